This is an optimization exercise on Yosys and OpenROAD, whose aim is small area, not a production implementation.
At most, simulation tests tie the RTL to the original design; equivalence was not proved.
Order is by start time. A run may have started before the one above it ended, and the first run may already hold edits.
The series may have gaps, and a smaller design here may also do less where the tests do not look.
The RTL of run 3 was laid out without a check of its function.
The clock cells of runs 8 to 15 come from the design's own scripts or RTL, not from TritonCTS.
The clock port is modelled as an ideal driver, which makes a skipped or thinned clock tree look cheaper than it is; a real chip needs a root buffer or a tree.
No activity file was given, so power comes from the tool's default toggle rates.

`flow/config.mk`:
```
export PLATFORM = sky130hd
export DESIGN_NAME = digitalAssign
export DESIGN_NICKNAME = digitalAssign
export VERILOG_FILES = /design/flow/design.v
export SDC_FILE = /design/flow/constraint.sdc
export NUM_CORES = 4
export LEC_CHECK = 0
export CAP_MARGIN = 20
export CORE_MARGIN = 2
export CORE_UTILIZATION = 40
export SLEW_MARGIN = 20
```
`flow/constraint.sdc`:
```
create_clock -name core_clock -period 10.0 [get_ports {clk}]
set_input_delay 2.0000 -clock core_clock [delete_from_list [all_inputs] [get_ports {clk}]]
set_output_delay 2.0000 -clock core_clock [all_outputs]
set_load 0.01 [all_outputs]
```
`flow/design.v`:
```
module digitalAssign(clk, rst, rst_n, a, b, c, d, e,  indicator, HEX, door, status1, status2, status3, status4, status5, i1, i2, i3, i4, i5, led);
input clk, rst, rst_n, a, b, c, d, e, i1, i2, i3, i4, i5;
output reg[7:0]indicator;
output reg door;
reg[4:0] current_state,next_state;
output [6:0] HEX;
output reg [6:0] status1, status2, status3, status4, status5;
output reg [17:0] led;
parameter IDLE=3'b000, VAL=3'b001, DENIED=3'b010,GRANTED=3'b011,OPEN=3'b100, CLOSE=3'b101;
reg [7:0] result;
wire [11:0] A1; 
wire slow_clk;
wire slow_tick;
wire div_tick;
ClockDivider #(
    .DIV_FACTOR(1500)  
) clock_divider_inst (
    .clk_in(clk),
    .rst(rst),
    .clk_out(slow_clk),
    .tick(div_tick)
);
assign slow_tick = div_tick & ~slow_clk;
wire [17:0] open_led, close_led;   
    open open_inst (
        .clock (clk),
        .rst_n (rst_n),
        .led   (open_led)
		);
	  close close_inst (
        .clock (clk),
        .rst_n (rst_n),
        .led   (close_led)
		);
always@(*) begin
indicator[7:0] = 1'b0;
door = 1'b0;
next_state = current_state;
result = 8'd0;
status1 = 7'b1111111;
status2 = 7'b1111111;
status3 = 7'b1111111;
status4 = 7'b1111111;
status5 = 7'b1111111;
led = 18'b000000000000000000;
case (current_state)
IDLE: begin 
result=3'd0;
indicator[0] = 1'b1;
status1 = 7'b1001111;  
status2 = 7'b1000000;  
status3 = 7'b1000111;  
status4 = 7'b0000110;  
status5 = 7'b1111111;  
led          = 18'b000000000000000000;
	if (a==0)   
		next_state=IDLE;
	else if(a == 1)
		next_state=VAL;
end
VAL: begin 
status1 = 7'b0001100;
status2 = 7'b0001110;
status3 = 7'b1001111;
status4 = 7'b1000000;
status5 = 7'b1111111;
result=3'd1;
led          = 18'b000000000000000000;
indicator[1] = 1'b1;
		if(b==1) begin  
			if((i1==1)&&(i2==1)&&(i3==0)&&(i4==1)&&(i5==0))begin  
				next_state=GRANTED;
			end else begin
				next_state=DENIED;
		end
	end
	else begin
		next_state=VAL;
	end
end
DENIED: begin 
status1 = 7'b1001000;
status2 = 7'b1000000;
status3 = 7'b0001100;
status4 = 7'b0000110;
status5 = 7'b1111111;
indicator[2] = 1'b1;
result=3'd2;
led          = 18'b000000000000000000;
		next_state=DENIED;
end
GRANTED: begin 
status1 = 7'b0001100;
status2 = 7'b0001000;
status3 = 7'b0010010;
status4 = 7'b0010010;
status5 = 7'b1111111;
indicator[0] = 1'b1;
indicator[1] = 1'b1;
indicator[2] = 1'b1;
indicator[3] = 1'b1;
indicator[4] = 1'b1;
indicator[5] = 1'b1;
indicator[6] = 1'b1;
indicator[7] = 1'b1;
led          = 18'b000000000000000000;
result=3'd3;
	if(c == 1) 
		next_state=OPEN;
	else
		next_state=GRANTED;
end
OPEN: begin
    status1       = 7'b1000000;
    status2       = 7'b0001100;
    status3       = 7'b0000110;
    status4       = 7'b1001000; 
    status5       = 7'b1111111;
    indicator[4]  = 1'b1;
    result        = 3'd4;
    door          = 1'b1;
	  led = open_led;
    if (d == 1) 
        next_state = CLOSE;
    else
        next_state = OPEN;
end
CLOSE: begin 
status1 = 7'b1000111;
status2 = 7'b1000000;
status3 = 7'b0010010;
status4 = 7'b0000110;
status5 = 7'b1000110;
indicator[5] = 1'b1;
result=3'd5;
led = close_led;
 if (e == 1) 
        next_state = IDLE;
    else
        next_state = CLOSE;
end
endcase
end 
always@(posedge clk or negedge rst)
begin
	if (!rst) begin
         current_state <= IDLE;
   end else if (slow_tick) begin
			current_state<=next_state;
	end
end
    bin_to_bcd bcd1_converter (
        .binary(result),
        .bcd(A1)
    );
    seven_seg seg2 (
        .bcd(A1[7:0]),
        .hex_out(HEX)
    );
endmodule 
module bin_to_bcd (
    input [7:0] binary,  
    output reg [11:0] bcd  
);
    integer i;
    reg [19:0] shift_reg;  
    always @(*) begin
        shift_reg = {12'd0, binary};
        for (i = 0; i < 8; i = i + 1) begin
            if (shift_reg[19:16] >= 5)
                shift_reg[19:16] = shift_reg[19:16] + 3;
            if (shift_reg[15:12] >= 5)
                shift_reg[15:12] = shift_reg[15:12] + 3;
            if (shift_reg[11:8] >= 5)
                shift_reg[11:8] = shift_reg[11:8] + 3;
            shift_reg = shift_reg << 1;
        end
        bcd = shift_reg[19:8];  
    end
endmodule
module seven_seg (
    input [3:0] bcd,  
    output reg [6:0] hex_out  
);
always @(*)
        case (bcd)
            4'd0: hex_out = 7'b1000000;  
            4'd1: hex_out = 7'b1111001;  
            4'd2: hex_out = 7'b0100100;  
            4'd3: hex_out = 7'b0110000;  
            4'd4: hex_out = 7'b0011001;  
            4'd5: hex_out = 7'b0010010;  
            4'd6: hex_out = 7'b0000010;  
            4'd7: hex_out = 7'b1111000;  
            4'd8: hex_out = 7'b0000000;  
            4'd9: hex_out = 7'b0010000;  
            default: hex_out = 7'b1111111;  
        endcase
endmodule
module close (
    input         clock,        
    input         rst_n,      
    output reg [17:0] led
);
    parameter TICK = 24'h000999;
    reg [23:0] slow_counter;
    always @(posedge clock or negedge rst_n) begin
        if (!rst_n) begin
            slow_counter = 24'd0;
            led          = 18'b000000000000000000;
        end else begin
            if (led == 18'b111111111111111111) begin
                slow_counter = slow_counter;
                led          = led;
            end else begin
                slow_counter = slow_counter + 1'b1;
                if (slow_counter == TICK) begin
                    led[8:0] = {led[7:0], ~led[8]};
						  led[17:9] = {~led[9], led[17:10]};
                    slow_counter = 24'd0;
                end
            end
        end
    end
endmodule
module open (
    input         clock,        
    input         rst_n,      
    output reg [17:0] led
);
    parameter TICK = 24'h000999;
    reg [23:0] slow_counter;
    always @(posedge clock or negedge rst_n) begin
        if (!rst_n) begin
            slow_counter = 24'd0;
            led          = 18'b111111111111111111;
        end else begin
            if (led == 18'b000000000000000000) begin
                slow_counter = slow_counter;
                led          = led;
            end else begin
                slow_counter = slow_counter + 1'b1;
                if (slow_counter == TICK) begin
						  led[8:0] = {~led[0], led[8:1]};
						  led[17:9] = {led[16:9], ~led[17]};
                    slow_counter = 24'd0;
                end
            end
        end
    end
endmodule
module ClockDivider(
    input wire clk_in,        
    input wire rst,         
    output reg clk_out,       
    output wire tick          
);
    parameter DIV_FACTOR = 25_000_000;  
    reg [31:0] counter;  
    assign tick = (counter == (DIV_FACTOR - 1));
    always @(posedge clk_in or negedge rst) begin
        if (!rst) begin
            counter <= 0;
            clk_out <= 0;
        end else begin
            if (tick) begin
                counter <= 0;
                clk_out <= ~clk_out;  
            end else begin
                counter <= counter + 1;
            end
        end
    end
endmodule
```
`flow/run.sh`:
```
#!/bin/bash
# synth_recipe.tcl (not shown) runs the flow's synth.tcl, then flattens the netlist and writes it again
# the make line also repeats each setting of config.mk as NAME=value (left out here)
make -C /OpenROAD-flow-scripts/flow DESIGN_CONFIG=/design/flow/config.mk WORK_HOME=/design/flow/orfs CLKGATE_MAP_FILE= SYNTH_SCRIPT=/design/flow/synth_recipe.tcl finish
```
==> results of run 1 <==
## metal layers
metal,up-vias,wire length [um],GRT usage
met5,-,0,0
met4,0,280,0.0671
met3,22,474,0.0356
met2,93,7620,0.263
met1,2743,7460,0.235
li1,2712,-,-
## layout by cell type, fill, tap and decap left out, types with 4 or more instances in the layout
master / count
dfrtp_1: 102
clkdlybuf4s50_1: 77
nand2_1: 66
xnor2_1: 53
nor2_1: 38
nand3_1: 35
inv_1: 30
nand4_1: 29
nor2b_1: 23
xor2_1: 22
a21oi_1: 21
nor3_1: 21
a22oi_1: 18
dfstp_2: 18
clkbuf_16: 17
and3_1: 16
mux2_2: 15
ha_1: 15
o21ai_0: 13
nor4_1: 11
nand2b_1: 10
and4_1: 10
and2_1: 9
or3_1: 8
mux2_4: 8
mux2_1: 8
mux2i_1: 6
o22ai_1: 5
a211oi_1: 5
a31oi_1: 5
a21o_1: 4
or4_1: 4
nand4b_1: 4
bufinv_16: 4
buf_4: 4
## worst max-delay path, cell delays in order (launching register included)
cell and delay (ns):
dfrtp_1 0.69, inv_1 0.28, ha_1 0.46, a21oi_1 0.05, o21ai_0 0.36, inv_1 0.12, ha_1 0.21, nor2_1 0.14
nor2_1 0.06, clkdlybuf4s50_1 0.48
## Yosys cell counts (all sizes together) (22+ instances only)
cell type  count  area [um^2]
buf           36          258
nor2          39          154
nor2b         23          144
nand4         34          262
nor3          22          115
nand3         37          195
inv           30          113
nand2         66          248
dfrtp        102         2550
xor2          22          193
clkbuf        23         91.3
mux2          31          379
xnor2         53          464
## flip-flops by register name, summed over array words and instances, names as in the netlist
signal / count
close_inst.led: 18
open_inst.led: 18
close_inst.slow_counter: 24
current_state: 3
open_inst.slow_counter: 24
clock_divider_inst.clk_out: 1
clock_divider_inst.counter: 32
## cell families after synthesis
logic type / share of synthesized area
compound gates: 0.0907
xor+xnor: 0.0907
fa+ha+maj: 0.0259
buf+inv: 0.0638
flops: 0.418
mux: 0.0606
other cells: 0.000518
simple gates: 0.250
## final timing paths
kind | to | from | slack [ns] | cells after the start
worst max-delay path | HEX[5] | current_state[1] | 4.73 | 9
worst min-delay path | clock_divider_inst.clk_out | clock_divider_inst.clk_out | 0.47 | 1
worst max register to register | open_inst.led[3] | open_inst.slow_counter[0] | 6.35 | 10
worst min register to register | clock_divider_inst.clk_out | clock_divider_inst.clk_out | 0.47 | 1
max in group asynchronous | current_state[2] | rst | 7.67 | 2
min in group asynchronous | open_inst.slow_counter[23] | rst_n | 1.61 | 1
## through the flow
step	util	area (um^2)
floorplan	-	7250
global placement	0.448	8000
detailed placement	0.448	8000
CTS	0.482	8610
global route	0.483	8610
finish	0.483	8610
## cell type report
class | instances | area, um^2
Clock buffer | 20 | 437
Clock inverter | 12 | 175
Fill cell | 1631 | 9230
Inverter | 30 | 113
Multi-Input combinational cell | 540 | 3760
Sequential cell | 120 | 3030
Tap cell | 229 | 287
Timing Repair Buffer | 82 | 812
==> impl_metrics.ini, run 1 <==
[die]
num_io_pins = 82
die_area_um2 = 19200
die_width_um = 139
num_rows = 49
die_h_um = 139
core_um2 = 17800
start_util = 0.406

[cts]
clock-sinks = 120
clock_path_buffers = 2
worstSkewPairLatency_ns = 0.41
cts_tree = done
numCtsBuffers = 17
cts_resized = 0
cts_setup_buffers = 0
htree_num_levels = 4
clkSlewWorstSetupHoldPaths_ns = 0.05
cts-root-buf = clkbuf_16
cts_hold_buf = 0

[timing]
relSlewSlack = 0.431
holdWs_ns = 0.468
min_period_ns = 5.27
fin_skew_ns = 0.00776
max_freq_mhz = 190
worstMarginPinSlew_ns = 0.854
setup_viol = 0
post-route-period-util = 0.527
setup_tns_ns = 0
slew_viol_final = 0
rsz0062_at_grt = no
setup_slack_ns = 4.73
hold_violations = 0

[critical_path]
cp-start-kind = register
path_max_fanout = 17
critPathKind = reg -> out
cp_data_required_time_ns = 8.00
cp-end-kind = output port
worstPathArrival_ns = 3.27

[global_route]
antenna_found_initial = 0
grt_pass1_wl_um = 27000
grt_pass1_vias = 5348
overflow = 0
grtUsageTotal = 0.170
grt_max_degree = 85

[logic_synthesis]
ys_types = 72
synthCells = 747
synth_seq_cells = 120
syn_area_um2 = 7240
ys.flop_type = dfrtp_1
async_flop_share = 1.00
ys_seq_area_frac = 0.418
yosysWarnings = 7
synth_edf_count = 0
avgSynthCellArea_um2 = 9.69

[placement]
gp_congestion = 0.831
portBuffers = 78
dp.cells = 1001
dpl_worst_slack_ns = 5.22
dp_hpwl_um = 11100

[drt]
drc = 0
drtAntennaViolNets = 0
detailroute.via_count = 5570
wirelength_um = 15800
wl_per_cell_um = 15.3
via_per_inst = 5.39
dr.pass1.iters = 5
drtIter0Drc = 402

[cells_and_area]
nets = 819
diodes = 0
drive_above_1_share = 0.118
syn2layout_area_growth_pct = 18.9
layout.cells.non_filler = 1033

[run_status]
status = complete, no violations

[flow_run]
maxCapViolations = 0

[min_path]
hp-class = reg -> reg
Power of run 1 is not shown: the default activity estimate is doubtful for this run.
==> inputs of run 2 (changes only) <==
==> flow/design.v (replaced) <==
module digitalAssign(clk, rst, rst_n, a, b, c, d, e, indicator, HEX, door,
                     status1, status2, status3, status4, status5,
                     i1, i2, i3, i4, i5, led);
input clk, rst, rst_n, a, b, c, d, e, i1, i2, i3, i4, i5;
output reg [7:0] indicator;
output reg door;
output reg [6:0] HEX;
output reg [6:0] status1, status2, status3, status4, status5;
output reg [17:0] led;
localparam IDLE=3'd0, VAL=3'd1, DENIED=3'd2, GRANTED=3'd3, OPEN=3'd4, CLOSE=3'd5;
reg  [11:0] div;
wire div_fb  = div[11] ^ div[9] ^ div[1] ^ div[0];
wire div_hit = (div[10:9] == 2'b11) & (div[7:4] == 4'b1000) & (div[2:0] == 3'b001);
always @(posedge clk or negedge rst)
    if (!rst) div <= 12'b100001110001;
    else      div <= {div[10:0], div_fb | div_hit};
reg [2:0] state, next_state;
always @(*) begin
    next_state = state;
    case (state)
    IDLE:    if (a) next_state = VAL;
    VAL:     if (b) next_state = ({i1,i2,i3,i4,i5} == 5'b11010) ? GRANTED : DENIED;
    GRANTED: if (c) next_state = OPEN;
    OPEN:    if (d) next_state = CLOSE;
    CLOSE:   if (e) next_state = IDLE;
    default: next_state = state;
    endcase
end
always @(posedge clk or negedge rst)
    if (!rst)         state <= IDLE;
    else if (div_hit) state <= next_state;
reg  [11:0] pre;
wire pre_fb  = pre[11] ^ pre[9] ^ pre[1] ^ pre[0];
wire pre_hit = (pre[11:10] == 2'b01) & (pre[6:0] == 7'b0001000);
reg  [3:0] k;
always @(posedge clk or negedge rst_n)
    if (!rst_n) begin
        pre <= 12'b110000010000;
        k   <= 4'd0;
    end else begin
        pre <= {pre[10:0], pre_fb & ~pre_hit};
        if (pre_hit && k != 4'd9) k <= k + 4'd1;
    end
wire [8:0] t;    
assign t[0] = k != 4'd0;
assign t[1] = k >= 4'd2;
assign t[2] = k >= 4'd3;
assign t[3] = k >= 4'd4;
assign t[4] = k >= 4'd5;
assign t[5] = k >= 4'd6;
assign t[6] = k >= 4'd7;
assign t[7] = k >= 4'd8;
assign t[8] = k >= 4'd9;
wire [8:0] t_rev = {t[0], t[1], t[2], t[3], t[4], t[5], t[6], t[7], t[8]};
wire [17:0] open_led  = {~t, ~t_rev};    
wire [17:0] close_led = {t_rev, t};      
always @(*) begin
    indicator = 8'h00; door = 1'b0; led = 18'd0;
    HEX = 7'b1111111;
    status1 = 7'b1111111; status2 = 7'b1111111; status3 = 7'b1111111;
    status4 = 7'b1111111; status5 = 7'b1111111;
    case (state)
    IDLE: begin
        indicator = 8'h01; HEX = 7'b1000000;
        status1 = 7'b1001111; status2 = 7'b1000000; status3 = 7'b1000111; status4 = 7'b0000110;
    end
    VAL: begin
        indicator = 8'h02; HEX = 7'b1111001;
        status1 = 7'b0001100; status2 = 7'b0001110; status3 = 7'b1001111; status4 = 7'b1000000;
    end
    DENIED: begin
        indicator = 8'h04; HEX = 7'b0100100;
        status1 = 7'b1001000; status2 = 7'b1000000; status3 = 7'b0001100; status4 = 7'b0000110;
    end
    GRANTED: begin
        indicator = 8'hFF; HEX = 7'b0110000;
        status1 = 7'b0001100; status2 = 7'b0001000; status3 = 7'b0010010; status4 = 7'b0010010;
    end
    OPEN: begin
        indicator = 8'h10; HEX = 7'b0011001; door = 1'b1; led = open_led;
        status1 = 7'b1000000; status2 = 7'b0001100; status3 = 7'b0000110; status4 = 7'b1001000;
    end
    CLOSE: begin
        indicator = 8'h20; HEX = 7'b0010010; led = close_led;
        status1 = 7'b1000111; status2 = 7'b1000000; status3 = 7'b0010010; status4 = 7'b0000110;
        status5 = 7'b1000110;
    end
    default: ;
    endcase
end
endmodule
==> impl_metrics.ini, run 2 <==
[logic_synthesis]
ys.flop_type = dfrtp_1
yosysMostFrequentCell = buf_4
avgSynthCellArea_um2 = 9.66
ys_types = 49
yosys-top-cells-count = buf_4, dfrtp_1, nor2_1
syn_area_um2 = 1920
synth_xor_area_frac = 0.0410
synth_seq_cells = 31
synth_top_family_by_area = simple AND/OR/NAND/NOR gates
synth_fa_ha_area_frac = 0.0455
synthCells = 199
yosysTopAreaCell = dfrtp_1
async_flop_share = 1.00
muxShareOfSynthArea = 0.0228
synth_compound_area_frac = 0.131
yosysWarnings = 1
synth_edf_count = 0
ys_seq_area_frac = 0.409
synthTopCellsByArea = dfrtp_1, buf_4, dfstp_2
synth-simple-area-share = 0.187
synth_top_area_frac = 0.299

[cells_and_area]
drive_above_1_share = 0.113
syn2layout_area_growth_pct = 34.4
diodes = 0
layout.cells.non_filler = 302
nets = 267
layout_commonest_cell = clkdlybuf4s50_1
layout_common_cells = clkdlybuf4s50_1, dfrtp_1, nor2_1

[critical_path]
cp-end-kind = output port
cp_data_required_time_ns = 8.00
worstPathArrival_ns = 2.63
critPathTopFamily = buffers and inverters
cp-start-kind = register
worstSetupStartpoint = state[2]
path_max_fanout = 16
path_cells = inv_1 -> nor2_1 -> nand2_1 -> a221oi_1 -> clkdlybuf4s50_1
timing.critical_path.buf_inv = 2
cp_slowest_stage_delay_ns = 0.62
critPathKind = reg -> out
regToRegStartpoint = state[0]
rrSetupSlack_ns = 8.03
slowest_stage = dfrtp_1

[cts]
worstSkewPairLatency_ns = 0.27
cts_tree = done
cts_setup_buffers = 0
htree_num_levels = 2
clock_path_buffers = 2
cts_resized = 0
clkSlewWorstSetupHoldPaths_ns = 0.06
cts-root-buf = clkbuf_8
cts_hold_buf = 0
clock-sinks = 31
numCtsBuffers = 5

[pwr]
p_per_area_nw_per_um2 = 97.8
seqPwrFrac = 0.503
clkPwrFrac = 0.351
power_leakage_nw = 1.14
sw_frac_of_total = 0.227
ir_drop_uv = 115
combPwrFrac = 0.145
switching_power_mw = 0.0573
intPower_mw = 0.195

[placement]
portBuffers = 78
dp_hpwl_um = 3110
dp.cells = 294
gp_congestion = 0.735

[drt]
drtIter0Drc = 82
drc = 0
wirelength_um = 3890
via_per_inst = 4.94
drtAntennaViolNets = 0
dr.pass1.iters = 4
wl_per_cell_um = 12.9
detailroute.via_count = 1491

[timing]
worstMarginPinSlew_ns = 0.782
relSlewSlack = 0.479
setup_viol = 0
min_period_ns = 4.63
max_freq_mhz = 216
post-route-period-util = 0.463
fin_skew_ns = 0.00425
setup_tns_ns = 0
rsz0062_at_grt = no
slew_viol_final = 0
hold_violations = 0

[global_route]
antenna_found_initial = 0
overflow = 0
grt_max_degree = 29
grt_pass1_wl_um = 6110
grt_pass1_vias = 1296
grtUsageTotal = 0.146

[flow_run]
maxCapViolations = 0

[die]
start_util = 0.410
num_rows = 25
die_h_um = 73.3
core_um2 = 4690
die_width_um = 73.3
num_io_pins = 82
die_area_um2 = 5380

[run_status]
status = complete, no violations

[min_path]
hold_start = div[8]
hp-class = reg -> reg
-- run 2: cell types whose count changed after synthesis, moves of 18 or more --
cell,previous run,this run
xor2_1,22,2
nand3_1,35,2
nand2_1,66,17
nor2_1,38,19
xnor2_1,53,7
nor3_1,21,3
inv_1,30,8
nor2b_1,23,2
nand4_1,29,0
dfrtp_1,102,23
-- run 2: path summary, 6_finish.rpt --
kind	end	depth (start not counted)
setup / recovery	led[3]	5
hold / removal	div[9]	0
setup reg to reg	state[0]	4
hold reg to reg	div[9]	0
max in group asynchronous	pre[6]	1
min in group asynchronous	div[9]	1
-- run 2: logic make-up after synthesis --
| logic type | count (synthesis) |
|---|---|
| AO/OA/AOI/OAI | 34 |
| XOR/XNOR | 9 |
| adder cells (fa/ha/maj) | 7 |
| buffers and inverters | 48 |
| flip-flops | 31 |
| multiplexers | 4 |
| other | 1 |
| AND/OR/NAND/NOR | 65 |
-- run 2: layout make-up --
cell class | instances | area [um^2]
clock buffer | 7 | 76.3
inverter | 9 | 33.8
sequential | 31 | 786
clock inverter | 1 | 5.00
multi-input combinational | 122 | 835
tap | 54 | 67.6
fill | 423 | 2110
timing repair buffer | 78 | 781
-- run 2: layer usage --
layer	vias to the layer above	track usage	routed length [um]
met5	-	0	0
met4	0	0.0545	57
met3	5	0.0316	331
met2	64	0.231	1740
met1	695	0.198	1760
li1	727	-	-
-- run 2: stage by stage --
stage / total power, mW / setup slack, ns / cell area [um^2] / utilization / hold WS, ns
2_1_floorplan: 0.148 / 6.24 / 1930 / - / 0.331
3_3_place_gp: 0.167 / 5.73 / 2500 / 0.533 / 0.335
3_5_place_dp: 0.167 / 5.66 / 2500 / 0.533 / 0.337
4_1_cts: 0.258 / 5.34 / 2580 / 0.551 / 0.348
5_1_grt: 0.265 / 5.14 / 2580 / 0.551 / 0.351
6_report: 0.253 / 5.37 / 2580 / 0.551 / 0.344
-- run 2: power groups by stage --
stage	registers [mW]	clock network [mW]	logic (mW)
after detailed placement	0.129	0	0.0373
after global placement	0.129	0	0.0373
after floorplan	0.128	0	0.0195
final	0.127	0.0888	0.0367
after CTS	0.127	0.0935	0.0373
after global routing	0.127	0.0985	0.0397
==> inputs of run 3 (changes only) <==
==> flow/design.v (replaced) <==
module digitalAssign(clk, rst, rst_n, a, b, c, d, e, indicator, HEX, door,
                     status1, status2, status3, status4, status5,
                     i1, i2, i3, i4, i5, led);
input clk, rst, rst_n, a, b, c, d, e, i1, i2, i3, i4, i5;
output reg [7:0] indicator;
output reg door;
output reg [6:0] HEX;
output reg [6:0] status1, status2, status3, status4, status5;
output reg [17:0] led;
localparam [2:0] IDLE = 3'd0;
localparam [2:0] VAL = 3'd1;
localparam [2:0] DENIED = 3'd2;
localparam [2:0] GRANTED = 3'd3;
localparam [2:0] OPEN = 3'd4;
localparam [2:0] CLOSE = 3'd5;
reg  [11:0] div;
wire div_fb  = div[11] ^ div[9] ^ div[1] ^ div[0];
wire div_hit = (div[10:9] == 2'b11) & (div[7:4] == 4'b1000) & (div[2:0] == 3'b001);
always @(posedge clk or negedge rst)
    if (!rst) div <= 12'b100001110001;
    else      div <= {div[10:0], div_fb | div_hit};
reg [2:0] state, next_state;
always @(*) begin
    case (state)
    IDLE:    next_state = a ? VAL : IDLE;
    VAL:     next_state = b ? (({i1,i2,i3,i4,i5} == 5'b11010) ? GRANTED : DENIED) : VAL;
    DENIED:  next_state = DENIED;
    GRANTED: next_state = c ? OPEN : GRANTED;
    OPEN:    next_state = d ? CLOSE : OPEN;
    CLOSE:   next_state = e ? IDLE : CLOSE;
    default: next_state = state;
    endcase
end
always @(posedge clk or negedge rst)
    if (!rst)         state <= IDLE;
    else if (div_hit) state <= next_state;
reg  [11:0] pre;
wire pre_fb  = pre[11] ^ pre[9] ^ pre[1] ^ pre[0];
wire pre_hit = (pre[11:10] == 2'b01) & (pre[6:0] == 7'b0001000);
reg  [3:0] k, k_next;
always @(*) begin
    case (k)
    4'd0: k_next = 4'd1;
    4'd1: k_next = 4'd2;
    4'd2: k_next = 4'd3;
    4'd3: k_next = 4'd4;
    4'd4: k_next = 4'd5;
    4'd5: k_next = 4'd6;
    4'd6: k_next = 4'd7;
    4'd7: k_next = 4'd8;
    4'd8: k_next = 4'd9;
    4'd9: k_next = 4'd9;
    default: k_next = k;
    endcase
end
always @(posedge clk or negedge rst_n)
    if (!rst_n) begin
        pre <= 12'b110000010000;
        k   <= 4'd0;
    end else begin
        pre <= {pre[10:0], pre_fb & ~pre_hit};
        if (pre_hit) k <= k_next;
    end
reg [8:0] lo;
always @(*) begin
    case (k)
    4'd0: lo = 9'b111111111;
    4'd1: lo = 9'b011111111;
    4'd2: lo = 9'b001111111;
    4'd3: lo = 9'b000111111;
    4'd4: lo = 9'b000011111;
    4'd5: lo = 9'b000001111;
    4'd6: lo = 9'b000000111;
    4'd7: lo = 9'b000000011;
    4'd8: lo = 9'b000000001;
    4'd9: lo = 9'b000000000;
    default: lo = 9'b000000000;
    endcase
end
wire [8:0] lc = ~{lo[0], lo[1], lo[2], lo[3], lo[4], lo[5], lo[6], lo[7], lo[8]};
always @(*) begin
    indicator = 8'h00; door = 1'b0; led = 18'd0;
    HEX = 7'b1111111;
    status1 = 7'b1111111; status2 = 7'b1111111; status3 = 7'b1111111;
    status4 = 7'b1111111; status5 = 7'b1111111;
    case (state)
    IDLE: begin
        indicator = 8'b00000001; HEX = 7'b1000000;
        status1 = 7'b1001111; status2 = 7'b1000000; status3 = 7'b1000111;
        status4 = 7'b0000110; status5 = 7'b1111111;
    end
    VAL: begin
        indicator = 8'b00000010; HEX = 7'b1111001;
        status1 = 7'b0001100; status2 = 7'b0001110; status3 = 7'b1001111;
        status4 = 7'b1000000; status5 = 7'b1111111;
    end
    DENIED: begin
        indicator = 8'b00000100; HEX = 7'b0100100;
        status1 = 7'b1001000; status2 = 7'b1000000; status3 = 7'b0001100;
        status4 = 7'b0000110; status5 = 7'b1111111;
    end
    GRANTED: begin
        indicator = 8'b11111111; HEX = 7'b0110000;
        status1 = 7'b0001100; status2 = 7'b0001000; status3 = 7'b0010010;
        status4 = 7'b0010010; status5 = 7'b1111111;
    end
    OPEN: begin
        indicator = 8'b00010000; HEX = 7'b0011001; door = 1'b1; led = {lo[0], lo[1], lo[2], lo[3], lo[4], lo[5], lo[6], lo[7], lo[8], lo};
        status1 = 7'b1000000; status2 = 7'b0001100; status3 = 7'b0000110;
        status4 = 7'b1001000; status5 = 7'b1111111;
    end
    CLOSE: begin
        indicator = 8'b00100000; HEX = 7'b0010010; led = {lc[0], lc[1], lc[2], lc[3], lc[4], lc[5], lc[6], lc[7], lc[8], lc};
        status1 = 7'b1000111; status2 = 7'b1000000; status3 = 7'b0010010;
        status4 = 7'b0000110; status5 = 7'b1000110;
    end
    default: ;
    endcase
end
endmodule
==> flow/flow/run.sh (new file) <==
#!/bin/bash
# Own layout flow: the standard synthesis and ORFS layout, with
#  - combinational cells from synthesis set to their smallest drive strength
#    (the resizer upsizes again wherever timing or slew needs it),
#  - the smallest buffer (buf_1) as the port buffer,
#  - a clock tree of small clock buffers without dummy loads.
set -euo pipefail
export BUFFER_PORTS_ARGS="-buffer_cell sky130_fd_sc_hd__buf_1"
export CTS_ARGS="-sink_clustering_enable -repair_clock_nets -dont_use_dummy_load -buf_list ${CTS_BUFS:-sky130_fd_sc_hd__clkbuf_4}"
export RECOVER_POWER=100

bash standard.sh synth > synth.log 2>&1
NET=orfs/results/$FLOW_PLATFORM/digitalAssign/base/1_2_yosys.v
cp $NET synth_netlist_orig.log
bash flow/downsize.sh $NET "$FLOW_HOME/platforms/$FLOW_PLATFORM/lib/sky130_fd_sc_hd__tt_025C_1v80.lib" > downsize.log 2>&1
touch $NET
bash standard.sh > layout.log 2>&1
==> flow/flow/downsize.sh (new file) <==
#!/bin/bash
# Replace every combinational cell of the netlist $1 by the smallest-area
# member of its family (same function and pins, lower drive strength).
# Flip-flops keep their cell type.
set -euo pipefail
NET=$1; LIB=$2
# cell areas from the liberty file: "name area"
awk '/^[ \t]*cell[ \t]*\(/ { gsub(/.*cell[ \t]*\([ \t]*"?|"?[ \t]*\).*/, ""); c=$0 }
     /^[ \t]*area[ \t]*:/ && c != "" { a=$0; gsub(/.*:[ \t]*|[ \t;]*$/, "", a); print c, a; c="" }' "$LIB" > areas.txt
# smallest member of each family (name without the _N suffix)
awk '{ n=$1; f=n; sub(/_[0-9]+$/, "", f);
       if (!(f in best) || $2+0 < ba[f]) { best[f]=n; ba[f]=$2+0 } }
     END { for (f in best) print f, best[f] }' areas.txt > smallest.txt
cp "$NET" "$NET.in"
awk 'NR==FNR { sm[$1]=$2; next }
     {
       if (match($0, /^[ \t]*sky130_fd_sc_hd__[a-z0-9_]+[ \t]/)) {
         cell=substr($0, RSTART, RLENGTH); gsub(/[ \t]/, "", cell)
         fam=cell; sub(/_[0-9]+$/, "", fam)
         if (fam !~ /__(df|sdf|edf|sedf|dl|sdl|conb|tap|fill|decap)/ && (fam in sm) && sm[fam] != cell) {
           print "resize " cell " -> " sm[fam] > "/dev/stderr"
           sub(cell, sm[fam])
         }
       }
       print
     }' smallest.txt "$NET.in" > "$NET"
rm -f "$NET.in"
==> flow/standard.sh (new file) <==
#!/bin/bash
# synth_recipe.tcl (not shown) runs the flow's synth.tcl, then flattens the netlist and writes it again
# the make line also repeats each setting of config.mk as NAME=value (left out here)
make -C /OpenROAD-flow-scripts/flow DESIGN_CONFIG=/design/flow/config.mk WORK_HOME=/design/flow/orfs CLKGATE_MAP_FILE= SYNTH_SCRIPT=/design/flow/synth_recipe.tcl "${@:-finish}"
removed: flow/run.sh
==> impl_metrics.ini, run 3 <==
[logic_synthesis]
synthCells = 180
syn_area_um2 = 1590
yosysWarnings = 1
avgSynthCellArea_um2 = 8.81

[cts]
numCtsBuffers = 5
htree_num_levels = 2
cts-root-buf = clkbuf_4
cts_resized = 0
clkSlewWorstSetupHoldPaths_ns = 0.09
clock_path_buffers = 2
cts_hold_buf = 0
worstSkewPairLatency_ns = 0.32
cts_tree = done
cts_setup_buffers = 0
clock-sinks = 31

[critical_path]
critPathCapture = led[3]
worstPathArrival_ns = 2.31
r2r_cells = 3
cp-end-kind = output port
r2r-end = state[0]
regToRegStartpoint = state[2]
cp_data_required_time_ns = 8.00
cp-start-kind = register
path_max_fanout = 14
worstSetupStartpoint = state[0]
rrSetupSlack_ns = 8.24
critPathKind = reg -> out

[min_path]
hp-class = reg -> reg
hold_path_depth = 0
hold_start = div[3]

[pwr]
ir_drop_uv = 92.1
power_leakage_nw = 0.836
p_per_area_nw_per_um2 = 103

[timing]
fin_skew_ns = 0.0173
min_period_ns = 4.31
max_freq_mhz = 232
worstMarginPinSlew_ns = 0.805
slew_viol_final = 0
hold_violations = 0
setup_viol = 0
setup_tns_ns = 0
rsz0062_at_grt = no
holdWs_ns = 0.335
post-route-period-util = 0.431
relSlewSlack = 0.464

[die]
die_width_um = 67.0
num_io_pins = 82
die_h_um = 67.0
die_area_um2 = 4490
num_rows = 22
core_um2 = 3740
start_util = 0.424

[drt]
wl_per_cell_um = 11.9
dr.pass1.iters = 4
via_per_inst = 4.72
drc = 0
detailroute.via_count = 1307
drtAntennaViolNets = 0
drtIter0Drc = 52
wirelength_um = 3300

[global_route]
overflow = 0
antenna_found_initial = 0
grtUsageTotal = 0.152
grt_pass1_wl_um = 5060
grt_max_degree = 19
grt_pass1_vias = 1067

[flow_run]
maxCapViolations = 0

[cells_and_area]
drive_above_1_share = 0.0480
diodes = 0
layout_common_cells = buf_1, dfrtp_1, inv_1, nand2_1, nor2_1
layout_commonest_cell = buf_1
fin_util = 0.494
final_area_um2 = 1850
syn2layout_area_growth_pct = 16.6
nets = 244
layout.cells.non_filler = 277

[placement]
dp.cells = 272
dp_hpwl_um = 2510
placed_area_um2 = 1810
gp_congestion = 0.712
portBuffers = 78

[run_status]
status = complete, no violations
-- run 3: worst max-delay path, cell delays in order, from the launching register on --
cell     delay, ns
dfrtp_1       0.58
nor2b_1       0.30
and2_0        0.40
inv_1         0.21
o21ai_0       0.20
o21a_1        0.15
buf_1         0.15
-- run 3: worst min path at each step --
stage / to / slack (ns)
2_1_floorplan: div[9] / 0.33
5_1_grt: div[4] / 0.34
6_report: div[4] / 0.34
4_1_cts: div[4] / 0.33
3_5_place_dp: div[9] / 0.34
3_3_place_gp: div[9] / 0.33
-- run 3: final cells by class --
class | instances | area, um^2
Inverter | 13 | 48.8
Sequential cell | 31 | 786
Tap cell | 48 | 60.1
Fill cell | 373 | 1890
Timing Repair Buffer | 78 | 293
Clock buffer | 5 | 37.5
Multi-Input combinational cell | 102 | 624
-- run 3: metrics by stage --
stage	total power, mW	worst slack [ns]
after global routing	0.200	5.33
final	0.191	5.69
after global placement	0.134	6.12
after CTS	0.193	5.66
after floorplan	0.130	6.27
after detailed placement	0.134	6.02
-- run 3: power breakdown --
group	internal (mW)	switching [mW]	leakage [nW]
Clock	0.0234	0.0361	0.0230
Sequential	0.125	0	0.400
Combinational	0.00181	0.00385	0.414
-- run 3: per-layer routing --
metal / share of wire / up-vias / global-route usage
met5: 0 / - / 0
met1: 0.48 / 600 / 0.224
met3: 0.060 / 5 / 0.0405
li1: - / 658 / -
met2: 0.45 / 44 / 0.214
met4: 0.011 / 0 / 0.0536
==> inputs of run 4 (changes only) <==
--- a/flow/design.v
+++ b/flow/design.v
@@ -13,9 +13,9 @@
 localparam [2:0] GRANTED = 3'd3;
-localparam [2:0] OPEN = 3'd4;
-localparam [2:0] CLOSE = 3'd5;
+localparam [2:0] OPEN = 3'd5;
+localparam [2:0] CLOSE = 3'd4;
 reg  [11:0] div;
-wire div_fb  = div[11] ^ div[9] ^ div[1] ^ div[0];
-wire div_hit = (div[10:9] == 2'b11) & (div[7:4] == 4'b1000) & (div[2:0] == 3'b001);
+wire div_fb  = div[11] ^ (div[0] | div[9]);
+wire div_hit = div[11] & ~div[10] & ~div[9] & div[8] & div[6] & ~div[5] & div[4] & ~div[3] & div[2] & div[1];
 always @(posedge clk or negedge rst)
-    if (!rst) div <= 12'b100001110001;
+    if (!rst) div <= 12'b000001100100;
     else      div <= {div[10:0], div_fb | div_hit};
@@ -37,4 +37,4 @@
 reg  [11:0] pre;
-wire pre_fb  = pre[11] ^ pre[9] ^ pre[1] ^ pre[0];
-wire pre_hit = (pre[11:10] == 2'b01) & (pre[6:0] == 7'b0001000);
+wire pre_fb  = pre[11] ^ (pre[3] | pre[6]);
+wire pre_hit = pre[10] & ~pre[9] & ~pre[8] & ~pre[6] & ~pre[5] & pre[4] & ~pre[2] & pre[1] & ~pre[0];
 reg  [3:0] k, k_next;
@@ -57,3 +57,3 @@
     if (!rst_n) begin
-        pre <= 12'b110000010000;
+        pre <= 12'b100100100100;
         k   <= 4'd0;
@@ -116,3 +116,12 @@
     end
-    default: ;
+    3'd6: begin   
+        indicator = 8'b00100100; HEX = 7'b0010110; door = 1'b0;
+        status1 = 7'b1000000; status2 = 7'b1000000; status3 = 7'b0010000;
+        status4 = 7'b0000110; status5 = 7'b1000110;
+    end
+    3'd7: begin   
+        indicator = 8'b11111101; HEX = 7'b0010000; door = 1'b1;
+        status1 = 7'b1000000; status2 = 7'b0001000; status3 = 7'b0010010;
+        status4 = 7'b0011010; status5 = 7'b1111111;
+    end
     endcase
--- a/flow/flow/run.sh
+++ b/flow/flow/run.sh
@@ -8,3 +8,3 @@
 export BUFFER_PORTS_ARGS="-buffer_cell sky130_fd_sc_hd__buf_1"
-export CTS_ARGS="-sink_clustering_enable -repair_clock_nets -dont_use_dummy_load -buf_list ${CTS_BUFS:-sky130_fd_sc_hd__clkbuf_4}"
+export CTS_ARGS="-repair_clock_nets -dont_use_dummy_load -buf_list sky130_fd_sc_hd__clkbuf_8 -root_buf sky130_fd_sc_hd__clkbuf_8"
 export RECOVER_POWER=100
==> impl_metrics.ini, run 4 <==
[drt]
drtAntennaViolNets = 0
dr.pass1.iters = 4
detailroute.via_count = 1255
wl_per_cell_um = 11.5
drc = 0
wirelength_um = 3030
drtIter0Drc = 52
via_per_inst = 4.75

[critical_path]
path_max_fanout = 23
worstSetupStartpoint = state[0]
r2r_cells = 4
cp-start-kind = register
regToRegStartpoint = state[0]
worstPathArrival_ns = 1.97
cp_data_required_time_ns = 8.00
cp-end-kind = output port
critPathKind = reg -> out

[cts]
cts-root-buf = clkbuf_8
cts_tree = done
clock-sinks = 31
cts_setup_buffers = 0
clkSlewWorstSetupHoldPaths_ns = 0.06
cts_resized = 0
numCtsBuffers = 5
clock_path_buffers = 2
htree_num_levels = 2
cts_hold_buf = 0
worstSkewPairLatency_ns = 0.27

[timing]
hold_violations = 0
rsz0062_at_grt = no
worstMarginPinSlew_ns = 0.796
relSlewSlack = 0.469
min_period_ns = 3.97
max_freq_mhz = 252
setup_viol = 0
post-route-period-util = 0.397
setup_slack_ns = 6.03
setup_tns_ns = 0
holdWs_ns = 0.348
slew_viol_final = 0
fin_skew_ns = 0.0108

[die]
num_io_pins = 82
start_util = 0.412
core_um2 = 3630
die_h_um = 65.1
die_width_um = 65.1
num_rows = 22
die_area_um2 = 4240

[cells_and_area]
nets = 231
syn2layout_area_growth_pct = 17.9
drive_above_1_share = 0.0463
diodes = 0
layout.cells.non_filler = 264
layout_commonest_cell = buf_1
layout_common_cells = buf_1, dfrtp_1, nor2_1
final_area_um2 = 1760

[run_status]
status = complete, no violations

[pwr]
ir_drop_uv = 82.4
power_leakage_nw = 0.863
p_per_area_nw_per_um2 = 121

[global_route]
grt_max_degree = 24
overflow = 0
antenna_found_initial = 0
grtUsageTotal = 0.144
grt_pass1_vias = 1067
grt_pass1_wl_um = 4690

[min_path]
hold_path_depth = 0
hold_start = div[7]
hp-class = reg -> reg

[placement]
dp.cells = 259
gp_congestion = 0.680
dp_hpwl_um = 2250
placed_area_um2 = 1690
portBuffers = 70
dpl_worst_slack_ns = 6.32

[logic_synthesis]
syn_area_um2 = 1500
synthCells = 174
avgSynthCellArea_um2 = 8.59
yosysWarnings = 1

[flow_run]
maxCapViolations = 0
==> run 4: per-stage QoR <==
| stage | util | total power, mW |
|---|---|---|
| global route | 0.485 | 0.225 |
| finish | 0.485 | 0.214 |
| CTS | 0.485 | 0.219 |
| floorplan | - | 0.131 |
| global placement | 0.466 | 0.134 |
| detailed placement | 0.466 | 0.134 |
==> run 4: final cells by class <==
type,instances,area (um^2)
fill,363,1870
sequential,31,785
multi-input combinational,99,546
timing repair buffer,70,263
clock buffer,5,68.8
tap,48,60.1
inverter,11,41.3
==> run 4: final timing paths <==
| path | endpoint | slack, ns |
|---|---|---|
| setup / recovery | status3[4] | 6.03 |
| hold / removal | div[8] | 0.35 |
| setup reg to reg | state[0] | 8.38 |
| hold reg to reg | div[8] | 0.35 |
| max in group asynchronous | k[2] | 7.71 |
| min in group asynchronous | div[3] | 1.76 |
==> run 4: critical path, stage by stage, from the launching register on <==
cell and delay (ns):
dfrtp_1 0.74, inv_1 0.35, nand2_1 0.22, inv_1 0.07, nor2_1 0.13, inv_1 0.07
buf_1 0.13
==> run 4: routing by layer <==
metal,track usage,part of all wire,vias up
li1,-,-,616
met1,0.177,0.43,580
met2,0.237,0.48,54
met3,0.0291,0.076,5
met4,0.0781,0.016,0
met5,0,0,-
==> run 4: power by group <==
part           internal (mW)  switching (mW)  leakage (nW)
registers              0.126               0         0.398
logic                0.00129         0.00481         0.429
clock network         0.0445          0.0373        0.0359
total                  0.171          0.0422         0.863
==> inputs of run 5 (changes only) <==
--- a/flow/flow/run.sh
+++ b/flow/flow/run.sh
@@ -8,3 +8,3 @@
 export BUFFER_PORTS_ARGS="-buffer_cell sky130_fd_sc_hd__buf_1"
-export CTS_ARGS="-repair_clock_nets -dont_use_dummy_load -buf_list sky130_fd_sc_hd__clkbuf_8 -root_buf sky130_fd_sc_hd__clkbuf_8"
+export CTS_ARGS="-sink_clustering_enable -repair_clock_nets -dont_use_dummy_load -buf_list ${CTS_BUFS:-sky130_fd_sc_hd__clkbuf_4}"
 export RECOVER_POWER=100
==> impl_metrics.ini, run 5 <==
[pwr]
switching_power_mw = 0.0389
power_leakage_nw = 0.849
seqPwrFrac = 0.664
clkPwrFrac = 0.304
p_per_area_nw_per_um2 = 109
totalPowerFinal_mw = 0.189
combPwrFrac = 0.032
intPower_mw = 0.150
sw_frac_of_total = 0.206
ir_drop_uv = 87.9

[placement]
dp_hpwl_um = 2250
dp.cells = 259
dpl_worst_slack_ns = 6.32
placed_area_um2 = 1690
gp_congestion = 0.680
portBuffers = 70

[timing]
slew_viol_final = 0
rsz0062_at_grt = no
post-route-period-util = 0.402
fin_skew_ns = 0.0140
max_freq_mhz = 249
hold_violations = 0
worstMarginPinSlew_ns = 0.800
setup_tns_ns = 0
relSlewSlack = 0.467
setup_viol = 0
min_period_ns = 4.02
setup_slack_ns = 5.98

[die]
die_width_um = 65.1
die_h_um = 65.1
start_util = 0.412
core_um2 = 3630
die_area_um2 = 4240
num_rows = 22
num_io_pins = 82

[cts]
numCtsBuffers = 5
cts_hold_buf = 0
clock_path_buffers = 2
clkSlewWorstSetupHoldPaths_ns = 0.08
worstSkewPairLatency_ns = 0.31
clock-sinks = 31
cts-root-buf = clkbuf_4
cts_resized = 0
htree_num_levels = 2
cts_tree = done
cts_setup_buffers = 0

[flow_run]
maxCapViolations = 0

[global_route]
grtUsageTotal = 0.142
grt_max_degree = 24
grt_pass1_wl_um = 4660
busiest_layer = met2
grt_use_met3 = 0.0445
grt_use_met1 = 0.175
use_met2 = 0.235
overflow = 0
grt_pass1_vias = 1049
antenna_found_initial = 0

[drt]
drc = 0
wirelength_um = 2990
wl_per_cell_um = 11.3
via_per_inst = 4.73
detailroute.via_count = 1249
dr.pass1.iters = 4
drtAntennaViolNets = 0
drtIter0Drc = 46

[critical_path]
critPathKind = reg -> out
cp_data_required_time_ns = 8.00
worstPathArrival_ns = 2.02
path_max_fanout = 23
cp-end-kind = output port
cp-start-kind = register

[logic_synthesis]
syn_area_um2 = 1500
synthCells = 174
avgSynthCellArea_um2 = 8.59
yosysWarnings = 1

[cells_and_area]
final_area_um2 = 1730
layout_common_cells = buf_1, dfrtp_1, nor2_1
layout_commonest_cell = buf_1
nets = 231
num-fill-cells = 369
diodes = 0
syn2layout_area_growth_pct = 15.8
drive_above_1_share = 0.0509
layout.cells.non_filler = 264

[run_status]
status = complete, no violations

[min_path]
hp-class = reg -> reg
## run 5: changes by cell type in the layout (fill, tap and decap cells not counted)
| cell | previous run | this run |
|---|---|---|
| dfstp_2 | 5 | 6 |
| dfstp_1 | 2 | 1 |
| clkbuf_8 | 5 | 0 |
| clkbuf_4 | 0 | 5 |
## run 5: routing by layer
layer | vias up | wire [um]
met5 | - | 0
met4 | 0 | 23
met3 | 4 | 246
met2 | 56 | 1430
met1 | 570 | 1290
li1 | 619 | -
## run 5: stage by stage
stage                      util  hold WS (ns)
after floorplan               -         0.331
after global placement    0.466         0.335
after detailed placement  0.466         0.342
after CTS                 0.477         0.357
after global routing      0.477         0.366
final                     0.477         0.356
## run 5: worst paths after layout
| kind | end | startpoint | slack [ns] | cells past startpoint |
|---|---|---|---|---|
| min in group asynchronous | div[4] | rst | 1.72 | 1 |
| hold / removal | div[8] | div[7] | 0.36 | 0 |
| hold reg to reg | div[8] | div[7] | 0.36 | 0 |
| setup / recovery | status3[4] | state[0] | 5.98 | 6 |
| max in group asynchronous | k[2] | rst_n | 7.75 | 1 |
| setup reg to reg | state[0] | state[0] | 8.37 | 4 |
## run 5: cell type report
type                    instances  area (um^2)  share of cell area
clock buffers                   5         37.5              0.0217
inverters                      11         41.3              0.0238
multi-input cells              99          546               0.315
flip-flops and latches         31          785               0.453
well taps                      48         60.1              0.0347
repair buffers                 70          263               0.152
## run 5: power groups by stage
| stage | Sequential (mW) | Combinational [mW] | Clock, mW |
|---|---|---|---|
| 2_1_floorplan | 0.128 | 0.00353 | 0 |
| 3_3_place_gp | 0.128 | 0.00623 | 0 |
| 3_5_place_dp | 0.128 | 0.00629 | 0 |
| 4_1_cts | 0.125 | 0.00627 | 0.0626 |
| 5_1_grt | 0.125 | 0.00726 | 0.0677 |
| 6_report | 0.125 | 0.00610 | 0.0575 |
## run 5: worst max-delay path, cell delays in order, from the launching register on
cell and delay, ns:
dfrtp_1 0.75, inv_1 0.34, nand2_1 0.22, inv_1 0.07, nor2_1 0.13, inv_1 0.07
buf_1 0.13
==> inputs of run 6 (changes only) <==
--- a/flow/flow/run.sh
+++ b/flow/flow/run.sh
@@ -8,3 +8,3 @@
 export BUFFER_PORTS_ARGS="-buffer_cell sky130_fd_sc_hd__buf_1"
-export CTS_ARGS="-sink_clustering_enable -repair_clock_nets -dont_use_dummy_load -buf_list ${CTS_BUFS:-sky130_fd_sc_hd__clkbuf_4}"
+export CTS_ARGS="-sink_clustering_enable -sink_clustering_size 40 -sink_clustering_max_diameter 400 -repair_clock_nets -dont_use_dummy_load -buf_list sky130_fd_sc_hd__clkbuf_4"
 export RECOVER_POWER=100
==> impl_metrics.ini, run 6 <==
[critical_path]
critPathTopFamily = flip-flops
cp_slowest_stage_delay_ns = 0.75
cp-end-kind = output port
worstPathArrival_ns = 2.02
timing.critical_path.buf_inv = 4
cpMostUsedCell = inv_1
path_cells = inv_1 -> nand2_1 -> inv_1 -> nor2_1 -> inv_1 -> buf_1
slowest_stage = dfrtp_1
path_max_fanout = 23
critPathKind = reg -> out
cp-start-kind = register
cp_data_required_time_ns = 8.00

[logic_synthesis]
avgSynthCellArea_um2 = 8.59
syn_area_um2 = 1500
yosysWarnings = 1
synthCells = 174

[drt]
via_per_inst = 4.73
drc = 0
drtAntennaViolNets = 0
wl_per_cell_um = 11.3
detailroute.via_count = 1249
wirelength_um = 2990
dr.pass1.iters = 4
drtIter0Drc = 46

[die]
die_area_um2 = 4240
die_width_um = 65.1
num_rows = 22
start_util = 0.412
die_h_um = 65.1
core_um2 = 3630
num_io_pins = 82

[cts]
clock_path_buffers = 2
worstSkewPairLatency_ns = 0.31
cts_hold_buf = 0
numCtsBuffers = 5
htree_num_levels = 2
clock-sinks = 31
cts_tree = done
cts_resized = 0
cts-root-buf = clkbuf_4
clkSlewWorstSetupHoldPaths_ns = 0.08
cts_setup_buffers = 0

[timing]
post-route-period-util = 0.402
rsz0062_at_grt = no
setup_tns_ns = 0
fin_skew_ns = 0.0140
slew_viol_final = 0
worstMarginPinSlew_ns = 0.800
hold_violations = 0
setup_slack_ns = 5.98
min_period_ns = 4.02
setup_viol = 0
max_freq_mhz = 249
relSlewSlack = 0.467

[cells_and_area]
multiInputGateArea_um2 = 546
syn2layout_area_growth_pct = 15.8
drive_above_1_share = 0.0509
layout_common_cells = buf_1, dfrtp_1, nor2_1
layout_commonest_cell = buf_1
diodes = 0
ff_latch_area_um2 = 785
num-fill-cells = 369
nets = 231

[global_route]
grt_pass1_wl_um = 4660
grt_pass1_vias = 1049
grtUsageTotal = 0.142
antenna_found_initial = 0
overflow = 0
grt_max_degree = 24

[pwr]
ir_drop_uv = 87.9
p_per_area_nw_per_um2 = 109
clkPwrFrac = 0.304
seqPwrFrac = 0.664
combPwrFrac = 0.032
power_leakage_nw = 0.849
switching_power_mw = 0.0389
sw_frac_of_total = 0.206
intPower_mw = 0.150

[placement]
gp_congestion = 0.680
portBuffers = 70
dp_hpwl_um = 2250
dpl_worst_slack_ns = 6.32

[min_path]
hp-class = reg -> reg

[run_status]
status = complete, no violations

[flow_run]
maxCapViolations = 0
run 6: cell type report:
| type | count | share of cell area |
|---|---|---|
| multi-input combinational | 99 | 0.315 |
| tap | 48 | 0.0347 |
| clock buffer | 5 | 0.0217 |
| inverter | 11 | 0.0238 |
| sequential | 31 | 0.453 |
| timing repair buffer | 70 | 0.152 |
run 6: metrics by stage:
| step | cell area [um^2] | utilization | instances | total power [mW] | hold slack (ns) |
|---|---|---|---|---|---|
| CTS | 1730 | 0.477 | 264 | 0.194 | 0.357 |
| global placement | 1690 | 0.466 | 259 | 0.134 | 0.335 |
| global route | 1730 | 0.477 | 264 | 0.200 | 0.366 |
| floorplan | 1530 | - | 183 | 0.131 | 0.331 |
| finish | 1730 | 0.477 | 264 | 0.189 | 0.356 |
| detailed placement | 1690 | 0.466 | 259 | 0.134 | 0.342 |
run 6: worst paths after layout:
path,start,to,slack (ns),depth (start not counted)
max in group asynchronous,rst_n,k[2],7.75,1
hold / removal,div[7],div[8],0.36,0
setup / recovery,state[0],status3[4],5.98,6
setup reg to reg,state[0],state[0],8.37,4
hold reg to reg,div[7],div[8],0.36,0
min in group asynchronous,rst,div[4],1.72,1
run 6: power groups by stage:
stage               registers, mW  logic, mW  clock network [mW]
floorplan                   0.128    0.00353                   0
global placement            0.128    0.00623                   0
detailed placement          0.128    0.00629                   0
CTS                         0.125    0.00627              0.0626
global route                0.125    0.00726              0.0677
finish                      0.125    0.00610              0.0575
run 6: layer usage:
layer | track usage | share of wire | vias to the layer above
li1 | - | - | 619
met2 | 0.235 | 0.48 | 56
met3 | 0.0445 | 0.082 | 4
met1 | 0.175 | 0.43 | 570
met4 | 0.0547 | 0.0077 | 0
met5 | 0 | 0 | -
==> inputs of run 7 (changes only) <==
==> flow/flow/run.sh (replaced) <==
#!/bin/bash
# Own layout flow: the standard ORFS layout with these changes:
#  - synthesis is the standard flow's own (synth_recipe.tcl), but ABC maps the
#    combinational logic with an area-oriented script (flow/area.abc);
#  - combinational cells are then set to their smallest drive strength
#    (the resizer upsizes again wherever timing or slew needs it);
#  - the smallest buffer (buf_1) is the port buffer;
#  - the clock tree uses small clock buffers and no dummy loads.
set -euo pipefail
W=$(pwd)
export FLOW_ABC_SCRIPT=$W/flow/area.abc
export FLOW_SYNTH_TCL=$W/synth_recipe.tcl
sed "s#SYNTH_SCRIPT=[^ ]*#SYNTH_SCRIPT=$W/flow/synth_abc.tcl#" standard.sh > flow_standard.sh
export BUFFER_PORTS_ARGS="-buffer_cell sky130_fd_sc_hd__buf_1"
export CTS_ARGS="-sink_clustering_enable -repair_clock_nets -dont_use_dummy_load -buf_list sky130_fd_sc_hd__clkbuf_4"
export RECOVER_POWER=100

bash flow_standard.sh synth > synth.log 2>&1
NET=orfs/results/$FLOW_PLATFORM/digitalAssign/base/1_2_yosys.v
cp $NET synth_netlist_orig.log
bash flow/downsize.sh $NET "$FLOW_HOME/platforms/$FLOW_PLATFORM/lib/sky130_fd_sc_hd__tt_025C_1v80.lib" > downsize.log 2>&1
touch $NET
bash flow_standard.sh > layout.log 2>&1
==> flow/flow/area.abc (new file) <==
&get -n
&st
&deepsyn -T 30
&dch -f
&nf -p -R 1000
&put
topo
==> flow/flow/synth_abc.tcl (new file) <==
# The standard synthesis (synth_recipe.tcl, unchanged), except that the
# combinational logic is mapped by ABC with the script in FLOW_ABC_SCRIPT
# (an area-oriented script) instead of ORFS's speed script. Registers are
# mapped by dfflibmap as in the standard synthesis and keep their names.
proc abc {args} {
  set i [lsearch -exact $args -script]
  if { $i >= 0 } {
    lset args [expr { $i + 1 }] $::env(FLOW_ABC_SCRIPT)
  }
  puts "abc with script $::env(FLOW_ABC_SCRIPT)"
  yosys abc {*}$args
}
source $::env(FLOW_SYNTH_TCL)
==> impl_metrics.ini, run 7 <==
[cts]
clock_path_buffers = 2
htree_num_levels = 2
cts_hold_buf = 0
cts_setup_buffers = 0
clkSlewWorstSetupHoldPaths_ns = 0.08
cts_resized = 0
clock-sinks = 31
cts-root-buf = clkbuf_4
worstSkewPairLatency_ns = 0.30
cts_tree = done
numCtsBuffers = 5

[drt]
drtIter0Drc = 42
wl_per_cell_um = 10.3
drc = 0
drtAntennaViolNets = 0
detailroute.via_count = 1143
wirelength_um = 2600
via_per_inst = 4.54
dr.pass1.iters = 4

[min_path]
hp-class = reg -> reg

[pwr]
power_leakage_nw = 0.729
clkPwrFrac = 0.302
ir_drop_uv = 59.0
sw_frac_of_total = 0.203
totalPowerFinal_mw = 0.188
switching_power_mw = 0.0382
seqPwrFrac = 0.666
p_per_area_nw_per_um2 = 115
combPwrFrac = 0.032
intPower_mw = 0.150

[critical_path]
path_max_fanout = 13
cp_data_required_time_ns = 8.00
cp-end-kind = output port
worstPathArrival_ns = 2.28
cp-start-kind = register
critPathKind = reg -> out

[global_route]
grt_pass1_wl_um = 4350
antenna_found_initial = 0
overflow = 0
grt_max_degree = 17
grtUsageTotal = 0.140
grt_pass1_vias = 998

[cells_and_area]
ff_latch_area_um2 = 785
diodes = 0
num-fill-cells = 329
layout_commonest_cell = buf_1
layout.cells.non_filler = 252
fin_util = 0.495
syn2layout_area_growth_pct = 19.9
drive_above_1_share = 0.0340
multiInputGateArea_um2 = 444
layout_common_cells = buf_1, dfrtp_1, nor2_1
nets = 221

[timing]
min_period_ns = 4.28
slew_viol_final = 0
setup_tns_ns = 0
fin_skew_ns = 0.00801
relSlewSlack = 0.470
holdWs_ns = 0.358
rsz0062_at_grt = no
post-route-period-util = 0.428
worstMarginPinSlew_ns = 0.796
max_freq_mhz = 234
setup_viol = 0
hold_violations = 0

[logic_synthesis]
synthCells = 154
syn_area_um2 = 1370
avgSynthCellArea_um2 = 8.88
yosysWarnings = 1

[placement]
dp.cells = 247
dp_hpwl_um = 2050
gp_congestion = 0.816
portBuffers = 70

[die]
core_um2 = 3310
die_h_um = 62.5
start_util = 0.413
num_rows = 21
num_io_pins = 82
die_area_um2 = 3900
die_width_um = 62.5

[flow_run]
maxCapViolations = 0

[run_status]
status = complete, no violations
==> run 7: power groups by stage <==
stage | Sequential, mW | Combinational [mW] | Clock [mW]
floorplan | 0.128 | 0.00349 | 0
global placement | 0.128 | 0.00601 | 0
detailed placement | 0.128 | 0.00617 | 0
CTS | 0.125 | 0.00617 | 0.0610
global route | 0.125 | 0.00712 | 0.0654
finish | 0.125 | 0.00605 | 0.0568
==> run 7: area by class of cell <==
cell class	instances	area share
flip-flops and latches	31	0.479
well taps	46	0.0351
repair buffers	70	0.160
clock buffers	5	0.0229
inverters	14	0.0321
multi-input cells	86	0.271
==> run 7: worst paths after layout <==
path	startpoint	depth (start not counted)	slack [ns]	end
setup / recovery	state[0]	7	5.72	led[0]
hold / removal	div[7]	0	0.36	div[8]
setup reg to reg	div[2]	5	8.27	state[0]
hold reg to reg	div[7]	0	0.36	div[8]
max in group asynchronous	rst_n	1	7.75	pre[4]
min in group asynchronous	rst	1	1.72	div[4]
==> run 7: per-stage QoR <==
step | area (um^2) | setup WS [ns]
after floorplan | 1400 | 6.06
after global placement | 1600 | 6.16
after detailed placement | 1600 | 6.06
after CTS | 1640 | 5.71
after global routing | 1640 | 5.48
final | 1640 | 5.72
==> run 7: routing by layer <==
layer  wire length [um]  global-route usage
met1               1130               0.165
met2               1290               0.231
met3                157              0.0468
met4                 18              0.0611
met5                  0                   0
==> run 7: worst max-delay path: stages, from the launching register on <==
cell      delay (ns)
dfrtp_1         0.51
or3_1           0.41
o21ai_0         0.10
or2_0           0.31
clkinv_1        0.15
nor2_1          0.19
o21ai_0         0.14
buf_1           0.15
==> inputs of run 8 (changes only) <==
--- a/flow/flow/run.sh
+++ b/flow/flow/run.sh
@@ -7,3 +7,4 @@
 #  - the smallest buffer (buf_1) is the port buffer;
-#  - the clock tree uses small clock buffers and no dummy loads.
+#  - the clock tree is a single clock buffer driving every register
+#    (flow/my_cts.tcl in place of ORFS's CTS step).
 set -euo pipefail
@@ -12,5 +13,8 @@
 export FLOW_SYNTH_TCL=$W/synth_recipe.tcl
+export FLOW_CLOCK_PORT=clk
+export FLOW_CLOCK_BUF=sky130_fd_sc_hd__clkbuf_4
+export FLOW_CLOCK_NBUF=3
 sed "s#SYNTH_SCRIPT=[^ ]*#SYNTH_SCRIPT=$W/flow/synth_abc.tcl#" standard.sh > flow_standard.sh
+sed "s#\"\${@:-finish}\"#RUN_SCRIPT=$W/flow/my_cts.tcl RUN_LOG_NAME_STEM=4_1_cts run#" flow_standard.sh > flow_cts.sh
 export BUFFER_PORTS_ARGS="-buffer_cell sky130_fd_sc_hd__buf_1"
-export CTS_ARGS="-sink_clustering_enable -repair_clock_nets -dont_use_dummy_load -buf_list sky130_fd_sc_hd__clkbuf_4"
 export RECOVER_POWER=100
@@ -22,2 +26,4 @@
 touch $NET
+bash flow_standard.sh place > place.log 2>&1
+bash flow_cts.sh > cts.log 2>&1
 bash flow_standard.sh > layout.log 2>&1
==> flow/flow/my_cts.tcl (new file) <==
# Clock tree of FLOW_CLOCK_NBUF clock buffers (FLOW_CLOCK_BUF) in parallel:
# the clock port drives each buffer, and each buffer drives the clock pins of
# one group of registers (groups split by x position). Replaces ORFS's CTS
# step; otherwise follows cts.tcl (timing repair, detailed placement, outputs).
utl::set_metrics_stage "cts__{}"
source $::env(SCRIPTS_DIR)/load.tcl
erase_non_stage_variables cts
load_design 3_place.odb 3_place.sdc

set block [ord::get_db_block]
set clk_net [$block findNet $::env(FLOW_CLOCK_PORT)]
set master [[ord::get_db] findMaster $::env(FLOW_CLOCK_BUF)]
set nbuf $::env(FLOW_CLOCK_NBUF)
set sinks {}
foreach it [$clk_net getITerms] {
  set loc [[$it getInst] getLocation]
  lappend sinks [list [lindex $loc 0] [lindex $loc 1] $it]
}
set sinks [lsort -integer -index 0 $sinks]
set n [llength $sinks]
puts "clock port drives $n pins; splitting them over $nbuf buffers"
for { set b 0 } { $b < $nbuf } { incr b } {
  set lo [expr { ($b * $n) / $nbuf }]
  set hi [expr { (($b + 1) * $n) / $nbuf - 1 }]
  set inst [odb::dbInst_create $block $master clkbuf_root_$b]
  set leaf [odb::dbNet_create $block clknet_root_$b]
  $leaf setSigType CLOCK
  set sx 0; set sy 0; set m 0
  foreach s [lrange $sinks $lo $hi] {
    set it [lindex $s 2]
    set sx [expr { $sx + [lindex $s 0] }]; set sy [expr { $sy + [lindex $s 1] }]; incr m
    $it disconnect
    $it connect $leaf
  }
  puts "clock buffer $b drives $m pins"
  [$inst findITerm A] connect $clk_net
  [$inst findITerm X] connect $leaf
  $inst setLocation [expr { $sx / $m }] [expr { $sy / $m }]
  $inst setPlacementStatus PLACED
}

set_dont_use $::env(DONT_USE_CELLS)
set_propagated_clock [all_clocks]
estimate_parasitics -placement
set_placement_padding -global \
  -left $::env(CELL_PAD_IN_SITES_DETAIL_PLACEMENT) \
  -right $::env(CELL_PAD_IN_SITES_DETAIL_PLACEMENT)
detailed_placement
estimate_parasitics -placement
repair_timing_helper
detailed_placement
check_placement -verbose
report_clock_min_period
report_checks -path_delay min_max
report_check_types -max_slew -max_capacitance
report_clock_skew
orfs_write_db $::env(RESULTS_DIR)/4_1_cts.odb
orfs_write_db $::env(RESULTS_DIR)/4_cts.odb
orfs_write_sdc $::env(RESULTS_DIR)/4_cts.sdc
==> impl_metrics.ini, run 8 <==
[run_status]
status = complete, no violations

[timing]
min_period_ns = 4.21
rsz0062_at_grt = no
setup_viol = 0
post-route-period-util = 0.421
relSlewSlack = 0.358
setup_tns_ns = 0
slew_viol_final = 0
fin_skew_ns = 0.00953
worstMarginPinSlew_ns = 0.955
max_freq_mhz = 238
holdWs_ns = 0.360
hold_violations = 0

[die]
num_io_pins = 82
die_area_um2 = 3820
num_rows = 20
start_util = 0.428
die_h_um = 61.8
die_width_um = 61.8
core_um2 = 3130

[drt]
wirelength_um = 2500
wl_per_cell_um = 10.4
drc = 0
drtAntennaViolNets = 0
drtIter0Drc = 36
dr.pass1.iters = 3
via_per_inst = 4.48
detailroute.via_count = 1074

[critical_path]
cp_slowest_stage_delay_ns = 0.50
r2r-end = state[0]
worstPathArrival_ns = 2.21
slowest_stage = dfrtp_1
cp-start-kind = register
regToRegStartpoint = div[2]
cpMostUsedCell = o21ai_0
r2r_cells = 4
critPathCapture = led[0]
cp-end-kind = output port
critPathKind = reg -> out
rrSetupSlack_ns = 8.13
path_max_fanout = 10
cp_data_required_time_ns = 8.00
worstSetupStartpoint = state[0]
path_cells = or3_1 -> o21ai_0 -> or2_0 -> clkinv_1 -> a31oi_1 -> o21ai_0 -> buf_1

[global_route]
grt_max_degree = 17
grt_pass1_wl_um = 3480
grtUsageTotal = 0.115
overflow = 0
grt_pass1_vias = 788
antenna_found_initial = 0

[cells_and_area]
layout_common_cells = buf_1, dfrtp_1, nor2_1
nets = 211
layout_commonest_cell = buf_1
syn2layout_area_growth_pct = 19.0
diodes = 0
final_area_um2 = 1590
drive_above_1_share = 0.0306

[logic_synthesis]
yosysWarnings = 1
synthCells = 146
syn_area_um2 = 1340
avgSynthCellArea_um2 = 9.16

[pwr]
ir_drop_uv = 82.9
p_per_area_nw_per_um2 = 108
power_leakage_nw = 0.724

[min_path]
hp-class = reg -> reg

[flow_run]
maxCapViolations = 0

[cts]
clkSlewWorstSetupHoldPaths_ns = 0.10
worstSkewPairLatency_ns = 0.16
cts_setup_buffers = 0
cts_resized = 0
cts_hold_buf = 0

[placement]
dp_hpwl_um = 2090
portBuffers = 70
placed_area_um2 = 1570
gp_congestion = 0.765
-- run 8: worst min-delay path by stage --
stage / cells after the start / endpoint / slack, ns / from
after floorplan: 0 / div[8] / 0.33 / div[7]
after global placement: 0 / div[8] / 0.34 / div[7]
after detailed placement: 0 / div[8] / 0.34 / div[7]
after global routing: 0 / pre[8] / 0.38 / pre[7]
final: 0 / div[8] / 0.36 / div[7]
-- run 8: layout make-up --
type / instances / area, um^2
flip-flops and latches: 31 / 785
well taps: 44 / 55.1
inverters: 13 / 48.8
multi-input cells: 79 / 418
plain buffers: 3 / 22.5
fillers: 295 / 1540
repair buffers: 70 / 263
-- run 8: power breakdown --
group          internal [mW]  total [mW]  switching, mW
Clock                 0.0144      0.0412         0.0268
Sequential             0.125       0.125              0
Combinational        0.00127     0.00607        0.00481
Total                  0.141       0.173         0.0316
-- run 8: critical path, delay by kind of cell, from the launching register on --
kind / cells / cell delay (ns)
buffers and inverters: 2 / 0.32
DFF: 1 / 0.50
AOI/OAI and AO/OA: 3 / 0.54
and+or+nand+nor: 2 / 0.70
-- run 8: routing by layer --
metal	vias up	share of wire	GRT usage	wire length (um)
met5	-	0	0	0
met4	0	0.0048	0.00912	12
met3	2	0.043	0.0104	108
met2	32	0.50	0.197	1260
met1	505	0.45	0.168	1120
li1	535	-	-	-
-- run 8: metrics by stage --
stage / setup WS, ns / cells / power [mW] / util
3_3_place_gp: 6.10 / 237 / 0.134 / 0.502
3_5_place_dp: 5.99 / 237 / 0.134 / 0.502
5_1_grt: 5.52 / 240 / 0.182 / 0.509
6_report: 5.79 / 240 / 0.173 / 0.509
2_1_floorplan: 6.02 / 155 / 0.131 / -
==> inputs of run 9 (changes only) <==
--- a/flow/flow/run.sh
+++ b/flow/flow/run.sh
@@ -14,4 +14,4 @@
 export FLOW_CLOCK_PORT=clk
-export FLOW_CLOCK_BUF=sky130_fd_sc_hd__clkbuf_4
-export FLOW_CLOCK_NBUF=3
+export FLOW_CLOCK_BUF=sky130_fd_sc_hd__clkbuf_16
+export FLOW_CLOCK_NBUF=1
 sed "s#SYNTH_SCRIPT=[^ ]*#SYNTH_SCRIPT=$W/flow/synth_abc.tcl#" standard.sh > flow_standard.sh
==> impl_metrics.ini, run 9 <==
[drt]
detailroute.via_count = 1063
wl_per_cell_um = 10.4
dr.pass1.iters = 4
drtAntennaViolNets = 0
drc = 0
via_per_inst = 4.47
drtIter0Drc = 40
wirelength_um = 2470

[global_route]
busiest_layer = met2
grtUsageTotal = 0.113
grt_max_degree = 32
grt_pass1_vias = 767
antenna_found_initial = 0
grt_pass1_wl_um = 3390
use_met2 = 0.197
overflow = 0
grt_use_met1 = 0.165
grt_use_met3 = 0.00621

[cts]
worstSkewPairLatency_ns = 0.16
cts_resized = 0
cts_hold_buf = 0
cts_setup_buffers = 0
clkSlewWorstSetupHoldPaths_ns = 0.10

[timing]
relSlewSlack = 0.356
worstMarginPinSlew_ns = 0.958
min_period_ns = 4.20
holdWs_ns = 0.363
setup_viol = 0
hold_violations = 0
post-route-period-util = 0.420
max_freq_mhz = 238
slew_viol_final = 0
fin_skew_ns = 0.00307
setup_tns_ns = 0
rsz0062_at_grt = no

[cells_and_area]
drive_above_1_share = 0.0206
layout_common_cells = buf_1, dfrtp_1, nor2_1
num-fill-cells = 297
ff_latch_area_um2 = 785
nets = 209
multiInputGateArea_um2 = 418
layout_commonest_cell = buf_1
layout.cells.non_filler = 238
diodes = 0
syn2layout_area_growth_pct = 19.2

[logic_synthesis]
avgSynthCellArea_um2 = 9.16
synthCells = 146
syn_area_um2 = 1340
yosysWarnings = 1

[run_status]
status = complete, no violations

[pwr]
sw_frac_of_total = 0.176
power_leakage_nw = 0.722
clkPwrFrac = 0.254
seqPwrFrac = 0.712
intPower_mw = 0.145
p_per_area_nw_per_um2 = 110
combPwrFrac = 0.035
switching_power_mw = 0.0311
ir_drop_uv = 86.1

[placement]
dp_hpwl_um = 2090
dp.cells = 237
portBuffers = 70
gp_congestion = 0.765

[die]
num_io_pins = 82
die_h_um = 61.8
die_width_um = 61.8
num_rows = 20
start_util = 0.428
die_area_um2 = 3820
core_um2 = 3130

[critical_path]
worstPathArrival_ns = 2.20
cp-end-kind = output port
path_max_fanout = 10
critPathKind = reg -> out
cp_data_required_time_ns = 8.00
cp-start-kind = register

[min_path]
hp-class = reg -> reg

[flow_run]
maxCapViolations = 0
run 9: path summary, 6_finish.rpt:
path | startpoint | to | slack [ns] | cells after the start
worst max-delay path | state[0] | led[0] | 5.80 | 7
worst min-delay path | div[7] | div[8] | 0.36 | 0
worst max register to register | div[2] | state[0] | 8.12 | 4
worst min register to register | div[7] | div[8] | 0.36 | 0
max in group asynchronous | rst_n | k[0] | 7.64 | 1
min in group asynchronous | rst | div[1] | 1.87 | 1
run 9: final cells by class:
class	count	share of cell area
flip-flops and latches	31	0.492
inverters	13	0.0306
multi-input cells	79	0.262
well taps	44	0.0345
repair buffers	70	0.165
plain buffers	1	0.0157
run 9: power by group through the flow:
stage | clock [mW] | combinational (mW) | sequential (mW)
detailed placement | 0 | 0.00620 | 0.128
floorplan | 0 | 0.00346 | 0.128
finish | 0.0447 | 0.00608 | 0.125
global route | 0.0528 | 0.00703 | 0.125
global placement | 0 | 0.00600 | 0.128
run 9: critical path, stage by stage (launching register included):
cell and delay [ns]:
dfrtp_1 0.50, or3_1 0.40, o21ai_0 0.10, or2_0 0.30, clkinv_1 0.16, a31oi_1 0.25
o21ai_0 0.19, buf_1 0.16
run 9: layer usage:
| metal | routed length, um | part of all wire | vias up |
|---|---|---|---|
| li1 | - | - | 529 |
| met1 | 1130 | 0.46 | 506 |
| met2 | 1240 | 0.50 | 28 |
| met3 | 92 | 0.037 | 0 |
| met4 | 0 | 0 | 0 |
| met5 | 0 | 0 | - |
run 9: stage by stage:
step / setup WS (ns) / cell area [um^2] / util / total power [mW]
floorplan: 6.02 / 1370 / - / 0.131
global route: 5.52 / 1590 / 0.510 / 0.185
finish: 5.80 / 1590 / 0.510 / 0.176
detailed placement: 5.99 / 1570 / 0.502 / 0.134
global placement: 6.10 / 1570 / 0.502 / 0.134
==> inputs of run 10 (changes only) <==
--- a/flow/flow/run.sh
+++ b/flow/flow/run.sh
@@ -7,3 +7,5 @@
 #  - the smallest buffer (buf_1) is the port buffer;
-#  - the clock tree is a single clock buffer driving every register
+#  - constant outputs share one tie cell per value;
+#  - the clock tree is three clock buffers in parallel, each driving a third
+#    of the registers
 #    (flow/my_cts.tcl in place of ORFS's CTS step).
@@ -14,4 +16,4 @@
 export FLOW_CLOCK_PORT=clk
-export FLOW_CLOCK_BUF=sky130_fd_sc_hd__clkbuf_16
-export FLOW_CLOCK_NBUF=1
+export FLOW_CLOCK_BUF=sky130_fd_sc_hd__clkbuf_4
+export FLOW_CLOCK_NBUF=3
 sed "s#SYNTH_SCRIPT=[^ ]*#SYNTH_SCRIPT=$W/flow/synth_abc.tcl#" standard.sh > flow_standard.sh
@@ -20,2 +22,4 @@
 export RECOVER_POWER=100
+# one tie cell per constant value instead of one per constant output port
+export SKIP_REPAIR_TIE_FANOUT=1
 
==> flow/flow/area.abc (replaced) <==
&get -n
&st
&deepsyn -I 1 -J 100
&dch -f
&nf -p -R 1000
&put
topo
==> impl_metrics.ini, run 10 <==
[logic_synthesis]
yosysWarnings = 1
avgSynthCellArea_um2 = 8.88
synthCells = 154
syn_area_um2 = 1370

[cts]
cts_resized = 0
worstSkewPairLatency_ns = 0.16
cts_hold_buf = 0
cts_setup_buffers = 0
clkSlewWorstSetupHoldPaths_ns = 0.09

[timing]
relSlewSlack = 0.472
max_freq_mhz = 242
min_period_ns = 4.13
slew_viol_final = 0
setup_slack_ns = 5.87
post-route-period-util = 0.413
rsz0062_at_grt = no
worstMarginPinSlew_ns = 0.793
fin_skew_ns = 0.00961
hold_violations = 0
setup_viol = 0
setup_tns_ns = 0

[cells_and_area]
ff_latch_area_um2 = 785
diodes = 0
layout_common_cells = buf_1, dfrtp_1, nor2_1
multiInputGateArea_um2 = 410
nets = 210
num-fill-cells = 319
drive_above_1_share = 0.0256
syn2layout_area_growth_pct = 16.3
layout_commonest_cell = buf_1

[die]
die_h_um = 62.5
num_io_pins = 82
die_area_um2 = 3900
core_um2 = 3310
die_width_um = 62.5
start_util = 0.413
num_rows = 21

[critical_path]
critPathKind = reg -> out
cp-end-kind = output port
cp-start-kind = register
cp_data_required_time_ns = 8.00
worstPathArrival_ns = 2.13
path_max_fanout = 13

[global_route]
grt_pass1_vias = 1003
grt_max_degree = 17
overflow = 0
grtUsageTotal = 0.136
antenna_found_initial = 0
grt_pass1_wl_um = 4600

[placement]
dpl_worst_slack_ns = 6.05
gp_congestion = 0.835
dp_hpwl_um = 2080
portBuffers = 70

[drt]
dr.pass1.iters = 4
wirelength_um = 2620
drtAntennaViolNets = 0
wl_per_cell_um = 10.9
detailroute.via_count = 1095
drtIter0Drc = 62
drc = 0
via_per_inst = 4.54

[flow_run]
maxCapViolations = 0

[run_status]
status = complete, no violations

[pwr]
power_leakage_nw = 0.691
p_per_area_nw_per_um2 = 108
totalPowerFinal_mw = 0.172
ir_drop_uv = 88.5

[min_path]
hp-class = reg -> reg
[run 10: area by class of cell]
cell class,count,area share
Timing Repair Buffer,70,0.165
Sequential cell,31,0.493
Multi-Input combinational cell,77,0.258
Tap cell,46,0.0362
Buffer,3,0.0142
Inverter,14,0.0330
[run 10: final timing paths]
check                      cells past startpoint  slack [ns]  startpoint       end
max reg2reg                                    5        8.31      div[2]  state[0]
min reg2reg                                    0        0.36      div[7]    div[8]
max in group asynchronous                      1        7.62       rst_n    pre[0]
min                                            0        0.36      div[7]    div[8]
max                                            7        5.87    state[0]    led[0]
min in group asynchronous                      1        1.87         rst  state[1]
[run 10: routing by layer]
layer	vias up	global-route usage	wire, um
met5	-	0	0
met4	0	0.0194	17
met3	4	0.00901	120
met2	29	0.227	1240
met1	509	0.200	1250
li1	553	-	-
[run 10: power by group]
| group | leakage, nW | internal (mW) | total [mW] | switching (mW) |
|---|---|---|---|---|
| registers | 0.404 | 0.125 | 0.125 | 0 |
| clock network | 0.0138 | 0.0144 | 0.0412 | 0.0268 |
| logic | 0.273 | 0.00127 | 0.00603 | 0.00475 |
[run 10: worst max-delay path, stage by stage (launching register included)]
cell and delay [ns]:
dfrtp_1 0.52, or3_1 0.41, o21ai_0 0.10, or2_0 0.30
clkinv_1 0.16, nor2_1 0.20, o21ai_0 0.14, buf_1 0.15
[run 10: through the flow]
step | cell area [um^2] | hold slack [ns] | instances | util
2_1_floorplan | 1370 | 0.331 | 154 | -
3_3_place_gp | 1570 | 0.338 | 238 | 0.474
3_5_place_dp | 1570 | 0.339 | 238 | 0.474
5_1_grt | 1590 | 0.386 | 241 | 0.480
6_report | 1590 | 0.363 | 241 | 0.480
==> inputs of run 11 (changes only) <==
--- a/flow/flow/run.sh
+++ b/flow/flow/run.sh
@@ -7,3 +7,2 @@
 #  - the smallest buffer (buf_1) is the port buffer;
-#  - constant outputs share one tie cell per value;
 #  - the clock tree is three clock buffers in parallel, each driving a third
@@ -22,4 +21,2 @@
 export RECOVER_POWER=100
-# one tie cell per constant value instead of one per constant output port
-export SKIP_REPAIR_TIE_FANOUT=1
 
==> impl_metrics.ini, run 11 <==
[global_route]
grt_pass1_wl_um = 4280
grt_pass1_vias = 988
antenna_found_initial = 0
grtUsageTotal = 0.126
grt_max_degree = 17
overflow = 0

[die]
num_io_pins = 82
start_util = 0.413
core_um2 = 3310
die_area_um2 = 3900
num_rows = 21
die_width_um = 62.5
die_h_um = 62.5

[drt]
wl_met2_um = 1260
drtAntennaViolNets = 0
routed.top_layer = met4
dr.pass1.iters = 4
drc = 0
wl_met3_um = 142
met1_length_um = 1090
wl_per_cell_um = 10.1
via_per_inst = 4.50
wirelength_um = 2520
drtIter0Drc = 40
detailroute.via_count = 1126

[cells_and_area]
layout_commonest_cell = buf_1
layout_common_cells = buf_1, dfrtp_1, nor2_1
drive_above_1_share = 0.0245
nets = 219
diodes = 0
syn2layout_area_growth_pct = 18.8

[min_path]
hp-class = reg -> reg
hold_start = div[7]

[cts]
cts_setup_buffers = 0
cts_resized = 0
clkSlewWorstSetupHoldPaths_ns = 0.10
worstSkewPairLatency_ns = 0.16
cts_hold_buf = 0

[logic_synthesis]
yosysWarnings = 1
syn_area_um2 = 1370
synthCells = 154
avgSynthCellArea_um2 = 8.88

[critical_path]
path_max_fanout = 13
path_cells = or3_1 -> o21ai_0 -> or2_0 -> clkinv_1 -> nor2_1 -> o21ai_0 -> buf_1
critPathKind = reg -> out
cpMostUsedCell = o21ai_0
regToRegStartpoint = div[2]
slowest_stage = dfrtp_1
cp-end-kind = output port
timing.critical_path.buf_inv = 2
cp_slowest_stage_delay_ns = 0.52
cp_data_required_time_ns = 8.00
worstPathArrival_ns = 2.14
critPathTopFamily = simple AND/OR/NAND/NOR gates
worstSetupStartpoint = state[0]
cp-start-kind = register

[placement]
dp_hpwl_um = 2050
portBuffers = 70
gp_congestion = 0.816

[timing]
rsz0062_at_grt = no
fin_skew_ns = 0.00822
worstMarginPinSlew_ns = 0.784
relSlewSlack = 0.477
post-route-period-util = 0.414
setup_tns_ns = 0
min_period_ns = 4.14
setup_viol = 0
hold_violations = 0
max_freq_mhz = 242
slew_viol_final = 0

[pwr]
p_per_area_nw_per_um2 = 106
ir_drop_uv = 69.8
power_leakage_nw = 0.720
totalPowerFinal_mw = 0.172

[flow_run]
maxCapViolations = 0

[run_status]
status = complete, no violations
## run 11: metrics by stage
stage	cell area, um^2	cells	hold slack [ns]	worst slack (ns)	util
after floorplan	1400	163	0.331	6.06	-
after global placement	1600	247	0.338	6.16	0.484
after detailed placement	1600	247	0.342	6.06	0.484
after global routing	1620	250	0.374	5.63	0.491
final	1620	250	0.362	5.86	0.491
## run 11: layout make-up
type / count / area (um^2)
Buffer: 3 / 22.5
Fill cell: 328 / 1690
Inverter: 14 / 52.6
Multi-Input combinational cell: 86 / 444
Sequential cell: 31 / 785
Tap cell: 46 / 57.6
Timing Repair Buffer: 70 / 263
## run 11: path summary, 6_finish.rpt
kind | depth (start not counted) | slack (ns) | end
worst max-delay path | 7 | 5.86 | led[0]
min in group asynchronous | 1 | 1.86 | state[0]
worst min-delay path | 0 | 0.36 | div[8]
max in group asynchronous | 1 | 7.63 | pre[4]
worst min register to register | 0 | 0.36 | div[8]
worst max register to register | 5 | 8.29 | state[0]
## run 11: worst register-to-register path: stages (launching register included)
cell      delay, ns
dfstp_1        0.54
nand4b_1       0.10
nor4_1         0.48
nor2b_1        0.32
nand3_1        0.11
o211ai_1       0.10
## run 11: layer usage
metal	GRT usage	vias up
met3	0.0126	4
met2	0.234	42
met1	0.161	529
li1	-	551
met5	0	-
met4	0.0167	0
## run 11: where the power goes
| part | total, mW | internal [mW] | switching (mW) |
|---|---|---|---|
| combinational | 0.00603 | 0.00127 | 0.00475 |
| clock | 0.0411 | 0.0144 | 0.0267 |
| sequential | 0.125 | 0.125 | 0 |
==> inputs of run 12 (changes only) <==
==> flow/flow/run.sh (replaced) <==
#!/bin/bash
# Own layout flow: the standard ORFS layout with these changes:
#  - synthesis is the standard flow's own (synth_recipe.tcl), but ABC maps the
#    combinational logic with an area-oriented script (flow/area.abc, with
#    &deepsyn); the script is run with several random seeds and the seed
#    giving the smallest cell area (flip-flops included, buffers excluded)
#    is used for the layout;
#  - combinational cells are then set to their smallest drive strength
#    (the resizer upsizes again wherever timing or slew needs it);
#  - the constant outputs share one tie cell;
#  - the smallest buffer (buf_1) is the port buffer;
#  - the clock tree is three clock buffers in parallel, each driving a third
#    of the registers (flow/my_cts.tcl in place of ORFS's CTS step).
set -euo pipefail
W=$(pwd)
export FLOW_SYNTH_TCL=$W/synth_recipe.tcl
export FLOW_CLOCK_PORT=clk
export FLOW_CLOCK_BUF=sky130_fd_sc_hd__clkbuf_4
export FLOW_CLOCK_NBUF=3
export BUFFER_PORTS_ARGS="-buffer_cell sky130_fd_sc_hd__buf_1"
export RECOVER_POWER=100
# keep the single tie cell instead of one per constant output port
export SKIP_REPAIR_TIE_FANOUT=1
PLAT=$FLOW_PLATFORM
sed "s#SYNTH_SCRIPT=[^ ]*#SYNTH_SCRIPT=$W/flow/synth_abc.tcl#" standard.sh > flow_standard.sh
sed "s#\"\${@:-finish}\"#RUN_SCRIPT=$W/flow/my_cts.tcl RUN_LOG_NAME_STEM=4_1_cts run#" flow_standard.sh > flow_cts.sh

# ---- pick the ABC seed
SEEDS="0 1 2 3 4 5 6 7"
mkdir -p seeds
for s in $SEEDS; do
  sed "s/&deepsyn /\&deepsyn -S $s /" flow/area.abc > seeds/area_$s.abc
  sed "s#WORK_HOME=[^ ]*#WORK_HOME=$W/seeds/orfs_$s#" flow_standard.sh > seeds/synth_$s.sh
done
run_seed() {
  FLOW_ABC_SCRIPT=$W/seeds/area_$1.abc bash seeds/synth_$1.sh synth > seeds/synth_$1.log 2>&1 || true
  awk '/sky130_fd_sc_hd__/ && $3 !~ /__buf_/ { s += $2 } END { printf "%.4f\n", s }' \
    seeds/orfs_$1/reports/$PLAT/digitalAssign/base/synth_stat.txt > seeds/area_$1.txt 2>/dev/null || echo 1e9 > seeds/area_$1.txt
}
for s in $SEEDS; do
  run_seed $s &
  if (( $(jobs -r | wc -l) >= ${NUM_CORES:-4} )); then wait -n; fi
done
wait
BEST=0; BESTA=1e9
for s in $SEEDS; do
  a=$(cat seeds/area_$s.txt)
  echo "seed $s area $a" >> seeds/summary.log
  if awk -v a="$a" -v b="$BESTA" 'BEGIN { exit !(a < b) }'; then BEST=$s; BESTA=$a; fi
done
echo "best seed $BEST area $BESTA" >> seeds/summary.log
rm -rf seeds/orfs_*
export FLOW_ABC_SCRIPT=$W/seeds/area_$BEST.abc

# ---- layout
bash flow_standard.sh synth > synth.log 2>&1
NET=orfs/results/$PLAT/digitalAssign/base/1_2_yosys.v
cp $NET synth_netlist_orig.log
bash flow/downsize.sh $NET "$FLOW_HOME/platforms/$PLAT/lib/sky130_fd_sc_hd__tt_025C_1v80.lib" > downsize.log 2>&1
python3 flow/merge_ties.py $NET > merge_ties.log 2>&1
touch $NET
bash flow_standard.sh place > place.log 2>&1
bash flow_cts.sh > cts.log 2>&1
bash flow_standard.sh > layout.log 2>&1
==> flow/flow/merge_ties.py (new file) <==
#!/usr/bin/env python3
"""Merge the synthesis netlist's tie-high and tie-low cells into one conb
cell, whose HI and LO pins then drive the constant-1 and constant-0 nets."""
import re, sys
path = sys.argv[1]
src = open(path).read()
pat = re.compile(r'\n(\s*)sky130_fd_sc_hd__conb_1 (\S+) \(\s*\.(HI|LO)\(([^()]+)\)\s*\);')
cells = pat.findall(src)
hi = [c for c in cells if c[2] == 'HI']
lo = [c for c in cells if c[2] == 'LO']
print(f"tie cells: {len(hi)} HI, {len(lo)} LO")
if len(hi) == 1 and len(lo) == 1:
    ind, name_lo, _, net_lo = lo[0]
    src = pat.sub(lambda m: '' if m.group(2) == name_lo else m.group(0), src)
    ind, name_hi, _, net_hi = hi[0]
    src = pat.sub(lambda m: (f"\n{ind}sky130_fd_sc_hd__conb_1 {name_hi} (\n{ind}  .HI({net_hi}),\n{ind}  .LO({net_lo})\n{ind});"
                             if m.group(2) == name_hi else m.group(0)), src)
    open(path, 'w').write(src)
    print(f"merged {name_lo} into {name_hi}")
==> impl_metrics.ini, run 12 <==
[run_status]
status = complete, no violations

[global_route]
grt_pass1_vias = 859
antenna_found_initial = 0
grt_max_degree = 17
overflow = 0
grt_pass1_wl_um = 3750
grtUsageTotal = 0.125

[pwr]
clkPwrFrac = 0.238
intPower_mw = 0.141
ir_drop_uv = 77.0
p_per_area_nw_per_um2 = 111
combPwrFrac = 0.034
sw_frac_of_total = 0.181
seqPwrFrac = 0.728
switching_power_mw = 0.0312
totalPowerFinal_mw = 0.172
power_leakage_nw = 0.674

[logic_synthesis]
syn_area_um2 = 1340
avgSynthCellArea_um2 = 9.03
yosysWarnings = 1
synthCells = 148

[timing]
worstMarginPinSlew_ns = 0.786
setup_viol = 0
rsz0062_at_grt = no
hold_violations = 0
max_freq_mhz = 243
fin_skew_ns = 0.0125
setup_tns_ns = 0
post-route-period-util = 0.411
setup_slack_ns = 5.89
min_period_ns = 4.11
slew_viol_final = 0
relSlewSlack = 0.476

[cells_and_area]
nets = 205
layout_common_cells = buf_1, dfrtp_1, nor2_1
syn2layout_area_growth_pct = 16.5
diodes = 0
layout_commonest_cell = buf_1
drive_above_1_share = 0.0423
num-fill-cells = 313

[die]
die_h_um = 61.8
die_width_um = 61.8
die_area_um2 = 3820
num_io_pins = 82
num_rows = 20
core_um2 = 3130
start_util = 0.427

[cts]
worstSkewPairLatency_ns = 0.16
cts_resized = 0
clkSlewWorstSetupHoldPaths_ns = 0.09
cts_setup_buffers = 0
cts_hold_buf = 0

[drt]
detailroute.via_count = 1080
drtIter0Drc = 59
drc = 0
wirelength_um = 2670
dr.pass1.iters = 4
wl_per_cell_um = 11.4
drtAntennaViolNets = 0
via_per_inst = 4.64

[critical_path]
cp_data_required_time_ns = 8.00
worstPathArrival_ns = 2.11
rrSetupSlack_ns = 8.18
critPathKind = reg -> out
path_max_fanout = 11
cp-start-kind = register
cp-end-kind = output port

[flow_run]
maxCapViolations = 0

[placement]
portBuffers = 70
gp_congestion = 0.845
dpl_worst_slack_ns = 6.05
dp_hpwl_um = 2160

[min_path]
hp-class = reg -> reg
run 12: power by group through the flow:
stage                     registers, mW  logic, mW  clock network, mW
after floorplan                   0.128    0.00340                  0
after global placement            0.128    0.00593                  0
after detailed placement          0.128    0.00610                  0
after global routing              0.125    0.00719             0.0473
final                             0.125    0.00594             0.0409
run 12: final timing paths:
path,depth (start not counted),startpoint,end
worst min register to register,0,div[7],div[8]
worst max register to register,5,div[2],state[2]
worst min-delay path,0,div[7],div[8]
max in group asynchronous,1,rst_n,pre[3]
min in group asynchronous,1,rst,div[9]
worst max-delay path,7,state[0],led[0]
run 12: final cells by class:
cell class,count,area (um^2),share of cell area
Timing Repair Buffer,70,263,0.169
Multi-Input combinational cell,72,383,0.246
Buffer,3,22.5,0.0145
Inverter,13,48.8,0.0314
Tap cell,44,55.1,0.0354
Sequential cell,31,785,0.504
run 12: per-layer routing:
| metal | wire [um] | global-route usage | vias up | part of all wire |
|---|---|---|---|---|
| met1 | 1170 | 0.187 | 515 | 0.44 |
| met5 | 0 | 0 | - | 0 |
| met3 | 115 | 0.0104 | 2 | 0.043 |
| li1 | - | - | 533 | - |
| met4 | 8 | 0.0122 | 0 | 0.0030 |
| met2 | 1370 | 0.208 | 30 | 0.51 |
run 12: stage by stage:
step                       util  hold WS [ns]  instance area, um^2  cells
after floorplan               -         0.331                 1340    148
after global placement    0.490         0.334                 1530    230
after detailed placement  0.490         0.339                 1530    230
after global routing      0.498         0.379                 1560    233
final                     0.498         0.356                 1560    233
run 12: critical path, stage by stage (launching register included):
cell and delay [ns]:
dfrtp_1 0.53, clkinv_1 0.27, o21ai_0 0.26, nand2b_1 0.24, clkinv_1 0.13, a21oi_1 0.21
o21ai_0 0.15, buf_1 0.15
==> inputs of run 13 (changes only) <==
--- a/flow/design.v
+++ b/flow/design.v
@@ -76,3 +76,3 @@
     4'd9: lo = 9'b000000000;
-    default: lo = 9'b000000000;
+    default: lo = 9'b111111111;
     endcase
@@ -117,2 +117,3 @@
     3'd6: begin   
+        led = {lc[0], lc[1], lc[2], lc[3], lc[4], lc[5], lc[6], lc[7], lc[8], lc};
         indicator = 8'b00100100; HEX = 7'b0010110; door = 1'b0;
@@ -122,2 +123,3 @@
     3'd7: begin   
+        led = {lc[0], lc[1], lc[2], lc[3], lc[4], lc[5], lc[6], lc[7], lc[8], lc};
         indicator = 8'b11111101; HEX = 7'b0010000; door = 1'b1;
==> impl_metrics.ini, run 13 <==
[pwr]
sw_frac_of_total = 0.183
seqPwrFrac = 0.726
intPower_mw = 0.141
combPwrFrac = 0.034
power_leakage_nw = 0.668
p_per_area_nw_per_um2 = 111
clkPwrFrac = 0.239
ir_drop_uv = 84.3
switching_power_mw = 0.0317

[drt]
wl_per_cell_um = 11.4
wl_met2_um = 1340
wl_met3_um = 155
drtAntennaViolNets = 0
met1_length_um = 1120
drc = 0
wirelength_um = 2630
detailroute.via_count = 1068
dr.pass1.iters = 4
drtIter0Drc = 61
routed.top_layer = met4
via_per_inst = 4.62

[logic_synthesis]
synthCells = 146
syn_area_um2 = 1330
yosysWarnings = 1
avgSynthCellArea_um2 = 9.14

[cts]
clkSlewWorstSetupHoldPaths_ns = 0.10
cts_hold_buf = 0
cts_setup_buffers = 0
worstSkewPairLatency_ns = 0.16
cts_resized = 0

[die]
num_rows = 20
core_um2 = 3100
num_io_pins = 82
die_h_um = 61.7
start_util = 0.430
die_width_um = 61.7
die_area_um2 = 3810

[critical_path]
critPathTopFamily = compound AO/OA/AOI/OAI gates
r2r-end = state[1]
cp_data_required_time_ns = 8.00
cp-end-kind = output port
cp_slowest_stage_delay_ns = 0.58
timing.critical_path.buf_inv = 2
regToRegStartpoint = div[2]
r2r_cells = 5
rrSetupSlack_ns = 8.27
critPathKind = reg -> out
worstPathArrival_ns = 2.60
path_cells = clkinv_1 -> nor2_1 -> nor2_1 -> o21ai_0 -> o21ai_0 -> o21bai_1 -> buf_1
slowest_stage = o21ai_0
path_max_fanout = 11
cp-start-kind = register

[timing]
post-route-period-util = 0.460
slew_viol_final = 0
relSlewSlack = 0.460
setup_viol = 0
worstMarginPinSlew_ns = 0.811
hold_violations = 0
setup_tns_ns = 0
rsz0062_at_grt = no
holdWs_ns = 0.363
min_period_ns = 4.60
fin_skew_ns = 0.0127
max_freq_mhz = 217

[cells_and_area]
syn2layout_area_growth_pct = 16.5
nets = 203
layout.cells.non_filler = 231
final_area_um2 = 1550
layout_commonest_cell = buf_1
ff_latch_area_um2 = 785
diodes = 0
multiInputGateArea_um2 = 392
layout_common_cells = buf_1, dfrtp_1, nor2_1
num-fill-cells = 307
drive_above_1_share = 0.0374

[flow_run]
maxCapViolations = 0

[min_path]
holdPathEnd = div[8]
hp-class = reg -> reg
hold_start = div[7]
hold_path_depth = 0

[global_route]
grtUsageTotal = 0.123
grt_max_degree = 17
grt_pass1_wl_um = 3640
overflow = 0
grt_pass1_vias = 881
antenna_found_initial = 0

[placement]
dp_hpwl_um = 2080
portBuffers = 70
gp_congestion = 0.726
placed_area_um2 = 1530
dp.cells = 228

[run_status]
status = complete, no violations
[run 13: how the worst max path moves through the flow]
stage,depth (start not counted),end,slack (ns),start
after floorplan,7,led[15],5.57,state[0]
after global placement,7,led[15],5.77,state[0]
after detailed placement,7,led[15],5.61,state[0]
after global routing,7,led[2],5.07,state[0]
final,7,led[2],5.40,state[0]
[run 13: final cells by class]
type,count,share of cell area
multi-input cells,73,0.252
inverters,10,0.0242
plain buffers,3,0.0145
well taps,44,0.0354
repair buffers,70,0.169
flip-flops and latches,31,0.505
[run 13: per-stage QoR]
stage	setup WS (ns)	power (mW)	utilization
after floorplan	5.57	0.131	-
after global placement	5.77	0.134	0.494
after detailed placement	5.61	0.134	0.494
after global routing	5.07	0.182	0.501
final	5.40	0.173	0.501
[run 13: metal layers]
layer,up-vias,GRT usage
li1,531,-
met1,487,0.147
met2,48,0.248
met3,2,0.0124
met4,0,0.00608
met5,-,0
[run 13: power by group through the flow]
stage / Combinational (mW) / Clock, mW / Sequential [mW]
after detailed placement: 0.00602 / 0 / 0.128
after floorplan: 0.00336 / 0 / 0.128
after global placement: 0.00582 / 0 / 0.128
after global routing: 0.00702 / 0.0493 / 0.125
final: 0.00592 / 0.0413 / 0.125
==> inputs of run 14 (changes only) <==
--- a/flow/flow/run.sh
+++ b/flow/flow/run.sh
@@ -3,6 +3,7 @@
 #  - synthesis is the standard flow's own (synth_recipe.tcl), but ABC maps the
-#    combinational logic with an area-oriented script (flow/area.abc, with
-#    &deepsyn); the script is run with several random seeds and the seed
-#    giving the smallest cell area (flip-flops included, buffers excluded)
-#    is used for the layout;
+#    combinational logic with an area-oriented script (&deepsyn, then the
+#    mapper of flow/area_nf.abc or flow/area_amap.abc); each script is run
+#    with several random seeds for &deepsyn, and the script and seed giving
+#    the smallest cell area (flip-flops included, buffers excluded) are used
+#    for the layout;
 #  - combinational cells are then set to their smallest drive strength
@@ -27,16 +28,32 @@
 
-# ---- pick the ABC seed
-SEEDS="0 1 2 3 4 5 6 7"
+# ---- pick the ABC script and seed
+LIB="$FLOW_HOME/platforms/$PLAT/lib/sky130_fd_sc_hd__tt_025C_1v80.lib"
+# cell areas, and the smallest cell of each family (as in flow/downsize.sh)
+awk '/^[ \t]*cell[ \t]*\(/ { gsub(/.*cell[ \t]*\([ \t]*"?|"?[ \t]*\).*/, ""); c=$0 }
+     /^[ \t]*area[ \t]*:/ && c != "" { a=$0; gsub(/.*:[ \t]*|[ \t;]*$/, "", a); print c, a; c="" }' "$LIB" > areas.txt
+awk '{ n=$1; f=n; sub(/_[0-9]+$/, "", f);
+       if (!(f in best) || $2+0 < ba[f]) { best[f]=n; ba[f]=$2+0 } }
+     END { for (f in best) print f, best[f] }' areas.txt > smallest.txt
+CANDS=""
 mkdir -p seeds
-for s in $SEEDS; do
-  sed "s/&deepsyn /\&deepsyn -S $s /" flow/area.abc > seeds/area_$s.abc
-  sed "s#WORK_HOME=[^ ]*#WORK_HOME=$W/seeds/orfs_$s#" flow_standard.sh > seeds/synth_$s.sh
+for m in nf amap; do
+  for s in 0 1 2 3 4 5 6 7; do
+    c=${m}_$s
+    CANDS="$CANDS $c"
+    sed "s/&deepsyn /\&deepsyn -S $s /" flow/area_$m.abc > seeds/area_$c.abc
+    sed "s#WORK_HOME=[^ ]*#WORK_HOME=$W/seeds/orfs_$c#" flow_standard.sh > seeds/synth_$c.sh
+  done
 done
-run_seed() {
+run_cand() {
   FLOW_ABC_SCRIPT=$W/seeds/area_$1.abc bash seeds/synth_$1.sh synth > seeds/synth_$1.log 2>&1 || true
-  awk '/sky130_fd_sc_hd__/ && $3 !~ /__buf_/ { s += $2 } END { printf "%.4f\n", s }' \
+  # area after setting combinational cells to their smallest size, without buffers
+  awk 'FILENAME == "areas.txt" { ar[$1]=$2; next } FILENAME == "smallest.txt" { sm[$1]=$2; next }
+       /sky130_fd_sc_hd__/ && $3 !~ /__buf_/ { c=$3; f=c; sub(/_[0-9]+$/, "", f)
+         if (c !~ /__df/ && (f in sm)) c=sm[f]; s += $1*ar[c] }
+       END { printf "%.4f\n", s }' areas.txt smallest.txt \
     seeds/orfs_$1/reports/$PLAT/digitalAssign/base/synth_stat.txt > seeds/area_$1.txt 2>/dev/null || echo 1e9 > seeds/area_$1.txt
+  rm -rf seeds/orfs_$1
 }
-for s in $SEEDS; do
-  run_seed $s &
+for c in $CANDS; do
+  run_cand $c &
   if (( $(jobs -r | wc -l) >= ${NUM_CORES:-4} )); then wait -n; fi
@@ -44,10 +61,9 @@
 wait
-BEST=0; BESTA=1e9
-for s in $SEEDS; do
-  a=$(cat seeds/area_$s.txt)
-  echo "seed $s area $a" >> seeds/summary.log
-  if awk -v a="$a" -v b="$BESTA" 'BEGIN { exit !(a < b) }'; then BEST=$s; BESTA=$a; fi
+BEST=""; BESTA=1e9
+for c in $CANDS; do
+  a=$(cat seeds/area_$c.txt)
+  echo "candidate $c area $a" >> seeds/summary.log
+  if awk -v a="$a" -v b="$BESTA" 'BEGIN { exit !(a < b) }'; then BEST=$c; BESTA=$a; fi
 done
-echo "best seed $BEST area $BESTA" >> seeds/summary.log
-rm -rf seeds/orfs_*
+echo "best $BEST area $BESTA" >> seeds/summary.log
 export FLOW_ABC_SCRIPT=$W/seeds/area_$BEST.abc
==> flow/flow/area_amap.abc (new file) <==
&get -n
&st
&deepsyn -I 1 -J 100
&put
dch -f
amap
topo
==> flow/flow/area_nf.abc (new file) <==
&get -n
&st
&deepsyn -I 1 -J 100
&dch -f
&nf -p -R 1000
&put
topo
removed: flow/flow/area.abc
==> impl_metrics.ini, run 14 <==
[drt]
drtIter0Drc = 46
drc = 0
detailroute.via_count = 1087
via_per_inst = 4.61
wl_per_cell_um = 10.7
drtAntennaViolNets = 0
wirelength_um = 2520
dr.pass1.iters = 4

[critical_path]
r2r-end = state[0]
cp-end-kind = output port
cp_data_required_time_ns = 8.00
r2r_cells = 7
cp-start-kind = register
rrSetupSlack_ns = 8.07
worstPathArrival_ns = 2.53
critPathKind = reg -> out
regToRegStartpoint = state[0]
path_max_fanout = 10

[pwr]
p_per_area_nw_per_um2 = 111
seqPwrFrac = 0.732
totalPowerFinal_mw = 0.171
intPower_mw = 0.141
sw_frac_of_total = 0.176
clkPwrFrac = 0.232
switching_power_mw = 0.0302
power_leakage_nw = 0.642
combPwrFrac = 0.036
ir_drop_uv = 85.8

[min_path]
hold_path_depth = 0
hold_start = div[7]
hp-class = reg -> reg
holdPathEnd = div[8]

[timing]
rsz0062_at_grt = no
max_freq_mhz = 221
worstMarginPinSlew_ns = 0.823
relSlewSlack = 0.446
post-route-period-util = 0.453
setup_tns_ns = 0
hold_violations = 0
setup_viol = 0
slew_viol_final = 0
setup_slack_ns = 5.47
fin_skew_ns = 0.0136
min_period_ns = 4.53
holdWs_ns = 0.360

[global_route]
grtUsageTotal = 0.114
grt_max_degree = 17
grt_pass1_wl_um = 3440
overflow = 0
grt_pass1_vias = 808
antenna_found_initial = 0

[placement]
gp_congestion = 0.752
dp_hpwl_um = 2110
portBuffers = 70
dpl_worst_slack_ns = 5.69

[cells_and_area]
nets = 206
diodes = 0
ff_latch_area_um2 = 785
layout_common_cells = buf_1, nor2_1, dfrtp_1
multiInputGateArea_um2 = 349
syn2layout_area_growth_pct = 15.2
drive_above_1_share = 0.0316
layout_commonest_cell = buf_1
num-fill-cells = 320

[die]
start_util = 0.408
die_area_um2 = 3830
core_um2 = 3280
die_h_um = 61.9
die_width_um = 61.9
num_io_pins = 82
num_rows = 21

[cts]
clkSlewWorstSetupHoldPaths_ns = 0.10
cts_hold_buf = 0
cts_setup_buffers = 0
cts_resized = 0
worstSkewPairLatency_ns = 0.16

[flow_run]
maxCapViolations = 0

[logic_synthesis]
synthCells = 154
syn_area_um2 = 1340
yosysWarnings = 1
avgSynthCellArea_um2 = 8.70

[run_status]
status = complete, no violations
## run 14: cell count changes in the layout (fill, tap and decap cells not counted), sizes merged, moves of 2 or more
cell / before / now
clkinv: 10 / 18
xor2: 4 / 0
and2: 3 / 0
nand2: 8 / 6
nor2: 23 / 26
## run 14: layer usage
metal	routed length, um	up-vias	GRT usage
met5	0	-	0
met4	10	0	0.00912
met3	103	3	0.00828
met2	1280	29	0.200
met1	1120	513	0.162
li1	-	542	-
## run 14: critical path: stages (launching register included)
cell and delay (ns):
dfrtp_1 0.42, clkinv_1 0.24, nor2_1 0.49, a21oi_1 0.08
o221ai_1 0.49, o21ai_0 0.27, o21bai_1 0.23, buf_1 0.14
## run 14: power groups by stage
stage	combinational [mW]	clock, mW	sequential, mW
finish	0.00617	0.0398	0.125
global route	0.00736	0.0481	0.125
detailed placement	0.00636	0	0.128
global placement	0.00620	0	0.128
floorplan	0.00372	0	0.128
## run 14: worst max path at each step
stage	slack [ns]	cells after the start	endpoint	from
2_1_floorplan	5.70	7	led[15]	state[0]
3_3_place_gp	5.89	7	led[2]	state[0]
3_5_place_dp	5.69	7	led[15]	state[0]
5_1_grt	5.21	7	led[2]	state[0]
6_report	5.47	7	led[15]	state[0]
## run 14: final cells by class
| cell class | instances | share of cell area |
|---|---|---|
| Buffer | 3 | 0.0146 |
| Inverter | 18 | 0.0438 |
| Multi-Input combinational cell | 68 | 0.226 |
| Sequential cell | 31 | 0.508 |
| Tap cell | 46 | 0.0373 |
| Timing Repair Buffer | 70 | 0.170 |
## run 14: stage by stage
| stage | utilization | area [um^2] | instances |
|---|---|---|---|
| after floorplan | - | 1340 | 154 |
| after global placement | 0.463 | 1520 | 233 |
| after detailed placement | 0.463 | 1520 | 233 |
| after global routing | 0.470 | 1540 | 236 |
| final | 0.470 | 1540 | 236 |
==> inputs of run 15 (changes only) <==
--- a/flow/design.v
+++ b/flow/design.v
@@ -11,6 +11,6 @@
 localparam [2:0] VAL = 3'd1;
-localparam [2:0] DENIED = 3'd2;
-localparam [2:0] GRANTED = 3'd3;
-localparam [2:0] OPEN = 3'd5;
-localparam [2:0] CLOSE = 3'd4;
+localparam [2:0] DENIED = 3'd3;
+localparam [2:0] GRANTED = 3'd7;
+localparam [2:0] OPEN = 3'd6;
+localparam [2:0] CLOSE = 3'd2;
 reg  [11:0] div;
@@ -76,3 +76,3 @@
     4'd9: lo = 9'b000000000;
-    default: lo = 9'b111111111;
+    default: lo = 9'b000000000;
     endcase
@@ -116,13 +116,11 @@
     end
-    3'd6: begin   
-        led = {lc[0], lc[1], lc[2], lc[3], lc[4], lc[5], lc[6], lc[7], lc[8], lc};
-        indicator = 8'b00100100; HEX = 7'b0010110; door = 1'b0;
-        status1 = 7'b1000000; status2 = 7'b1000000; status3 = 7'b0010000;
-        status4 = 7'b0000110; status5 = 7'b1000110;
+    3'd4: begin   
+        indicator = 8'b00010001; HEX = 7'b0001001; door = 1'b1;
+        status1 = 7'b1001100; status2 = 7'b1000100; status3 = 7'b0000110;
+        status4 = 7'b1001100; status5 = 7'b1111111;
     end
-    3'd7: begin   
-        led = {lc[0], lc[1], lc[2], lc[3], lc[4], lc[5], lc[6], lc[7], lc[8], lc};
-        indicator = 8'b11111101; HEX = 7'b0010000; door = 1'b1;
-        status1 = 7'b1000000; status2 = 7'b0001000; status3 = 7'b0010010;
-        status4 = 7'b0011010; status5 = 7'b1111111;
+    3'd5: begin   
+        indicator = 8'b00010011; HEX = 7'b0111001; door = 1'b0;
+        status1 = 7'b0001100; status2 = 7'b0001110; status3 = 7'b0000110;
+        status4 = 7'b1000000; status5 = 7'b1111111;
     end
==> impl_metrics.ini, run 15 <==
[critical_path]
worstPathArrival_ns = 2.46
r2r-end = state[0]
path_max_fanout = 6
cp-start-kind = register
rrSetupSlack_ns = 7.95
critPathKind = reg -> out
cp-end-kind = output port
r2r_cells = 4
cp_data_required_time_ns = 8.00
regToRegStartpoint = div[6]

[pwr]
clkPwrFrac = 0.237
combPwrFrac = 0.034
ir_drop_uv = 80.6
sw_frac_of_total = 0.180
p_per_area_nw_per_um2 = 112
seqPwrFrac = 0.729
power_leakage_nw = 0.649
switching_power_mw = 0.0310
intPower_mw = 0.141

[cells_and_area]
final_area_um2 = 1540
layout.cells.non_filler = 231
syn2layout_area_growth_pct = 15.1
nets = 203
drive_above_1_share = 0.0481
layout_common_cells = buf_1, nor2_1, dfrtp_1
diodes = 0
layout_commonest_cell = buf_1

[drt]
wirelength_um = 2660
wl_per_cell_um = 11.5
detailroute.via_count = 1087
via_per_inst = 4.71
dr.pass1.iters = 4
drtIter0Drc = 64
drc = 0
drtAntennaViolNets = 0

[logic_synthesis]
avgSynthCellArea_um2 = 8.85
syn_area_um2 = 1340
yosysWarnings = 1
synthCells = 151

[placement]
dp.cells = 228
portBuffers = 70
dp_hpwl_um = 2210
gp_congestion = 0.763
placed_area_um2 = 1520

[die]
core_um2 = 3130
die_h_um = 61.8
start_util = 0.427
die_width_um = 61.8
die_area_um2 = 3820
num_io_pins = 82
num_rows = 20

[cts]
cts_resized = 0
clkSlewWorstSetupHoldPaths_ns = 0.10
cts_setup_buffers = 0
worstSkewPairLatency_ns = 0.16
cts_hold_buf = 0

[global_route]
grt_pass1_wl_um = 3800
overflow = 0
grtUsageTotal = 0.127
grt_use_met1 = 0.166
use_met2 = 0.238
busiest_layer = met2
grt_use_met3 = 0.0124
grt_pass1_vias = 897
grt_max_degree = 17
antenna_found_initial = 0

[timing]
fin_skew_ns = 0.00954
slew_viol_final = 0
min_period_ns = 4.46
post-route-period-util = 0.446
setup_viol = 0
setup_tns_ns = 0
relSlewSlack = 0.307
hold_violations = 0
rsz0062_at_grt = no
max_freq_mhz = 224
worstMarginPinSlew_ns = 1.03

[run_status]
status = complete, no violations

[flow_run]
maxCapViolations = 0

[min_path]
holdPathEnd = div[6]
hold_start = div[5]
hold_path_depth = 0
hp-class = reg -> reg
[run 15: through the flow]
step	hold WS, ns	worst slack [ns]	power (mW)	utilization
after global placement	0.337	5.93	0.134	0.484
after floorplan	0.331	5.65	0.131	-
after detailed placement	0.340	5.75	0.134	0.484
final	0.361	5.54	0.172	0.492
after global routing	0.369	5.23	0.180	0.492
[run 15: power by group through the flow]
stage	clock network [mW]	logic, mW	registers (mW)
2_1_floorplan	0	0.00334	0.128
3_3_place_gp	0	0.00589	0.128
3_5_place_dp	0	0.00596	0.128
5_1_grt	0.0477	0.00710	0.125
6_report	0.0407	0.00586	0.125
[run 15: metal layers]
layer,part of all wire,vias up
met5,0,-
met4,0,0
met3,0.074,0
met2,0.51,52
met1,0.42,500
li1,-,535
[run 15: layout make-up]
cell class | count | area [um^2]
sequential | 31 | 785
multi-input combinational | 65 | 345
fill | 303 | 1590
tap | 44 | 55.1
timing repair buffer | 70 | 263
buffer | 3 | 22.5
inverter | 18 | 67.6
[run 15: worst max path at each step]
stage,startpoint,endpoint,slack [ns]
after floorplan,state[1],led[13],5.65
after global placement,state[1],led[4],5.93
after detailed placement,state[1],led[13],5.75
after global routing,state[1],led[4],5.23
final,state[1],led[13],5.54
[run 15: critical path, stage by stage (launching register included)]
cell and delay (ns):
dfrtp_1 0.43, clkinv_1 0.12, nor2_1 0.33, o21ai_0 0.15, a31oi_1 0.28, clkinv_1 0.20
a21oi_1 0.14, o32ai_1 0.13, a21oi_1 0.21, or2_0 0.15, buf_1 0.16

-- separate check: timing with driven ports --
No port has a modelled driver above. Below, the same layouts with a new extraction and two added sets of constraints. Step 1: set_driving_cell puts a clkbuf_16 on clk and a buf_2 on each other input, an assumption about the parent block. Step 2 moves the port delays by t, midway between the first and last clock arrival at a register: inputs arrive t later, outputs are due t later. That takes back most of the time a late clock gives input paths. Three values: ideal, step 1, step 2; two values: the first two.
run	shift t [ns]	setup slack, ns	hold WS [ns]
run 1	0.451	4.732 / 4.689 / 5.140	0.468 / 0.468 / 0.468
run 2	0.290	5.366 / 5.345 / 5.635	0.344 / 0.344 / 0.344
run 3	0.333	5.685 / 5.665 / 5.997	0.335 / 0.335 / 0.335
run 4	0.288	6.028 / 6.007 / 6.296	0.348 / 0.348 / 0.348
run 5	0.325	5.981 / 5.962 / 6.287	0.356 / 0.356 / 0.356
run 6	0.325	5.981 / 5.962 / 6.287	0.356 / 0.356 / 0.356
run 7	0.325	5.723 / 5.702 / 6.026	0.358 / 0.358 / 0.358
run 8	0.184	5.791 / 5.762 / 5.946	0.360 / 0.360 / 0.360
run 9	0.183	5.795 / 5.769 / 5.953	0.363 / 0.363 / 0.363
run 10	0.188	5.865 / 5.834 / 6.021	0.363 / 0.363 / 0.363
run 11	0.189	5.860 / 5.827 / 6.016	0.362 / 0.362 / 0.362
run 12	0.189	5.891 / 5.859 / 6.048	0.356 / 0.356 / 0.356
run 13	0.184	5.401 / 5.372 / 5.557	0.363 / 0.363 / 0.363
run 14	0.183	5.469 / 5.440 / 5.623	0.360 / 0.360 / 0.360
run 15	0.184	5.538 / 5.510 / 5.694	0.361 / 0.361 / 0.361
After both steps every run listed still meets setup and hold.
